From an optimization exercise on the open Yosys and OpenROAD flow, aimed at small area, a short achievable clock period and few clock cycles per item; shortcuts taken in it are not production practice. Only simulation tests tie the RTL to the original design; equivalence was not proved. Order is by start time. A run may have started before the one above it ended, and the first run may already hold edits. Not every run is shown, and edits may drop behaviour that the tests do not exercise. Power and IR drop assume default switching activity.

**flow/config.mk**
```make
export PLATFORM = sky130hd
export DESIGN_NAME = Life_Main
export DESIGN_NICKNAME = Life_Main
export VERILOG_FILES = /design/flow/design.v
export SDC_FILE = /design/flow/constraint.sdc
export NUM_CORES = 4
export LEC_CHECK = 0
export CAP_MARGIN = 20
export CORE_MARGIN = 2
export CORE_UTILIZATION = 40
export SLEW_MARGIN = 20
```
**flow/constraint.sdc**
```tcl
create_clock -name core_clock -period 5.0 [get_ports {Clk}]
set_input_delay 1.0000 -clock core_clock [delete_from_list [all_inputs] [get_ports {Clk}]]
set_output_delay 1.0000 -clock core_clock [all_outputs]
set_load 0.01 [all_outputs]
```
**flow/design.v**
```verilog
module CELL ( DATA_IN, cell_value, Reset, WR, Enable,
                Clk, NEIGHBORS);
   parameter DUMMY=0;
   input       DATA_IN;          
   output      cell_value;       
   input       Reset;
   input       WR;               
   input       Enable;           
   input       Clk;
   input [7:0] NEIGHBORS;        
   reg	       cell_value;       
   integer     i, count;
   always @(posedge Clk)
      begin
	 if (Reset)
	    begin
	       cell_value <= 1'b0;
	    end
	 else if (WR)
	    begin
	       cell_value <= DATA_IN;
	    end
	 else if (Enable) begin
	    count = 0;
	    for (i=0; i < 8; i = i + 1) begin
	       count = count + NEIGHBORS[i];
	    end 
	    if (cell_value) begin
	       if ((count != 2) & (count != 3))
		  cell_value <= 1'b0;
	    end
	    else
	       if (count == 3)
		  begin
		     cell_value <= 1'b1;
		  end
	 end			
      end   
endmodule
module Life_Block ( Clk, Reset, RD, WR, Addr, DataIn, DataOut, 
		   ScanIn, ScanOut, ScanEnable,
		   Id, Enable, BLOCK_VALUE, 
		   NORTH_EDGE, SOUTH_EDGE, EAST_EDGE, WEST_EDGE,
		   NW_EDGE, SW_EDGE, NE_EDGE, SE_EDGE);
   parameter IDWIDTH  = 8,
	     SCAN   = 1;
   input			 Clk;
   input			 Reset;
   input			 RD, WR;
   input [15	     -1:0]	 Addr;
   input [32	     -1:0]	 DataIn;
   output [32	     -1:0] DataOut;
   input [32	     -1:0]	 ScanIn;
   output [32	     -1:0] ScanOut;
   input			 ScanEnable;   
   input [IDWIDTH-1:0]     Id;           
   input		     Enable;      
   output [32	     -1:0] BLOCK_VALUE;  
   input [32	     -1:0]  NORTH_EDGE;
   input [32	     -1:0]  SOUTH_EDGE;
   input		     EAST_EDGE;
   input		     WEST_EDGE;
   input		     NW_EDGE;
   input		     SW_EDGE;
   input		     NE_EDGE;
   input		     SE_EDGE;
   wire [32	     -1:0]    n0;  
   wire [32	     -1:0]    n1;
   wire [32	     -1:0]    n2;
   wire [32	     -1:0]    n3;
   wire [32	     -1:0]    n4;
   wire [32	     -1:0]    n5;
   wire [32	     -1:0]    n6;
   wire [32	     -1:0]    n7;
   wire CELL_WR;  
   wire [32	     -1:0]	 DIN;  
CELL #(0) cell_0 (.DATA_IN(DIN[0]), .cell_value(BLOCK_VALUE[0]), 
             .Reset(Reset),.WR(CELL_WR), .Enable(Enable), .Clk(Clk),
         .NEIGHBORS({n7[0],n6[0],n5[0],n4[0],n3[0],n2[0],n1[0],n0[0]}));
CELL #(0) cell_1 (.DATA_IN(DIN[1]), .cell_value(BLOCK_VALUE[1]), 
             .Reset(Reset),.WR(CELL_WR), .Enable(Enable), .Clk(Clk),
         .NEIGHBORS({n7[1],n6[1],n5[1],n4[1],n3[1],n2[1],n1[1],n0[1]}));
CELL #(0) cell_2 (.DATA_IN(DIN[2]), .cell_value(BLOCK_VALUE[2]), 
             .Reset(Reset),.WR(CELL_WR), .Enable(Enable), .Clk(Clk),
         .NEIGHBORS({n7[2],n6[2],n5[2],n4[2],n3[2],n2[2],n1[2],n0[2]}));
CELL #(0) cell_3 (.DATA_IN(DIN[3]), .cell_value(BLOCK_VALUE[3]), 
             .Reset(Reset),.WR(CELL_WR), .Enable(Enable), .Clk(Clk),
         .NEIGHBORS({n7[3],n6[3],n5[3],n4[3],n3[3],n2[3],n1[3],n0[3]}));
CELL #(0) cell_4 (.DATA_IN(DIN[4]), .cell_value(BLOCK_VALUE[4]), 
             .Reset(Reset),.WR(CELL_WR), .Enable(Enable), .Clk(Clk),
         .NEIGHBORS({n7[4],n6[4],n5[4],n4[4],n3[4],n2[4],n1[4],n0[4]}));
CELL #(0) cell_5 (.DATA_IN(DIN[5]), .cell_value(BLOCK_VALUE[5]), 
             .Reset(Reset),.WR(CELL_WR), .Enable(Enable), .Clk(Clk),
         .NEIGHBORS({n7[5],n6[5],n5[5],n4[5],n3[5],n2[5],n1[5],n0[5]}));
CELL #(0) cell_6 (.DATA_IN(DIN[6]), .cell_value(BLOCK_VALUE[6]), 
             .Reset(Reset),.WR(CELL_WR), .Enable(Enable), .Clk(Clk),
         .NEIGHBORS({n7[6],n6[6],n5[6],n4[6],n3[6],n2[6],n1[6],n0[6]}));
CELL #(0) cell_7 (.DATA_IN(DIN[7]), .cell_value(BLOCK_VALUE[7]), 
             .Reset(Reset),.WR(CELL_WR), .Enable(Enable), .Clk(Clk),
         .NEIGHBORS({n7[7],n6[7],n5[7],n4[7],n3[7],n2[7],n1[7],n0[7]}));
CELL #(0) cell_8 (.DATA_IN(DIN[8]), .cell_value(BLOCK_VALUE[8]), 
             .Reset(Reset),.WR(CELL_WR), .Enable(Enable), .Clk(Clk),
         .NEIGHBORS({n7[8],n6[8],n5[8],n4[8],n3[8],n2[8],n1[8],n0[8]}));
CELL #(0) cell_9 (.DATA_IN(DIN[9]), .cell_value(BLOCK_VALUE[9]), 
             .Reset(Reset),.WR(CELL_WR), .Enable(Enable), .Clk(Clk),
         .NEIGHBORS({n7[9],n6[9],n5[9],n4[9],n3[9],n2[9],n1[9],n0[9]}));
CELL #(0) cell_10 (.DATA_IN(DIN[10]), .cell_value(BLOCK_VALUE[10]), 
             .Reset(Reset),.WR(CELL_WR), .Enable(Enable), .Clk(Clk),
         .NEIGHBORS({n7[10],n6[10],n5[10],n4[10],n3[10],n2[10],n1[10],n0[10]}));
CELL #(0) cell_11 (.DATA_IN(DIN[11]), .cell_value(BLOCK_VALUE[11]), 
             .Reset(Reset),.WR(CELL_WR), .Enable(Enable), .Clk(Clk),
         .NEIGHBORS({n7[11],n6[11],n5[11],n4[11],n3[11],n2[11],n1[11],n0[11]}));
CELL #(0) cell_12 (.DATA_IN(DIN[12]), .cell_value(BLOCK_VALUE[12]), 
             .Reset(Reset),.WR(CELL_WR), .Enable(Enable), .Clk(Clk),
         .NEIGHBORS({n7[12],n6[12],n5[12],n4[12],n3[12],n2[12],n1[12],n0[12]}));
CELL #(0) cell_13 (.DATA_IN(DIN[13]), .cell_value(BLOCK_VALUE[13]), 
             .Reset(Reset),.WR(CELL_WR), .Enable(Enable), .Clk(Clk),
         .NEIGHBORS({n7[13],n6[13],n5[13],n4[13],n3[13],n2[13],n1[13],n0[13]}));
CELL #(0) cell_14 (.DATA_IN(DIN[14]), .cell_value(BLOCK_VALUE[14]), 
             .Reset(Reset),.WR(CELL_WR), .Enable(Enable), .Clk(Clk),
         .NEIGHBORS({n7[14],n6[14],n5[14],n4[14],n3[14],n2[14],n1[14],n0[14]}));
CELL #(0) cell_15 (.DATA_IN(DIN[15]), .cell_value(BLOCK_VALUE[15]), 
             .Reset(Reset),.WR(CELL_WR), .Enable(Enable), .Clk(Clk),
         .NEIGHBORS({n7[15],n6[15],n5[15],n4[15],n3[15],n2[15],n1[15],n0[15]}));
CELL #(0) cell_16 (.DATA_IN(DIN[16]), .cell_value(BLOCK_VALUE[16]), 
             .Reset(Reset),.WR(CELL_WR), .Enable(Enable), .Clk(Clk),
         .NEIGHBORS({n7[16],n6[16],n5[16],n4[16],n3[16],n2[16],n1[16],n0[16]}));
CELL #(0) cell_17 (.DATA_IN(DIN[17]), .cell_value(BLOCK_VALUE[17]), 
             .Reset(Reset),.WR(CELL_WR), .Enable(Enable), .Clk(Clk),
         .NEIGHBORS({n7[17],n6[17],n5[17],n4[17],n3[17],n2[17],n1[17],n0[17]}));
CELL #(0) cell_18 (.DATA_IN(DIN[18]), .cell_value(BLOCK_VALUE[18]), 
             .Reset(Reset),.WR(CELL_WR), .Enable(Enable), .Clk(Clk),
         .NEIGHBORS({n7[18],n6[18],n5[18],n4[18],n3[18],n2[18],n1[18],n0[18]}));
CELL #(0) cell_19 (.DATA_IN(DIN[19]), .cell_value(BLOCK_VALUE[19]), 
             .Reset(Reset),.WR(CELL_WR), .Enable(Enable), .Clk(Clk),
         .NEIGHBORS({n7[19],n6[19],n5[19],n4[19],n3[19],n2[19],n1[19],n0[19]}));
CELL #(0) cell_20 (.DATA_IN(DIN[20]), .cell_value(BLOCK_VALUE[20]), 
             .Reset(Reset),.WR(CELL_WR), .Enable(Enable), .Clk(Clk),
         .NEIGHBORS({n7[20],n6[20],n5[20],n4[20],n3[20],n2[20],n1[20],n0[20]}));
CELL #(0) cell_21 (.DATA_IN(DIN[21]), .cell_value(BLOCK_VALUE[21]), 
             .Reset(Reset),.WR(CELL_WR), .Enable(Enable), .Clk(Clk),
         .NEIGHBORS({n7[21],n6[21],n5[21],n4[21],n3[21],n2[21],n1[21],n0[21]}));
CELL #(0) cell_22 (.DATA_IN(DIN[22]), .cell_value(BLOCK_VALUE[22]), 
             .Reset(Reset),.WR(CELL_WR), .Enable(Enable), .Clk(Clk),
         .NEIGHBORS({n7[22],n6[22],n5[22],n4[22],n3[22],n2[22],n1[22],n0[22]}));
CELL #(0) cell_23 (.DATA_IN(DIN[23]), .cell_value(BLOCK_VALUE[23]), 
             .Reset(Reset),.WR(CELL_WR), .Enable(Enable), .Clk(Clk),
         .NEIGHBORS({n7[23],n6[23],n5[23],n4[23],n3[23],n2[23],n1[23],n0[23]}));
CELL #(0) cell_24 (.DATA_IN(DIN[24]), .cell_value(BLOCK_VALUE[24]), 
             .Reset(Reset),.WR(CELL_WR), .Enable(Enable), .Clk(Clk),
         .NEIGHBORS({n7[24],n6[24],n5[24],n4[24],n3[24],n2[24],n1[24],n0[24]}));
CELL #(0) cell_25 (.DATA_IN(DIN[25]), .cell_value(BLOCK_VALUE[25]), 
             .Reset(Reset),.WR(CELL_WR), .Enable(Enable), .Clk(Clk),
         .NEIGHBORS({n7[25],n6[25],n5[25],n4[25],n3[25],n2[25],n1[25],n0[25]}));
CELL #(0) cell_26 (.DATA_IN(DIN[26]), .cell_value(BLOCK_VALUE[26]), 
             .Reset(Reset),.WR(CELL_WR), .Enable(Enable), .Clk(Clk),
         .NEIGHBORS({n7[26],n6[26],n5[26],n4[26],n3[26],n2[26],n1[26],n0[26]}));
CELL #(0) cell_27 (.DATA_IN(DIN[27]), .cell_value(BLOCK_VALUE[27]), 
             .Reset(Reset),.WR(CELL_WR), .Enable(Enable), .Clk(Clk),
         .NEIGHBORS({n7[27],n6[27],n5[27],n4[27],n3[27],n2[27],n1[27],n0[27]}));
CELL #(0) cell_28 (.DATA_IN(DIN[28]), .cell_value(BLOCK_VALUE[28]), 
             .Reset(Reset),.WR(CELL_WR), .Enable(Enable), .Clk(Clk),
         .NEIGHBORS({n7[28],n6[28],n5[28],n4[28],n3[28],n2[28],n1[28],n0[28]}));
CELL #(0) cell_29 (.DATA_IN(DIN[29]), .cell_value(BLOCK_VALUE[29]), 
             .Reset(Reset),.WR(CELL_WR), .Enable(Enable), .Clk(Clk),
         .NEIGHBORS({n7[29],n6[29],n5[29],n4[29],n3[29],n2[29],n1[29],n0[29]}));
CELL #(0) cell_30 (.DATA_IN(DIN[30]), .cell_value(BLOCK_VALUE[30]), 
             .Reset(Reset),.WR(CELL_WR), .Enable(Enable), .Clk(Clk),
         .NEIGHBORS({n7[30],n6[30],n5[30],n4[30],n3[30],n2[30],n1[30],n0[30]}));
CELL #(0) cell_31 (.DATA_IN(DIN[31]), .cell_value(BLOCK_VALUE[31]), 
             .Reset(Reset),.WR(CELL_WR), .Enable(Enable), .Clk(Clk),
         .NEIGHBORS({n7[31],n6[31],n5[31],n4[31],n3[31],n2[31],n1[31],n0[31]}));
   assign n0[30:1] = NORTH_EDGE[30:1];
   assign n1[30:1] = NORTH_EDGE[29:0];
   assign n2[30:1] = BLOCK_VALUE[29:0];
   assign n3[30:1] = SOUTH_EDGE[29:0];
   assign n4[30:1] = SOUTH_EDGE[30:1];
   assign n5[30:1] = SOUTH_EDGE[31:2];
   assign n6[30:1] = BLOCK_VALUE[31:2];
   assign n7[30:1] = NORTH_EDGE[31:2];
   assign n0[32	     -1] = NORTH_EDGE[32	     -1];
   assign n1[32	     -1] = NORTH_EDGE[32	     -2];
   assign n2[32	     -1] = BLOCK_VALUE[32	     -2];
   assign n3[32	     -1] = SOUTH_EDGE[32	     -2];
   assign n4[32	     -1] = SOUTH_EDGE[32	     -1];
   assign n5[32	     -1] = SW_EDGE;
   assign n6[32	     -1] = WEST_EDGE;
   assign n7[32	     -1] = NW_EDGE;
   assign n0[0] = NORTH_EDGE[0];
   assign n1[0] = NE_EDGE;
   assign n2[0] = EAST_EDGE;
   assign n3[0] = SE_EDGE;
   assign n4[0] = SOUTH_EDGE[0];
   assign n5[0] = SOUTH_EDGE[1];
   assign n6[0] = BLOCK_VALUE[1];
   assign n7[0] = NORTH_EDGE[1];
   assign CELL_WR = SCAN ? ScanEnable : WR && (Id==Addr[IDWIDTH-1:0]);
   assign DataOut = (!SCAN && Id==Addr[IDWIDTH-1:0]) ? 
      BLOCK_VALUE : 32'd0  ;
   assign ScanOut = SCAN ? BLOCK_VALUE: 0;
   assign DIN = SCAN ? ScanIn: DataIn;
endmodule
module Life_Control (Clk, Reset, RD, WR, Addr, DataIn, DataOut,
		       ScanIn, ScanOut, ScanEnable,
		       Id,ScanId,Enable);
   parameter WIDTH = 8,
	     CWIDTH = 8,
	     IDWIDTH = 8,
	     SCAN   = 1;
   input			 Clk,Reset,RD,WR;
   input [15	     -1:0]	 Addr;
   input [32	     -1:0]	 DataIn;
   output [32	     -1:0] DataOut;
   input [IDWIDTH-1:0]		 ScanId;
   input [WIDTH-1:0]		 ScanIn;
   output [WIDTH-1:0]		 ScanOut;
   output			 ScanEnable;   
   input [IDWIDTH-1:0]		 Id;
   output			 Enable;
   reg [CWIDTH-1:0]		 count;
   reg [WIDTH-1:0]		 ScanReg;
   assign ScanEnable=(SCAN && (RD || WR) && Addr[IDWIDTH-1:0]==ScanId);
   assign ScanOut= WR ? DataIn[WIDTH-1:0]: 0;
   assign DataOut[32	     -1:0] =
      (Addr[IDWIDTH-1:0] == Id) ? count:
            (ScanEnable && RD) ? ScanIn: 32'd0  ;
   assign Enable = !(count==0);
   always @(posedge Clk)
      begin
	 ScanReg <= ScanIn;
	 if (Reset)
	    count <= 0;
	 else if (WR && (Addr[IDWIDTH-1:0]==Id))
	    count <= DataIn[CWIDTH-1:0];
	 else
	    if(count) 
	       count <= count-1;
      end
endmodule
module Life_Main (
             Clk,
             Reset,
             RD,
             WR,
             Addr,
             DataIn,
             DataOut
            );
input  Clk,Reset,RD,WR;
input  [15	     -1:0] Addr;
input  [32	     -1:0] DataIn;
output [32	     -1:0] DataOut;
wire [31:0] nOut0_0;
wire [31:0] nScanOut0;
wire [31:0] nOut0_1;
wire [31:0] nScanOut1;
wire [31:0] nOut0_2;
wire [31:0] nScanOut2;
wire [31:0] nOut0_3;
wire [31:0] nScanOut3;
wire [31:0] nOut0_4;
wire [31:0] nScanOut4;
wire [31:0] nOut0_5;
wire [31:0] nScanOut5;
wire [31:0] nOut0_6;
wire [31:0] nScanOut6;
wire [31:0] nOut0_7;
wire [31:0] nScanOut7;
wire [31:0] nOut0_8;
wire [31:0] nScanOut8;
wire [31:0] nOut0_9;
wire [31:0] nScanOut9;
wire [31:0] nOut0_10;
wire [31:0] nScanOut10;
wire [31:0] nOut0_11;
wire [31:0] nScanOut11;
wire [31:0] nOut0_12;
wire [31:0] nScanOut12;
wire [31:0] nOut0_13;
wire [31:0] nScanOut13;
wire [31:0] nOut0_14;
wire [31:0] nScanOut14;
wire [31:0] nOut0_15;
wire [31:0] nScanOut15;
wire [31:0] nOut1_0;
wire [31:0] nScanOut16;
wire [31:0] nOut1_1;
wire [31:0] nScanOut17;
wire [31:0] nOut1_2;
wire [31:0] nScanOut18;
wire [31:0] nOut1_3;
wire [31:0] nScanOut19;
wire [31:0] nOut1_4;
wire [31:0] nScanOut20;
wire [31:0] nOut1_5;
wire [31:0] nScanOut21;
wire [31:0] nOut1_6;
wire [31:0] nScanOut22;
wire [31:0] nOut1_7;
wire [31:0] nScanOut23;
wire [31:0] nOut1_8;
wire [31:0] nScanOut24;
wire [31:0] nOut1_9;
wire [31:0] nScanOut25;
wire [31:0] nOut1_10;
wire [31:0] nScanOut26;
wire [31:0] nOut1_11;
wire [31:0] nScanOut27;
wire [31:0] nOut1_12;
wire [31:0] nScanOut28;
wire [31:0] nOut1_13;
wire [31:0] nScanOut29;
wire [31:0] nOut1_14;
wire [31:0] nScanOut30;
wire [31:0] nOut1_15;
wire [31:0] nScanOut31;
wire [0:0] nEnable;
wire [0:0] nScanEnable;
wire [31:0] nScanOut32;
Life_Block #( 1, 1 ) U_Life_Block_0 ( .Clk(Clk), .Reset(Reset), .RD(RD), .WR(WR), .Addr(Addr), .DataIn(DataIn), .DataOut(), .Id(1'd0), .Enable(nEnable), .BLOCK_VALUE(nOut0_0), .NORTH_EDGE(32'd0), .SOUTH_EDGE(nOut0_1), .EAST_EDGE(nOut1_0[31]), .NE_EDGE(1'd0), .SE_EDGE(nOut1_1[31]), .WEST_EDGE(1'd0), .NW_EDGE(1'd0), .SW_EDGE(1'd0), .ScanIn(nScanOut1), .ScanOut(nScanOut0), .ScanEnable(nScanEnable) );
Life_Block #( 1, 1 ) U_Life_Block_1 ( .Clk(Clk), .Reset(Reset), .RD(RD), .WR(WR), .Addr(Addr), .DataIn(DataIn), .DataOut(), .Id(1'd0), .Enable(nEnable), .BLOCK_VALUE(nOut0_1), .NORTH_EDGE(nOut0_0), .SOUTH_EDGE(nOut0_2), .EAST_EDGE(nOut1_1[31]), .NE_EDGE(nOut1_0[31]), .SE_EDGE(nOut1_2[31]), .WEST_EDGE(1'd0), .NW_EDGE(1'd0), .SW_EDGE(1'd0), .ScanIn(nScanOut2), .ScanOut(nScanOut1), .ScanEnable(nScanEnable) );
Life_Block #( 1, 1 ) U_Life_Block_2 ( .Clk(Clk), .Reset(Reset), .RD(RD), .WR(WR), .Addr(Addr), .DataIn(DataIn), .DataOut(), .Id(1'd0), .Enable(nEnable), .BLOCK_VALUE(nOut0_2), .NORTH_EDGE(nOut0_1), .SOUTH_EDGE(nOut0_3), .EAST_EDGE(nOut1_2[31]), .NE_EDGE(nOut1_1[31]), .SE_EDGE(nOut1_3[31]), .WEST_EDGE(1'd0), .NW_EDGE(1'd0), .SW_EDGE(1'd0), .ScanIn(nScanOut3), .ScanOut(nScanOut2), .ScanEnable(nScanEnable) );
Life_Block #( 1, 1 ) U_Life_Block_3 ( .Clk(Clk), .Reset(Reset), .RD(RD), .WR(WR), .Addr(Addr), .DataIn(DataIn), .DataOut(), .Id(1'd0), .Enable(nEnable), .BLOCK_VALUE(nOut0_3), .NORTH_EDGE(nOut0_2), .SOUTH_EDGE(nOut0_4), .EAST_EDGE(nOut1_3[31]), .NE_EDGE(nOut1_2[31]), .SE_EDGE(nOut1_4[31]), .WEST_EDGE(1'd0), .NW_EDGE(1'd0), .SW_EDGE(1'd0), .ScanIn(nScanOut4), .ScanOut(nScanOut3), .ScanEnable(nScanEnable) );
Life_Block #( 1, 1 ) U_Life_Block_4 ( .Clk(Clk), .Reset(Reset), .RD(RD), .WR(WR), .Addr(Addr), .DataIn(DataIn), .DataOut(), .Id(1'd0), .Enable(nEnable), .BLOCK_VALUE(nOut0_4), .NORTH_EDGE(nOut0_3), .SOUTH_EDGE(nOut0_5), .EAST_EDGE(nOut1_4[31]), .NE_EDGE(nOut1_3[31]), .SE_EDGE(nOut1_5[31]), .WEST_EDGE(1'd0), .NW_EDGE(1'd0), .SW_EDGE(1'd0), .ScanIn(nScanOut5), .ScanOut(nScanOut4), .ScanEnable(nScanEnable) );
Life_Block #( 1, 1 ) U_Life_Block_5 ( .Clk(Clk), .Reset(Reset), .RD(RD), .WR(WR), .Addr(Addr), .DataIn(DataIn), .DataOut(), .Id(1'd0), .Enable(nEnable), .BLOCK_VALUE(nOut0_5), .NORTH_EDGE(nOut0_4), .SOUTH_EDGE(nOut0_6), .EAST_EDGE(nOut1_5[31]), .NE_EDGE(nOut1_4[31]), .SE_EDGE(nOut1_6[31]), .WEST_EDGE(1'd0), .NW_EDGE(1'd0), .SW_EDGE(1'd0), .ScanIn(nScanOut6), .ScanOut(nScanOut5), .ScanEnable(nScanEnable) );
Life_Block #( 1, 1 ) U_Life_Block_6 ( .Clk(Clk), .Reset(Reset), .RD(RD), .WR(WR), .Addr(Addr), .DataIn(DataIn), .DataOut(), .Id(1'd0), .Enable(nEnable), .BLOCK_VALUE(nOut0_6), .NORTH_EDGE(nOut0_5), .SOUTH_EDGE(nOut0_7), .EAST_EDGE(nOut1_6[31]), .NE_EDGE(nOut1_5[31]), .SE_EDGE(nOut1_7[31]), .WEST_EDGE(1'd0), .NW_EDGE(1'd0), .SW_EDGE(1'd0), .ScanIn(nScanOut7), .ScanOut(nScanOut6), .ScanEnable(nScanEnable) );
Life_Block #( 1, 1 ) U_Life_Block_7 ( .Clk(Clk), .Reset(Reset), .RD(RD), .WR(WR), .Addr(Addr), .DataIn(DataIn), .DataOut(), .Id(1'd0), .Enable(nEnable), .BLOCK_VALUE(nOut0_7), .NORTH_EDGE(nOut0_6), .SOUTH_EDGE(nOut0_8), .EAST_EDGE(nOut1_7[31]), .NE_EDGE(nOut1_6[31]), .SE_EDGE(nOut1_8[31]), .WEST_EDGE(1'd0), .NW_EDGE(1'd0), .SW_EDGE(1'd0), .ScanIn(nScanOut8), .ScanOut(nScanOut7), .ScanEnable(nScanEnable) );
Life_Block #( 1, 1 ) U_Life_Block_8 ( .Clk(Clk), .Reset(Reset), .RD(RD), .WR(WR), .Addr(Addr), .DataIn(DataIn), .DataOut(), .Id(1'd0), .Enable(nEnable), .BLOCK_VALUE(nOut0_8), .NORTH_EDGE(nOut0_7), .SOUTH_EDGE(nOut0_9), .EAST_EDGE(nOut1_8[31]), .NE_EDGE(nOut1_7[31]), .SE_EDGE(nOut1_9[31]), .WEST_EDGE(1'd0), .NW_EDGE(1'd0), .SW_EDGE(1'd0), .ScanIn(nScanOut9), .ScanOut(nScanOut8), .ScanEnable(nScanEnable) );
Life_Block #( 1, 1 ) U_Life_Block_9 ( .Clk(Clk), .Reset(Reset), .RD(RD), .WR(WR), .Addr(Addr), .DataIn(DataIn), .DataOut(), .Id(1'd0), .Enable(nEnable), .BLOCK_VALUE(nOut0_9), .NORTH_EDGE(nOut0_8), .SOUTH_EDGE(nOut0_10), .EAST_EDGE(nOut1_9[31]), .NE_EDGE(nOut1_8[31]), .SE_EDGE(nOut1_10[31]), .WEST_EDGE(1'd0), .NW_EDGE(1'd0), .SW_EDGE(1'd0), .ScanIn(nScanOut10), .ScanOut(nScanOut9), .ScanEnable(nScanEnable) );
Life_Block #( 1, 1 ) U_Life_Block_10 ( .Clk(Clk), .Reset(Reset), .RD(RD), .WR(WR), .Addr(Addr), .DataIn(DataIn), .DataOut(), .Id(1'd0), .Enable(nEnable), .BLOCK_VALUE(nOut0_10), .NORTH_EDGE(nOut0_9), .SOUTH_EDGE(nOut0_11), .EAST_EDGE(nOut1_10[31]), .NE_EDGE(nOut1_9[31]), .SE_EDGE(nOut1_11[31]), .WEST_EDGE(1'd0), .NW_EDGE(1'd0), .SW_EDGE(1'd0), .ScanIn(nScanOut11), .ScanOut(nScanOut10), .ScanEnable(nScanEnable) );
Life_Block #( 1, 1 ) U_Life_Block_11 ( .Clk(Clk), .Reset(Reset), .RD(RD), .WR(WR), .Addr(Addr), .DataIn(DataIn), .DataOut(), .Id(1'd0), .Enable(nEnable), .BLOCK_VALUE(nOut0_11), .NORTH_EDGE(nOut0_10), .SOUTH_EDGE(nOut0_12), .EAST_EDGE(nOut1_11[31]), .NE_EDGE(nOut1_10[31]), .SE_EDGE(nOut1_12[31]), .WEST_EDGE(1'd0), .NW_EDGE(1'd0), .SW_EDGE(1'd0), .ScanIn(nScanOut12), .ScanOut(nScanOut11), .ScanEnable(nScanEnable) );
Life_Block #( 1, 1 ) U_Life_Block_12 ( .Clk(Clk), .Reset(Reset), .RD(RD), .WR(WR), .Addr(Addr), .DataIn(DataIn), .DataOut(), .Id(1'd0), .Enable(nEnable), .BLOCK_VALUE(nOut0_12), .NORTH_EDGE(nOut0_11), .SOUTH_EDGE(nOut0_13), .EAST_EDGE(nOut1_12[31]), .NE_EDGE(nOut1_11[31]), .SE_EDGE(nOut1_13[31]), .WEST_EDGE(1'd0), .NW_EDGE(1'd0), .SW_EDGE(1'd0), .ScanIn(nScanOut13), .ScanOut(nScanOut12), .ScanEnable(nScanEnable) );
Life_Block #( 1, 1 ) U_Life_Block_13 ( .Clk(Clk), .Reset(Reset), .RD(RD), .WR(WR), .Addr(Addr), .DataIn(DataIn), .DataOut(), .Id(1'd0), .Enable(nEnable), .BLOCK_VALUE(nOut0_13), .NORTH_EDGE(nOut0_12), .SOUTH_EDGE(nOut0_14), .EAST_EDGE(nOut1_13[31]), .NE_EDGE(nOut1_12[31]), .SE_EDGE(nOut1_14[31]), .WEST_EDGE(1'd0), .NW_EDGE(1'd0), .SW_EDGE(1'd0), .ScanIn(nScanOut14), .ScanOut(nScanOut13), .ScanEnable(nScanEnable) );
Life_Block #( 1, 1 ) U_Life_Block_14 ( .Clk(Clk), .Reset(Reset), .RD(RD), .WR(WR), .Addr(Addr), .DataIn(DataIn), .DataOut(), .Id(1'd0), .Enable(nEnable), .BLOCK_VALUE(nOut0_14), .NORTH_EDGE(nOut0_13), .SOUTH_EDGE(nOut0_15), .EAST_EDGE(nOut1_14[31]), .NE_EDGE(nOut1_13[31]), .SE_EDGE(nOut1_15[31]), .WEST_EDGE(1'd0), .NW_EDGE(1'd0), .SW_EDGE(1'd0), .ScanIn(nScanOut15), .ScanOut(nScanOut14), .ScanEnable(nScanEnable) );
Life_Block #( 1, 1 ) U_Life_Block_15 ( .Clk(Clk), .Reset(Reset), .RD(RD), .WR(WR), .Addr(Addr), .DataIn(DataIn), .DataOut(), .Id(1'd0), .Enable(nEnable), .BLOCK_VALUE(nOut0_15), .NORTH_EDGE(nOut0_14), .SOUTH_EDGE(32'd0), .EAST_EDGE(nOut1_15[31]), .NE_EDGE(nOut1_14[31]), .SE_EDGE(1'd0), .WEST_EDGE(1'd0), .NW_EDGE(1'd0), .SW_EDGE(1'd0), .ScanIn(nScanOut16), .ScanOut(nScanOut15), .ScanEnable(nScanEnable) );
Life_Block #( 1, 1 ) U_Life_Block_16 ( .Clk(Clk), .Reset(Reset), .RD(RD), .WR(WR), .Addr(Addr), .DataIn(DataIn), .DataOut(), .Id(1'd0), .Enable(nEnable), .BLOCK_VALUE(nOut1_0), .NORTH_EDGE(32'd0), .SOUTH_EDGE(nOut1_1), .EAST_EDGE(1'd0), .NE_EDGE(1'd0), .SE_EDGE(1'd0), .WEST_EDGE(nOut0_0[0]), .NW_EDGE(1'd0), .SW_EDGE(nOut0_1[0]), .ScanIn(nScanOut17), .ScanOut(nScanOut16), .ScanEnable(nScanEnable) );
Life_Block #( 1, 1 ) U_Life_Block_17 ( .Clk(Clk), .Reset(Reset), .RD(RD), .WR(WR), .Addr(Addr), .DataIn(DataIn), .DataOut(), .Id(1'd0), .Enable(nEnable), .BLOCK_VALUE(nOut1_1), .NORTH_EDGE(nOut1_0), .SOUTH_EDGE(nOut1_2), .EAST_EDGE(1'd0), .NE_EDGE(1'd0), .SE_EDGE(1'd0), .WEST_EDGE(nOut0_1[0]), .NW_EDGE(nOut0_0[0]), .SW_EDGE(nOut0_2[0]), .ScanIn(nScanOut18), .ScanOut(nScanOut17), .ScanEnable(nScanEnable) );
Life_Block #( 1, 1 ) U_Life_Block_18 ( .Clk(Clk), .Reset(Reset), .RD(RD), .WR(WR), .Addr(Addr), .DataIn(DataIn), .DataOut(), .Id(1'd0), .Enable(nEnable), .BLOCK_VALUE(nOut1_2), .NORTH_EDGE(nOut1_1), .SOUTH_EDGE(nOut1_3), .EAST_EDGE(1'd0), .NE_EDGE(1'd0), .SE_EDGE(1'd0), .WEST_EDGE(nOut0_2[0]), .NW_EDGE(nOut0_1[0]), .SW_EDGE(nOut0_3[0]), .ScanIn(nScanOut19), .ScanOut(nScanOut18), .ScanEnable(nScanEnable) );
Life_Block #( 1, 1 ) U_Life_Block_19 ( .Clk(Clk), .Reset(Reset), .RD(RD), .WR(WR), .Addr(Addr), .DataIn(DataIn), .DataOut(), .Id(1'd0), .Enable(nEnable), .BLOCK_VALUE(nOut1_3), .NORTH_EDGE(nOut1_2), .SOUTH_EDGE(nOut1_4), .EAST_EDGE(1'd0), .NE_EDGE(1'd0), .SE_EDGE(1'd0), .WEST_EDGE(nOut0_3[0]), .NW_EDGE(nOut0_2[0]), .SW_EDGE(nOut0_4[0]), .ScanIn(nScanOut20), .ScanOut(nScanOut19), .ScanEnable(nScanEnable) );
Life_Block #( 1, 1 ) U_Life_Block_20 ( .Clk(Clk), .Reset(Reset), .RD(RD), .WR(WR), .Addr(Addr), .DataIn(DataIn), .DataOut(), .Id(1'd0), .Enable(nEnable), .BLOCK_VALUE(nOut1_4), .NORTH_EDGE(nOut1_3), .SOUTH_EDGE(nOut1_5), .EAST_EDGE(1'd0), .NE_EDGE(1'd0), .SE_EDGE(1'd0), .WEST_EDGE(nOut0_4[0]), .NW_EDGE(nOut0_3[0]), .SW_EDGE(nOut0_5[0]), .ScanIn(nScanOut21), .ScanOut(nScanOut20), .ScanEnable(nScanEnable) );
Life_Block #( 1, 1 ) U_Life_Block_21 ( .Clk(Clk), .Reset(Reset), .RD(RD), .WR(WR), .Addr(Addr), .DataIn(DataIn), .DataOut(), .Id(1'd0), .Enable(nEnable), .BLOCK_VALUE(nOut1_5), .NORTH_EDGE(nOut1_4), .SOUTH_EDGE(nOut1_6), .EAST_EDGE(1'd0), .NE_EDGE(1'd0), .SE_EDGE(1'd0), .WEST_EDGE(nOut0_5[0]), .NW_EDGE(nOut0_4[0]), .SW_EDGE(nOut0_6[0]), .ScanIn(nScanOut22), .ScanOut(nScanOut21), .ScanEnable(nScanEnable) );
Life_Block #( 1, 1 ) U_Life_Block_22 ( .Clk(Clk), .Reset(Reset), .RD(RD), .WR(WR), .Addr(Addr), .DataIn(DataIn), .DataOut(), .Id(1'd0), .Enable(nEnable), .BLOCK_VALUE(nOut1_6), .NORTH_EDGE(nOut1_5), .SOUTH_EDGE(nOut1_7), .EAST_EDGE(1'd0), .NE_EDGE(1'd0), .SE_EDGE(1'd0), .WEST_EDGE(nOut0_6[0]), .NW_EDGE(nOut0_5[0]), .SW_EDGE(nOut0_7[0]), .ScanIn(nScanOut23), .ScanOut(nScanOut22), .ScanEnable(nScanEnable) );
Life_Block #( 1, 1 ) U_Life_Block_23 ( .Clk(Clk), .Reset(Reset), .RD(RD), .WR(WR), .Addr(Addr), .DataIn(DataIn), .DataOut(), .Id(1'd0), .Enable(nEnable), .BLOCK_VALUE(nOut1_7), .NORTH_EDGE(nOut1_6), .SOUTH_EDGE(nOut1_8), .EAST_EDGE(1'd0), .NE_EDGE(1'd0), .SE_EDGE(1'd0), .WEST_EDGE(nOut0_7[0]), .NW_EDGE(nOut0_6[0]), .SW_EDGE(nOut0_8[0]), .ScanIn(nScanOut24), .ScanOut(nScanOut23), .ScanEnable(nScanEnable) );
Life_Block #( 1, 1 ) U_Life_Block_24 ( .Clk(Clk), .Reset(Reset), .RD(RD), .WR(WR), .Addr(Addr), .DataIn(DataIn), .DataOut(), .Id(1'd0), .Enable(nEnable), .BLOCK_VALUE(nOut1_8), .NORTH_EDGE(nOut1_7), .SOUTH_EDGE(nOut1_9), .EAST_EDGE(1'd0), .NE_EDGE(1'd0), .SE_EDGE(1'd0), .WEST_EDGE(nOut0_8[0]), .NW_EDGE(nOut0_7[0]), .SW_EDGE(nOut0_9[0]), .ScanIn(nScanOut25), .ScanOut(nScanOut24), .ScanEnable(nScanEnable) );
Life_Block #( 1, 1 ) U_Life_Block_25 ( .Clk(Clk), .Reset(Reset), .RD(RD), .WR(WR), .Addr(Addr), .DataIn(DataIn), .DataOut(), .Id(1'd0), .Enable(nEnable), .BLOCK_VALUE(nOut1_9), .NORTH_EDGE(nOut1_8), .SOUTH_EDGE(nOut1_10), .EAST_EDGE(1'd0), .NE_EDGE(1'd0), .SE_EDGE(1'd0), .WEST_EDGE(nOut0_9[0]), .NW_EDGE(nOut0_8[0]), .SW_EDGE(nOut0_10[0]), .ScanIn(nScanOut26), .ScanOut(nScanOut25), .ScanEnable(nScanEnable) );
Life_Block #( 1, 1 ) U_Life_Block_26 ( .Clk(Clk), .Reset(Reset), .RD(RD), .WR(WR), .Addr(Addr), .DataIn(DataIn), .DataOut(), .Id(1'd0), .Enable(nEnable), .BLOCK_VALUE(nOut1_10), .NORTH_EDGE(nOut1_9), .SOUTH_EDGE(nOut1_11), .EAST_EDGE(1'd0), .NE_EDGE(1'd0), .SE_EDGE(1'd0), .WEST_EDGE(nOut0_10[0]), .NW_EDGE(nOut0_9[0]), .SW_EDGE(nOut0_11[0]), .ScanIn(nScanOut27), .ScanOut(nScanOut26), .ScanEnable(nScanEnable) );
Life_Block #( 1, 1 ) U_Life_Block_27 ( .Clk(Clk), .Reset(Reset), .RD(RD), .WR(WR), .Addr(Addr), .DataIn(DataIn), .DataOut(), .Id(1'd0), .Enable(nEnable), .BLOCK_VALUE(nOut1_11), .NORTH_EDGE(nOut1_10), .SOUTH_EDGE(nOut1_12), .EAST_EDGE(1'd0), .NE_EDGE(1'd0), .SE_EDGE(1'd0), .WEST_EDGE(nOut0_11[0]), .NW_EDGE(nOut0_10[0]), .SW_EDGE(nOut0_12[0]), .ScanIn(nScanOut28), .ScanOut(nScanOut27), .ScanEnable(nScanEnable) );
Life_Block #( 1, 1 ) U_Life_Block_28 ( .Clk(Clk), .Reset(Reset), .RD(RD), .WR(WR), .Addr(Addr), .DataIn(DataIn), .DataOut(), .Id(1'd0), .Enable(nEnable), .BLOCK_VALUE(nOut1_12), .NORTH_EDGE(nOut1_11), .SOUTH_EDGE(nOut1_13), .EAST_EDGE(1'd0), .NE_EDGE(1'd0), .SE_EDGE(1'd0), .WEST_EDGE(nOut0_12[0]), .NW_EDGE(nOut0_11[0]), .SW_EDGE(nOut0_13[0]), .ScanIn(nScanOut29), .ScanOut(nScanOut28), .ScanEnable(nScanEnable) );
Life_Block #( 1, 1 ) U_Life_Block_29 ( .Clk(Clk), .Reset(Reset), .RD(RD), .WR(WR), .Addr(Addr), .DataIn(DataIn), .DataOut(), .Id(1'd0), .Enable(nEnable), .BLOCK_VALUE(nOut1_13), .NORTH_EDGE(nOut1_12), .SOUTH_EDGE(nOut1_14), .EAST_EDGE(1'd0), .NE_EDGE(1'd0), .SE_EDGE(1'd0), .WEST_EDGE(nOut0_13[0]), .NW_EDGE(nOut0_12[0]), .SW_EDGE(nOut0_14[0]), .ScanIn(nScanOut30), .ScanOut(nScanOut29), .ScanEnable(nScanEnable) );
Life_Block #( 1, 1 ) U_Life_Block_30 ( .Clk(Clk), .Reset(Reset), .RD(RD), .WR(WR), .Addr(Addr), .DataIn(DataIn), .DataOut(), .Id(1'd0), .Enable(nEnable), .BLOCK_VALUE(nOut1_14), .NORTH_EDGE(nOut1_13), .SOUTH_EDGE(nOut1_15), .EAST_EDGE(1'd0), .NE_EDGE(1'd0), .SE_EDGE(1'd0), .WEST_EDGE(nOut0_14[0]), .NW_EDGE(nOut0_13[0]), .SW_EDGE(nOut0_15[0]), .ScanIn(nScanOut31), .ScanOut(nScanOut30), .ScanEnable(nScanEnable) );
Life_Block #( 1, 1 ) U_Life_Block_31 ( .Clk(Clk), .Reset(Reset), .RD(RD), .WR(WR), .Addr(Addr), .DataIn(DataIn), .DataOut(), .Id(1'd0), .Enable(nEnable), .BLOCK_VALUE(nOut1_15), .NORTH_EDGE(nOut1_14), .SOUTH_EDGE(32'd0), .EAST_EDGE(1'd0), .NE_EDGE(1'd0), .SE_EDGE(1'd0), .WEST_EDGE(nOut0_15[0]), .NW_EDGE(nOut0_14[0]), .SW_EDGE(1'd0), .ScanIn(nScanOut32), .ScanOut(nScanOut31), .ScanEnable(nScanEnable) );
Life_Control #( 32, 7, 1, 1 ) U_Life_Control ( .Clk(Clk), .Reset(Reset), .RD(RD), .WR(WR), .Addr(Addr), .DataIn(DataIn), .DataOut(DataOut), .Id(1'd1), .Enable(nEnable), .ScanId(1'd0), .ScanEnable(nScanEnable), .ScanIn(nScanOut0), .ScanOut(nScanOut32) );
endmodule
```
**flow/run.sh**
```bash
#!/bin/bash
# synth_recipe.tcl (not shown) runs the flow's synth.tcl, then flattens the netlist and writes it again
# the make line also repeats each setting of config.mk as NAME=value (left out here)
make -C /OpenROAD-flow-scripts/flow DESIGN_CONFIG=/design/flow/config.mk WORK_HOME=/design/flow/orfs CLKGATE_MAP_FILE= SYNTH_SCRIPT=/design/flow/synth_recipe.tcl finish
```
==> results of run 1 <==
-- power by group through the flow --
| stage | Clock, W | Sequential (W) | Combinational [W] |
|---|---|---|---|
| after detailed placement | 0 | 0.00957 | 0.0168 |
| after global routing | 0.0125 | 0.00947 | 0.0189 |
| after global placement | 0 | 0.00957 | 0.0166 |
| after CTS | 0.0123 | 0.00940 | 0.0170 |
| after floorplan | 0 | 0.00930 | 0.0118 |
| final | 0.0119 | 0.00937 | 0.0168 |
-- cell usage after synthesis, types with 2 or more instances --
master	n
sky130_fd_sc_hd__a2111oi_1	3
sky130_fd_sc_hd__a211oi_1	594
sky130_fd_sc_hd__a21oi_1	1861
sky130_fd_sc_hd__and2_0	228
sky130_fd_sc_hd__and2_1	26
sky130_fd_sc_hd__buf_1	7
sky130_fd_sc_hd__buf_2	53
sky130_fd_sc_hd__buf_4	18
sky130_fd_sc_hd__buf_6	33
sky130_fd_sc_hd__clkbuf_1	380
sky130_fd_sc_hd__dfxtp_1	1031
sky130_fd_sc_hd__fa_1	3780
sky130_fd_sc_hd__ha_1	2758
sky130_fd_sc_hd__inv_1	4527
sky130_fd_sc_hd__nand2_1	919
sky130_fd_sc_hd__nand2b_1	2
sky130_fd_sc_hd__nand3_1	4
sky130_fd_sc_hd__nand3b_1	230
sky130_fd_sc_hd__nand4b_1	640
sky130_fd_sc_hd__nor2_1	353
sky130_fd_sc_hd__nor2b_1	34
sky130_fd_sc_hd__nor3_1	330
sky130_fd_sc_hd__nor3b_1	447
sky130_fd_sc_hd__o21ai_0	7
sky130_fd_sc_hd__o221ai_1	32
sky130_fd_sc_hd__o22ai_1	228
sky130_fd_sc_hd__o31ai_1	851
sky130_fd_sc_hd__o31ai_2	20
sky130_fd_sc_hd__xor2_1	3
-- per-stage QoR --
stage / util / power [W] / hold WS (ns) / area (sq um) / setup slack (ns)
2_1_floorplan: - / 0.0211 / 0.448 / 191000 / 1.58
3_3_place_gp: 0.420 / 0.0262 / 0.467 / 200000 / 0.651
3_5_place_dp: 0.420 / 0.0264 / 0.468 / 200000 / 0.649
4_1_cts: 0.431 / 0.0387 / 0.450 / 205000 / 0.649
5_1_grt: 0.431 / 0.0408 / 0.484 / 205000 / 0.682
6_report: 0.431 / 0.0380 / 0.455 / 205000 / 0.794
-- worst min-delay path by stage --
stage / start / endpoint / cells past startpoint
global route: U_Life_Block_27.cell_31.cell_value / U_Life_Block_26.cell_31.cell_value / 2
finish: U_Life_Block_27.cell_31.cell_value / U_Life_Block_26.cell_31.cell_value / 2
floorplan: U_Life_Block_18.cell_30.cell_value / U_Life_Block_17.cell_30.cell_value / 2
CTS: Reset / U_Life_Control.count[5] / 2
detailed placement: U_Life_Block_18.cell_31.cell_value / U_Life_Block_17.cell_31.cell_value / 2
global placement: U_Life_Block_18.cell_31.cell_value / U_Life_Block_17.cell_31.cell_value / 2
-- cell families after synthesis --
family                     Yosys count  share of synthesized area
and+or+nand+nor                   3217                     0.0993
adders and majority gates         6538                      0.576
DFF                               1031                      0.108
AOI/OAI and AO/OA                 3600                      0.116
buffers and inverters             5019                      0.101
xor gates and xnor gates             4                   0.000183
-- layout make-up --
| type | instances | area (sq um) |
|---|---|---|
| multi-input combinational | 13400 | 151000 |
| inverter | 4527 | 17000 |
| sequential | 1031 | 20600 |
| tap | 6375 | 7980 |
| timing repair buffer | 237 | 2640 |
| clock buffer | 253 | 4840 |
| clock inverter | 26 | 283 |
| antenna | 5 | 12.5 |
| fill | 45900 | 271000 |
-- placed cells by master (no fill, tap or decap), drive strengths merged, types with 2 or more instances in the layout --
cell type,n
nor2b,34
a21oi,1861
nor3,330
o31ai,871
dfxtp,1031
diode,5
clkbuf,254
xor2,3
o221ai,32
nand4b,640
nand3b,230
clkdlybuf4s50,65
a2111oi,3
nand2,919
bufinv,3
inv,4531
ha,2758
o22ai,228
a211oi,594
nor2,354
nor3b,447
nand3,4
nand2b,2
fa,3780
buf,171
o21ai,7
clkinv,19
and2,254
-- critical path, stage by stage --
cell and delay, ns:
sky130_fd_sc_hd__clkdlybuf4s50_1 0.45, sky130_fd_sc_hd__buf_4 0.16, sky130_fd_sc_hd__nor2b_2 0.35, sky130_fd_sc_hd__and2_1 0.56, sky130_fd_sc_hd__clkdlybuf4s50_1 0.66
-- layer usage --
| layer | vias up | routed length [um] | GRT usage | share of wire |
|---|---|---|---|---|
| met5 | - | 26 | 0 | 0.000058 |
| met3 | 370 | 15000 | 0.0175 | 0.034 |
| met4 | 4 | 8120 | 0.0341 | 0.018 |
| met1 | 67000 | 213000 | 0.268 | 0.48 |
| li1 | 64000 | - | - | - |
| met2 | 1669 | 210000 | 0.318 | 0.47 |
==> reports/qor.json, run 1 <==
{
  "run_status": "finished clean",
  "final.min_clock_period_ns": 4.21,
  "grt_max_degree": 106,
  "max_cap_viol_count": 0,
  "grt-ovfl-total": 0,
  "drc_errors": 0,
  "drtIter0Drc": 6199,
  "power.combinational.fraction": 0.440,
  "cts_tree": "done",
  "synth.yosys.seq_area_share": 0.108,
  "setup-tns-final_ns": 0,
  "coreArea_sq_um": 475000,
  "synth.yosys.warnings": 2,
  "r2r.worst_path.cells": 11,
  "internal-power_w": 0.0210,
  "path_max_fanout": 10,
  "p_seq_frac": 0.246,
  "vias": 133000,
  "die-area_sq_um": 484000,
  "p_switching_w": 0.0171,
  "finalHoldViolCount": 0,
  "final_cells": 25800,
  "postCtsResizedCells": 0,
  "post_route_cells_drive_above_1_share": 0.0221,
  "io_buffers": 68,
  "crit_path_end": "DataOut[25]",
  "timing.fmax_ghz": 0.238,
  "clockPowerShare": 0.313,
  "grt_pass1_wl_um": 759000,
  "critPathRequiredTime_ns": 4.00,
  "synth_async_sr_flop_share": 0,
  "leakage_nw": 108,
  "vdd.ir_drop.worst_v": 0.000447,
  "worst_r2r_startpoint": "U_Life_Block_16.cell_31.cell_value",
  "layout-area-overhead-vs-synth_pct": 7.10,
  "synth_largest_area_cell": "sky130_fd_sc_hd__fa_1",
  "registers.top_by_ff_count": "U_Life_Control.count",
  "cellPowerDensity_nw_per_um2": 186,
  "cts.hold.buffers_added": 0,
  "io_pins": 83,
  "htreeDepth": 4,
  "max_slew_margin": 0.301,
  "place.detailed.hpwl_um": 334000,
  "worstSetupEndpointType": "output pin",
  "numCtsBuffers": 164,
  "r2r_setup_slack_ns": 1.07,
  "clock_sinks": 1031,
  "synth.cell_area_sq_um": 191000,
  "vias_per_cell": 5.16,
  "placed_cell_count": 25500,
  "post-route-period-util": 0.841,
  "synthesis.area_per_instance_sq_um": 9.86,
  "track_usage": 0.189,
  "synth_edf_count": 0,
  "firstDrtPassIters": 6,
  "route.final.wire_length_um": 447000,
  "worstHoldPathType": "flip-flop to flip-flop",
  "swShare": 0.449,
  "clock_tree_root": "sky130_fd_sc_hd__clkbuf_16",
  "synth.ff_latch_count": 1031,
  "netlist_instances": 19400,
  "startpoint_type": "input port",
  "largest_reg_flops": 7,
  "grt_pass1_vias": 144000,
  "yosysTopAreaCellShare": 0.396,
  "worst_slew_pin_slew_ns": 1.05,
  "setup_viol_count_final": 0,
  "r2r-end": "U_Life_Block_17.cell_31.cell_value",
  "number_of_antenna_violations_at_the_first_check_in_global_routing": 5,
  "synthTopCellsByArea": "sky130_fd_sc_hd__fa_1 40%, sky130_fd_sc_hd__ha_1 18%, sky130_fd_sc_hd__dfxtp_1 11%, sky130_fd_sc_hd__inv_1 8.9%, sky130_fd_sc_hd__a21oi_1 4.9%",
  "core.rowCount": 253,
  "die_y_um": 696,
  "worstSkewPairLatency_ns": 0.93,
  "skew_ns": 0.0629,
  "initial_utilization": 0.402,
  "report.final.slew_viol_count": 0,
  "floorplan.die.width_um": 696,
  "place.gp.congestion": 0.786,
  "wl_per_cell_um": 17.3,
  "netlist_cell_types": 39,
  "finalNetCount": 25900,
  "worst-endpoint-arrival_ns": 3.21,
  "post-cts-setup-buffer-count": 0,
  "setup.worst_path.start": "RD",
  "synth_ff_type": "sky130_fd_sc_hd__dfxtp_1",
  "grt_setup_unrepaired": "no",
  "drt.antenna.violating_nets": 0,
  "clock_tree.buffer_depth": 4,
  "timing.setup.critical_path_class": "input port to output pin",
  "cts.clk_slew.worst_paths_ns": 0.06
}
Testbench counts, summed over its fixed seeds: cycles 17,185, items 128.
==> inputs of run 2 (changes only) <==
==> flow/design.v (replaced) <==
module Life_FA (a, b, c, s, co);
  input  a, b, c;
  output s, co;
  assign s  = a ^ b ^ c;
  assign co = (a & b) | (a & c) | (b & c);
endmodule
module Life_HA (a, b, s, co);
  input  a, b;
  output s, co;
  assign s  = a ^ b;
  assign co = a & b;
endmodule
module Life_Pair (a0, b0, a1, b1, sa, sb, kb);
  input  a0, b0, a1, b1;
  output sa, sb, kb;
  wire   ka;
  Life_HA h (.a(a0), .b(a1), .s(sa), .co(ka));
  Life_FA f (.a(b0), .b(b1), .c(ka), .s(sb), .co(kb));
endmodule
module Life_c_a21o (A1, A2, B1, X);
  input  A1, A2, B1;
  output X;
  assign X = (A1&A2) | (B1);
endmodule
module Life_c_a31oi (A1, A2, A3, B1, Y);
  input  A1, A2, A3, B1;
  output Y;
  assign Y = (~A1&~B1) | (~A2&~B1) | (~A3&~B1);
endmodule
module Life_c_nand2 (A, B, Y);
  input  A, B;
  output Y;
  assign Y = (~A) | (~B);
endmodule
module Life_c_nor2 (A, B, Y);
  input  A, B;
  output Y;
  assign Y = (~A&~B);
endmodule
module Life_c_o21ai (A1, A2, B1, Y);
  input  A1, A2, B1;
  output Y;
  assign Y = (~A1&~A2) | (~B1);
endmodule
module Life_c_o22ai (A1, A2, B1, B2, Y);
  input  A1, A2, B1, B2;
  output Y;
  assign Y = (~B1&~B2) | (~A1&~A2);
endmodule
module Life_c_o311ai (A1, A2, A3, B1, C1, Y);
  input  A1, A2, A3, B1, C1;
  output Y;
  assign Y = (~A1&~A2&~A3) | (~B1) | (~C1);
endmodule
module Life_Next (sa, sb, kb, ao, bo, c, sin, ld, st, hd, d);
  input  sa, sb, kb, ao, bo, c, sin, ld, st, hd;
  output d;
  wire   _00_, _01_, _02_, _03_, _04_, _05_, _06_, _07_, _08_, _09_, _10_;
  Life_c_a21o g11 (.A1(sb), .A2(bo), .B1(kb), .X(_00_));
  Life_c_nor2 g12 (.A(sa), .B(ao), .Y(_01_));
  Life_c_o22ai g13 (.A1(sa), .A2(ao), .B1(sb), .B2(bo), .Y(_02_));
  Life_c_nor2 g14 (.A(_02_), .B(_00_), .Y(_03_));
  Life_c_a31oi g15 (.A1(c), .A2(_00_), .A3(_01_), .B1(_03_), .Y(_04_));
  Life_c_nand2 g16 (.A(sa), .B(ao), .Y(_05_));
  Life_c_nor2 g17 (.A(c), .B(_05_), .Y(_06_));
  Life_c_o21ai g18 (.A1(sb), .A2(bo), .B1(kb), .Y(_07_));
  Life_c_nand2 g19 (.A(_07_), .B(st), .Y(_08_));
  Life_c_nand2 g20 (.A(ld), .B(sin), .Y(_09_));
  Life_c_nand2 g21 (.A(c), .B(hd), .Y(_10_));
  Life_c_o311ai g22 (.A1(_06_), .A2(_08_), .A3(_04_), .B1(_09_), .C1(_10_), .Y(d));
endmodule
module Life_Main (Clk, Reset, RD, WR, Addr, DataIn, DataOut);
  input         Clk, Reset, RD, WR;
  input  [14:0] Addr;
  input  [31:0] DataIn;
  output [31:0] DataOut;
  reg  [6:0]  count;           
  wire        run   = |count;
  wire        shift = (RD | WR) & ~Addr[0];
  wire        go    = WR & Addr[0] & (|DataIn[6:0]);
  wire        ld = ~Reset & shift;
  wire        st = ~Reset & ~shift & (run | go);
  wire        hd = ~Reset & ~shift & ~(run | go);
  wire [63:0] row  [0:15];     
  wire [63:0] sin  [0:15];     
  genvar r, x;
  generate
    for (r = 0; r < 16; r = r + 1) begin : R
      reg  [63:0] q;
      wire [63:0] d;
      wire [63:0] a, b;        
      wire [65:0] ae = {1'b0, a, 1'b0};
      wire [65:0] be = {1'b0, b, 1'b0};
      for (x = 0; x < 64; x = x + 1) begin : C
        if (r == 0) begin : T
          Life_HA v (.a(q[x]), .b(row[1][x]), .s(a[x]), .co(b[x]));
        end else if (r == 15) begin : B
          Life_HA v (.a(row[14][x]), .b(q[x]), .s(a[x]), .co(b[x]));
        end else begin : M
          Life_FA v (.a(row[r-1][x]), .b(q[x]), .c(row[r+1][x]), .s(a[x]), .co(b[x]));
        end
      end
      for (x = 0; x < 64; x = x + 2) begin : P
        wire sa, sb, kb;
        Life_Pair p (.a0(a[x]), .b0(b[x]), .a1(a[x+1]), .b1(b[x+1]), .sa(sa), .sb(sb), .kb(kb));
        Life_Next n0 (.sa(sa), .sb(sb), .kb(kb), .ao(ae[x]), .bo(be[x]), .c(q[x]),
                      .sin(sin[r][x]), .ld(ld), .st(st), .hd(hd), .d(d[x]));
        Life_Next n1 (.sa(sa), .sb(sb), .kb(kb), .ao(ae[x+3]), .bo(be[x+3]), .c(q[x+1]),
                      .sin(sin[r][x+1]), .ld(ld), .st(st), .hd(hd), .d(d[x+1]));
      end
      assign row[r] = q;
      always @(posedge Clk) q <= d;
    end
    for (r = 0; r < 15; r = r + 1) begin : S
      assign sin[r] = row[r + 1];
    end
  endgenerate
  assign sin[15] = {row[0][31:0], WR ? DataIn : 32'd0};
  always @(posedge Clk) begin
    if (Reset)
      count <= 7'd0;
    else if (WR & Addr[0])
      count <= go ? DataIn[6:0] - 7'd1 : 7'd0;
    else if (run)
      count <= count - 7'd1;
  end
  assign DataOut = Addr[0] ? {25'd0, count} : row[0][63:32];
endmodule
--- a/flow/config.mk
+++ b/flow/config.mk
@@ -9,3 +9,5 @@
 export CORE_MARGIN = 2
 export CORE_UTILIZATION = 40
+export SETUP_SLACK_MARGIN = 2.4
 export SLEW_MARGIN = 20
+export SYNTH_HIERARCHICAL = 1
==> run 2 against run 1 <==
- global-route usage grew 3.9 points
- wire length down 19%
- hold slack gained 0.075 ns
- largest cell class unchanged
- highest routed layer is now met4
- count of clock-buffer cells in the layout is 17 lower
- clock power decreased by 6%
- maximum frequency is 60% higher
- total power decreased by 33%
- still clean
- sequential share of layout area rose by 6.7 points
==> reports/qor.json, run 2 <==
{
  "path_delay_family": "multiplexers",
  "design_power_total_w": 0.0253,
  "setup-tns-final_ns": 0,
  "die-area_sq_um": 303000,
  "worst_slew_pin_slew_ns": 1.18,
  "vias": 119000,
  "timing.fmax_ghz": 0.381,
  "setup.worst_path.start": "Addr[0]",
  "multiInputGateArea_sq_um": 100000,
  "synth_edf_count": 0,
  "max_cap_viol_count": 0,
  "layout.cells.most_common": "sky130_fd_sc_hd__nand2_1",
  "die_y_um": 550,
  "numCtsBuffers": 153,
  "synth.yosys.seq_area_share": 0.173,
  "track_usage": 0.228,
  "finalNetCount": 18300,
  "leakage_nw": 64.4,
  "run_status": "finished clean",
  "vdd.ir_drop.worst_v": 0.000226,
  "synth.ff_latch_count": 1031,
  "synth_ff_type": "sky130_fd_sc_hd__dfxtp_1",
  "worstSetupEndpointType": "output pin",
  "swShare": 0.331,
  "max_slew_margin": 0.209,
  "synthTopCellsByArea": "sky130_fd_sc_hd__fa_1 24%, sky130_fd_sc_hd__dfxtp_1 17%, sky130_fd_sc_hd__nand2_1 13%, sky130_fd_sc_hd__nor2_1 9.7%, sky130_fd_sc_hd__o311ai_1 7.5%",
  "largestRegisters": "R.q: 1024 flops, count: 7 flops",
  "vias_per_cell": 5.87,
  "r2r_setup_slack_ns": 2.46,
  "cts_tree": "done",
  "final_cell_mix": "4,086 x sky130_fd_sc_hd__nand2_1, 3,079 x sky130_fd_sc_hd__nor2_1, 1,212 x sky130_fd_sc_hd__fa_1",
  "synth_largest_area_cell": "sky130_fd_sc_hd__fa_1",
  "wl_per_cell_um": 17.8,
  "grt-ovfl-total": 0,
  "post-route-period-util": 0.524,
  "worst_r2r_startpoint": "R[3].q[14]",
  "timing.critical_path.slowest_cell_delay_ns": 0.36,
  "r2r-end": "R[3].q[15]",
  "dp_worst_setup_slack_ns": 0.420,
  "synth.yosys.warnings": 7,
  "layout-area-overhead-vs-synth_pct": 16.2,
  "cts.hold.buffers_added": 0,
  "post_route_cells_drive_above_1_share": 0.113,
  "worstHoldPathType": "flip-flop to flip-flop",
  "coreArea_sq_um": 297000,
  "internal-power_w": 0.0169,
  "synthesis.area_per_instance_sq_um": 7.69,
  "synth_async_sr_flop_share": 0,
  "clockPowerShare": 0.441,
  "layout_filler_cell_count": 28800,
  "setup_viol_count_final": 0,
  "p_seq_frac": 0.329,
  "grt_pass1_wl_um": 576000,
  "worstPathCellList": "buf_16 -> mux2_2 -> buf_6",
  "seqCellArea_sq_um": 23200,
  "clock_tree_root": "sky130_fd_sc_hd__clkbuf_16",
  "drtIter0Drc": 9663,
  "drt.antenna.violating_nets": 0,
  "io_buffers": 68,
  "yosys-top-cells-count": "4,104 x sky130_fd_sc_hd__nand2_1, 3,080 x sky130_fd_sc_hd__nor2_1, 1,408 x sky130_fd_sc_hd__fa_1",
  "yosysTopAreaCellShare": 0.236,
  "core.rowCount": 200,
  "power.combinational.fraction": 0.231,
  "r2r.worst_path.cells": 7,
  "postLayoutSetupSlackWorst_ns": 2.38,
  "cpMaxStageDelayCell": "sky130_fd_sc_hd__mux2_2",
  "worst_hold_path_cell_count": 2,
  "grt_pass1_vias": 106000,
  "route.final.wire_length_um": 360000,
  "netlist_instances": 15500,
  "timing.setup.critical_path_class": "input port to output pin",
  "worstSetupPathDepth": 3,
  "largest_reg_flops": 1024,
  "finalHoldViolCount": 0,
  "crit_path_end": "DataOut[1]",
  "htreeDepth": 4,
  "startpoint_type": "input port",
  "buf_inv_on_cp": 2,
  "floorplan.die.width_um": 550,
  "report.final.slew_viol_count": 0,
  "drc_errors": 0,
  "number_of_antenna_violations_at_the_first_check_in_global_routing": 8,
  "place.detailed.hpwl_um": 257000,
  "grt_max_degree": 106,
  "cellPowerDensity_nw_per_um2": 183,
  "synth.cell_area_sq_um": 119000,
  "io_pins": 83,
  "yosys.cell_count.top_type": "sky130_fd_sc_hd__nand2_1",
  "cts.clk_slew.worst_paths_ns": 0.05,
  "final.min_clock_period_ns": 2.62,
  "clock_tree.buffer_depth": 4,
  "worst-endpoint-arrival_ns": 1.62,
  "worstSkewPairLatency_ns": 0.83,
  "critPathRequiredTime_ns": 4.00,
  "path_max_fanout": 13,
  "place.gp.congestion": 0.842,
  "clock_sinks": 1031,
  "registers.top_by_ff_count": "R.q",
  "skew_ns": 0.0530,
  "p_switching_w": 0.00838,
  "firstDrtPassIters": 6,
  "initial_utilization": 0.402,
  "grt_setup_unrepaired": "yes",
  "netlist_cell_types": 39
}
## run 2: worst reg2reg max path, stage by stage (launching register included)
cell and delay, ns:
sky130_fd_sc_hd__dfxtp_2 0.46, sky130_fd_sc_hd__fa_2 0.54, sky130_fd_sc_hd__ha_1 0.24, sky130_fd_sc_hd__fa_1 0.55, sky130_fd_sc_hd__a21o_1 0.24, sky130_fd_sc_hd__nor2_1 0.10
sky130_fd_sc_hd__a31oi_1 0.05, sky130_fd_sc_hd__o311ai_1 0.24
## run 2: per-stage QoR
stage               area, sq um  hold WS (ns)  instances   util
CTS                      134000         0.530      20200  0.453
global route             139000         0.546      20200  0.467
floorplan                120000         0.528      15700      -
global placement         127000         0.564      19800  0.428
finish                   139000         0.529      20200  0.467
detailed placement       127000         0.570      19800  0.428
## run 2: worst min-delay path by stage
stage	startpoint	endpoint	slack (ns)
2_1_floorplan	count[6]	count[6]	0.53
3_3_place_gp	R[15].q[10]	R[15].q[10]	0.56
3_5_place_dp	R[15].q[29]	R[15].q[29]	0.57
4_1_cts	R[0].q[51]	R[0].q[51]	0.53
5_1_grt	R[0].q[48]	R[0].q[48]	0.55
6_report	R[0].q[48]	R[0].q[48]	0.53
## run 2: cell type report
class | count | share of cell area
Clock inverter | 27 | 0.00171
Tap cell | 3939 | 0.0356
Inverter | 4 | 0.000108
Multi-Input combinational cell | 14700 | 0.725
Clock buffer | 236 | 0.0341
Antenna cell | 2 | 0.0000361
Sequential cell | 1031 | 0.168
Timing Repair Buffer | 323 | 0.0356
## run 2: per-layer routing
metal,track usage,routed length [um],part of all wire
met1,0.355,180000,0.50
met2,0.340,153000,0.42
met3,0.0243,21700,0.060
met4,0.0376,5610,0.016
met5,0,0,0
## run 2: timing repair
action / in CTS / in global routing
gates cloned: 30 / 29
hold endpoints to repair: 0 / 0
pin swaps: 2 / 61
buffers inserted: 50 / 19
gates resized for setup: 673 / 1503
endpoints found under the setup margin: 1056 / 1037
## run 2: kinds of logic after synthesis
| group | Yosys count | share of synthesized area |
|---|---|---|
| multiplexers | 9 | 0.000829 |
| other | 1 | 0.0000314 |
| AO/OA/AOI/OAI | 5137 | 0.291 |
| XOR/XNOR | 8 | 0.000588 |
| buffers and inverters | 13 | 0.000420 |
| flip-flops | 1031 | 0.173 |
| adder cells (fa/ha/maj) | 2052 | 0.304 |
| AND/OR/NAND/NOR | 7254 | 0.230 |
## run 2: power groups by stage
stage                     Clock (W)  Sequential (W)  Combinational, W
final                        0.0112         0.00832           0.00584
after global routing         0.0117         0.00835           0.00638
after CTS                    0.0114         0.00858           0.00529
after detailed placement          0         0.00877           0.00443
after global placement            0         0.00877           0.00438
after floorplan                   0         0.00867           0.00457
## run 2: per-module statistics from Yosys (local to each module, per instance), excerpt
module,cell area (sq um),times used
Life_FA,20.0,1408
Life_HA,12.5,640
Life_Main,21600,1
Life_c_a21o,7.51,1024
Life_c_a31oi,6.26,1024
Life_c_nand2,3.75,4096
Life_c_nor2,3.75,3072
Life_c_o21ai,5.00,1024
Life_c_o22ai,6.26,1024
Life_c_o311ai,8.76,1024
Testbench counts for the RTL of run 2, summed over its fixed seeds: cycles 17,057, items 128.
==> inputs of run 3 (changes only) <==
--- a/flow/config.mk
+++ b/flow/config.mk
@@ -9,5 +9,5 @@
 export CORE_MARGIN = 2
 export CORE_UTILIZATION = 40
-export SETUP_SLACK_MARGIN = 2.4
+export SETUP_SLACK_MARGIN = 2.0
 export SLEW_MARGIN = 20
 export SYNTH_HIERARCHICAL = 1
==> run 3 against run 2 <==
- combinational power shrank 16%
- total power shrank 2.8%
- clock skew grew 0.0032 ns
- synthesized cell count unchanged
- critical endpoint is now R[0].q[41]
==> reports/qor.json, run 3 <==
{
  "die_y_um": 550,
  "netlist_cell_types": 39,
  "worst_r2r_startpoint": "R[8].q[22]",
  "clock_tree.buffer_depth": 4,
  "setup-tns-final_ns": 0,
  "internal-power_w": 0.0166,
  "yosys.area_share.simple": 0.230,
  "floorplan.die.width_um": 550,
  "power.combinational.fraction": 0.199,
  "critPathRequiredTime_ns": 5.72,
  "r2r-end": "R[8].q[23]",
  "die-area_sq_um": 303000,
  "synth.cell_area_sq_um": 119000,
  "r2r.worst_path.cells": 7,
  "max_cap_viol_count": 0,
  "final_design_area_no_fill_sq_um": 133000,
  "p_seq_frac": 0.349,
  "worst_slew_pin_slew_ns": 1.21,
  "timing.setup.critical_path_class": "input port to flip-flop",
  "post-route-period-util": 0.589,
  "finalHoldViolCount": 0,
  "clock_sinks": 1031,
  "cts.clk_slew.worst_paths_ns": 0.06,
  "numCtsBuffers": 153,
  "layout.cells.most_common": "sky130_fd_sc_hd__nand2_1",
  "worstSetupEndpointType": "flip-flop",
  "swShare": 0.324,
  "yosys-top-cells-count": "4,104 x sky130_fd_sc_hd__nand2_1, 3,080 x sky130_fd_sc_hd__nor2_1, 1,408 x sky130_fd_sc_hd__fa_1",
  "io_pins": 83,
  "route.final.wire_length_um": 345000,
  "drtIter0Drc": 9803,
  "leakage_nw": 63.3,
  "synthesis.area_per_instance_sq_um": 7.69,
  "clock_tree_root": "sky130_fd_sc_hd__clkbuf_16",
  "crit_path_end": "R[0].q[41]",
  "largest_reg_flops": 1024,
  "grt_pass1_vias": 106000,
  "post_route_cells_drive_above_1_share": 0.0280,
  "synth_ff_type": "sky130_fd_sc_hd__dfxtp_1",
  "vdd.ir_drop.worst_v": 0.000218,
  "synth.ff_latch_count": 1031,
  "clockPowerShare": 0.453,
  "layout-area-overhead-vs-synth_pct": 11.5,
  "vias": 117000,
  "grt-ovfl-total": 0,
  "drc_errors": 0,
  "dominant_combinational_cell_family_by_area_after_synthesis": "adder cells",
  "io_buffers": 68,
  "cellPowerDensity_nw_per_um2": 185,
  "setup.worst_path.start": "DataIn[6]",
  "cts_tree": "done",
  "skew_ns": 0.0562,
  "worstHoldPathType": "flip-flop to flip-flop",
  "number_of_antenna_violations_at_the_first_check_in_global_routing": 9,
  "synth_largest_area_cell": "sky130_fd_sc_hd__fa_1",
  "firstDrtPassIters": 7,
  "final_cell_mix": "4,104 x sky130_fd_sc_hd__nand2_1, 3,080 x sky130_fd_sc_hd__nor2_1, 1,408 x sky130_fd_sc_hd__fa_1",
  "r2r_setup_slack_ns": 2.16,
  "worstSkewPairLatency_ns": 0.83,
  "vias_per_cell": 5.82,
  "place.gp.congestion": 0.842,
  "largestRegisters": "R.q: 1024 flops, count: 7 flops",
  "registers.top_by_ff_count": "R.q",
  "wl_per_cell_um": 17.1,
  "layout.core_utilization": 0.448,
  "fraction_of_synthesized_cell_area_in_xor_and_xnor_cells": 0.000588,
  "synth_async_sr_flop_share": 0,
  "coreArea_sq_um": 297000,
  "run_status": "finished clean",
  "worst-endpoint-arrival_ns": 3.67,
  "netlist_instances": 15500,
  "cts.hold.buffers_added": 0,
  "post_synth_fa_ha_maj_area_fraction": 0.304,
  "placement.cell_area_sq_um": 127000,
  "muxShareOfSynthArea": 0.000829,
  "track_usage": 0.223,
  "place.detailed.hpwl_um": 257000,
  "worst_hold_path_cell_count": 2,
  "synth_edf_count": 0,
  "report.final.slew_viol_count": 0,
  "htreeDepth": 4,
  "initial_utilization": 0.402,
  "max_slew_margin": 0.185,
  "grt_setup_unrepaired": "yes",
  "startpoint_type": "input port",
  "yosys.cell_count.top_type": "sky130_fd_sc_hd__nand2_1",
  "setup_viol_count_final": 0,
  "fraction_of_the_mapped_netlist_area_in_compound_gates": 0.291,
  "drt.antenna.violating_nets": 0,
  "path_max_fanout": 25,
  "grt_max_degree": 106,
  "p_switching_w": 0.00798,
  "yosysTopAreaCellShare": 0.236,
  "synth.yosys.warnings": 7,
  "core.rowCount": 200,
  "design_power_total_w": 0.0246,
  "grt_pass1_wl_um": 566000,
  "final.min_clock_period_ns": 2.95,
  "timing.fmax_ghz": 0.339,
  "finalNetCount": 18200,
  "synth.yosys.seq_area_share": 0.173,
  "synthTopCellsByArea": "sky130_fd_sc_hd__fa_1 24%, sky130_fd_sc_hd__dfxtp_1 17%, sky130_fd_sc_hd__nand2_1 13%, sky130_fd_sc_hd__nor2_1 9.7%, sky130_fd_sc_hd__o311ai_1 7.5%"
}
-- run 3: cell counts after synthesis --
Identical to the previous run, type by type.
-- run 3: worst min-delay path by stage --
stage / startpoint / to / slack (ns)
CTS: R[0].q[47] / R[0].q[47] / 0.55
floorplan: count[6] / count[6] / 0.53
global route: R[0].q[48] / R[0].q[48] / 0.58
detailed placement: R[15].q[29] / R[15].q[29] / 0.57
finish: R[0].q[47] / R[0].q[47] / 0.55
global placement: R[15].q[10] / R[15].q[10] / 0.56
-- run 3: cells by family (layout without fill, tap and decap cells) --
group           after synthesis  in the layout
flops                      1031           1031
simple gates               7254           7254
buf+inv                      13            502
compound gates             5137           5137
xor+xnor                      8              8
other cells                   1            193
mux                           9              9
fa+ha+maj                  2052           2052
-- run 3: worst max-delay path: stages --
cell and delay [ns]:
sky130_fd_sc_hd__dlygate4sd2_1 0.65, sky130_fd_sc_hd__nor2b_1 0.11, sky130_fd_sc_hd__buf_4 0.21, sky130_fd_sc_hd__a21boi_1 0.15, sky130_fd_sc_hd__o21ai_1 0.11, sky130_fd_sc_hd__a21oi_4 0.21
sky130_fd_sc_hd__buf_12 0.17, sky130_fd_sc_hd__buf_16 0.16, sky130_fd_sc_hd__buf_12 0.15, sky130_fd_sc_hd__bufbuf_16 0.33, sky130_fd_sc_hd__nand2_1 0.09, sky130_fd_sc_hd__o311ai_2 0.29
-- run 3: final cells by class --
cell class	instances	area (sq um)
fillers	29400	164000
multi-input cells	14700	99400
flip-flops and latches	1031	20700
well taps	3939	4930
clock buffers	236	4730
repair buffers	235	3010
clock inverters	27	236
inverters	4	15.0
diodes	1	2.50
-- run 3: repair_timing --
action                                   CTS  global route
gates resized for setup                  109            25
pin swaps                                  1             1
setup buffers                             13            10
endpoints found under the setup margin  1055           805
gates cloned                               6            11
-- run 3: per-module statistics from Yosys, one instance, submodules excluded, a selection --
module         copies in the design  flip-flops and latches
Life_c_o311ai                  1024                       0
Life_c_nor2                    3072                       0
Life_c_nand2                   4096                       0
Life_Main                         1                    1031
Life_c_o22ai                   1024                       0
Life_c_a31oi                   1024                       0
Life_HA                         640                       0
Life_c_a21o                    1024                       0
-- run 3: per-layer routing --
layer	up-vias	global-route usage	share of wire
li1	58300	-	-
met1	55600	0.345	0.51
met2	2921	0.332	0.42
met3	310	0.0256	0.057
met4	2	0.0375	0.015
met5	-	0	0.000026
-- run 3: power groups by stage --
stage / Combinational (W) / Clock (W) / Sequential (W)
after floorplan: 0.00457 / 0 / 0.00867
after global placement: 0.00438 / 0 / 0.00877
after detailed placement: 0.00443 / 0 / 0.00877
after CTS: 0.00467 / 0.0114 / 0.00859
after global routing: 0.00544 / 0.0117 / 0.00862
final: 0.00490 / 0.0111 / 0.00858
-- run 3: metrics by stage --
| step | instances | worst slack [ns] | hold WS [ns] |
|---|---|---|---|
| floorplan | 15700 | -13.25 | 0.528 |
| global route | 20100 | 1.97 | 0.576 |
| detailed placement | 19800 | 0.420 | 0.570 |
| CTS | 20100 | 2.02 | 0.553 |
| global placement | 19800 | 0.491 | 0.564 |
| finish | 20100 | 2.05 | 0.552 |
==> inputs of run 4 (changes only) <==
--- a/flow/design.v
+++ b/flow/design.v
@@ -70,4 +70,22 @@
   Life_c_o311ai g22 (.A1(_06_), .A2(_08_), .A3(_04_), .B1(_09_), .C1(_10_), .Y(d));
 endmodule
+module Life_c_nand3 (A, B, C, Y);
+  input  A, B, C;
+  output Y;
+  assign Y = (~A) | (~B) | (~C);
+endmodule
+module Life_NextE (sa, sb, kb, c, sin, ld, st, hd, d);
+  input  sa, sb, kb, c, sin, ld, st, hd;
+  output d;
+  wire   _00_, _01_, _02_, _03_, _04_, _05_, _06_;
+  Life_c_nor2 g07 (.A(sa), .B(sb), .Y(_00_));
+  Life_c_nand3 g08 (.A(_00_), .B(kb), .C(c), .Y(_01_));
+  Life_c_nand2 g09 (.A(sa), .B(sb), .Y(_02_));
+  Life_c_o21ai g10 (.A1(kb), .A2(_02_), .B1(_01_), .Y(_03_));
+  Life_c_nand2 g11 (.A(_03_), .B(st), .Y(_04_));
+  Life_c_nand2 g12 (.A(hd), .B(c), .Y(_05_));
+  Life_c_nand2 g13 (.A(ld), .B(sin), .Y(_06_));
+  Life_c_nand3 g14 (.A(_04_), .B(_05_), .C(_06_), .Y(d));
+endmodule
 module Life_Main (Clk, Reset, RD, WR, Addr, DataIn, DataOut);
   input         Clk, Reset, RD, WR;
@@ -90,6 +108,4 @@
       wire [63:0] d;
       wire [63:0] a, b;        
-      wire [65:0] ae = {1'b0, a, 1'b0};
-      wire [65:0] be = {1'b0, b, 1'b0};
       for (x = 0; x < 64; x = x + 1) begin : C
         if (r == 0) begin : T
@@ -104,8 +120,18 @@
         wire sa, sb, kb;
         Life_Pair p (.a0(a[x]), .b0(b[x]), .a1(a[x+1]), .b1(b[x+1]), .sa(sa), .sb(sb), .kb(kb));
-        Life_Next n0 (.sa(sa), .sb(sb), .kb(kb), .ao(ae[x]), .bo(be[x]), .c(q[x]),
-                      .sin(sin[r][x]), .ld(ld), .st(st), .hd(hd), .d(d[x]));
-        Life_Next n1 (.sa(sa), .sb(sb), .kb(kb), .ao(ae[x+3]), .bo(be[x+3]), .c(q[x+1]),
-                      .sin(sin[r][x+1]), .ld(ld), .st(st), .hd(hd), .d(d[x+1]));
+        if (x == 0) begin : E0
+          Life_NextE n0 (.sa(sa), .sb(sb), .kb(kb), .c(q[x]),
+                         .sin(sin[r][x]), .ld(ld), .st(st), .hd(hd), .d(d[x]));
+        end else begin : N0
+          Life_Next n0 (.sa(sa), .sb(sb), .kb(kb), .ao(a[x-1]), .bo(b[x-1]), .c(q[x]),
+                        .sin(sin[r][x]), .ld(ld), .st(st), .hd(hd), .d(d[x]));
+        end
+        if (x == 62) begin : E1
+          Life_NextE n1 (.sa(sa), .sb(sb), .kb(kb), .c(q[x+1]),
+                         .sin(sin[r][x+1]), .ld(ld), .st(st), .hd(hd), .d(d[x+1]));
+        end else begin : N1
+          Life_Next n1 (.sa(sa), .sb(sb), .kb(kb), .ao(a[x+2]), .bo(b[x+2]), .c(q[x+1]),
+                        .sin(sin[r][x+1]), .ld(ld), .st(st), .hd(hd), .d(d[x+1]));
+        end
       end
       assign row[r] = q;
--- a/flow/config.mk
+++ b/flow/config.mk
@@ -9,5 +9,5 @@
 export CORE_MARGIN = 2
 export CORE_UTILIZATION = 40
-export SETUP_SLACK_MARGIN = 2.0
+export SETUP_SLACK_MARGIN = 2.4
 export SLEW_MARGIN = 20
 export SYNTH_HIERARCHICAL = 1
==> run 4 against run 3 <==
- still clean on timing, DRC and antenna
- largest power group unchanged
- count of clock-buffer cells in the layout rose by 10
- combinational power decreased by 9.2%
- flip-flop and latch count stayed put
- die area is 0.71% lower
- setup slack improved by 0.26 ns
- hold slack worse by 0.050 ns
- first-iteration DRC count is 24% lower
- final cell count decreased by 1.5%
- final area rose by 1.9%
- global-route usage down 0.11 points
- synthesized cell count shrank 0.83%
- total power decreased by 4.6%
==> reports/qor.json, run 4 <==
{
  "run_status": "finished clean",
  "synthesis.area_per_instance_sq_um": 7.70,
  "grt_setup_unrepaired": "yes",
  "layout-area-overhead-vs-synth_pct": 14.5,
  "wl_per_cell_um": 17.4,
  "finalHoldViolCount": 0,
  "clock_sinks": 1031,
  "coreArea_sq_um": 294000,
  "place.detailed.hpwl_um": 243000,
  "postLayoutSetupSlackWorst_ns": 2.31,
  "multiInputGateArea_sq_um": 99000,
  "fraction_of_synthesized_cell_area_in_xor_and_xnor_cells": 0.000592,
  "critPathRequiredTime_ns": 4.00,
  "route.final.wire_length_um": 345000,
  "cts.hold.buffers_added": 0,
  "fraction_of_the_mapped_netlist_area_in_compound_gates": 0.285,
  "yosys.cell_count.top_type": "sky130_fd_sc_hd__nand2_1",
  "post-route-period-util": 0.538,
  "drc_errors": 0,
  "max_cap_viol_count": 0,
  "floorplan.die.width_um": 548,
  "cellPowerDensity_nw_per_um2": 173,
  "netlist_cell_types": 38,
  "placement.cell_area_sq_um": 125000,
  "r2r_setup_slack_ns": 2.43,
  "p_seq_frac": 0.350,
  "r2r-end": "R[14].q[27]",
  "startpoint_of_the_most_critical_hold_path": "R[0].q[63]",
  "io_buffers": 68,
  "clock_tree.buffer_depth": 4,
  "vias": 115000,
  "numCtsBuffers": 154,
  "clock_tree_root": "sky130_fd_sc_hd__clkbuf_16",
  "grt-ovfl-total": 0,
  "synth.ff_latch_count": 1031,
  "final_cells": 19800,
  "initial_utilization": 0.402,
  "worstSetupPathDepth": 2,
  "finalNetCount": 17900,
  "yosys.area_share.simple": 0.232,
  "synth.yosys.seq_area_share": 0.174,
  "grt_pass1_vias": 108000,
  "die_y_um": 548,
  "setup-tns-final_ns": 0,
  "max_slew_margin": 0.209,
  "muxShareOfSynthArea": 0.000835,
  "timing.fmax_ghz": 0.372,
  "track_usage": 0.221,
  "swShare": 0.316,
  "synth.cell_area_sq_um": 118000,
  "htreeDepth": 4,
  "worst-endpoint-arrival_ns": 1.69,
  "vdd.ir_drop.worst_v": 0.000248,
  "layout.cells.most_common": "sky130_fd_sc_hd__nand2_1",
  "synth_edf_count": 0,
  "firstDrtPassIters": 8,
  "worst_slew_pin_slew_ns": 1.15,
  "report.final.slew_viol_count": 0,
  "leakage_nw": 62.5,
  "synth.yosys.warnings": 7,
  "worstSkewPairLatency_ns": 0.84,
  "synth_async_sr_flop_share": 0,
  "final_design_area_no_fill_sq_um": 136000,
  "power.combinational.fraction": 0.189,
  "core.rowCount": 199,
  "netlist_instances": 15400,
  "buf_inv_on_cp": 1,
  "die-area_sq_um": 300000,
  "grt_pass1_wl_um": 563000,
  "drtIter0Drc": 7458,
  "synth_largest_area_cell": "sky130_fd_sc_hd__fa_1",
  "clockPowerShare": 0.461,
  "r2r.worst_path.cells": 14,
  "largestRegisters": "R.q: 1024 flops, count: 7 flops",
  "yosysTopAreaCellShare": 0.238,
  "timing.critical_path.slowest_cell_delay_ns": 0.37,
  "worstHoldPathType": "flip-flop to flip-flop",
  "io_pins": 83,
  "skew_ns": 0.0458,
  "crit_path_end": "DataOut[0]",
  "worst_r2r_startpoint": "count[2]",
  "placed_cell_count": 19400,
  "cts_tree": "done",
  "worstSetupEndpointType": "output pin",
  "grt_max_degree": 112,
  "cts.clk_slew.worst_paths_ns": 0.05,
  "internal-power_w": 0.0161,
  "worstPathCellList": "mux2_4 -> buf_6",
  "startpoint_type": "flip-flop",
  "yosys-top-cells-count": "4,104 x sky130_fd_sc_hd__nand2_1, 3,015 x sky130_fd_sc_hd__nor2_1, 1,408 x sky130_fd_sc_hd__fa_1",
  "layout_filler_cell_count": 29000,
  "setup_viol_count_final": 0,
  "drt.antenna.violating_nets": 0,
  "largest_reg_flops": 1024,
  "synth_ff_type": "sky130_fd_sc_hd__dfxtp_1",
  "dp_worst_setup_slack_ns": 0.862,
  "registers.top_by_ff_count": "R.q",
  "synthTopCellsByArea": "sky130_fd_sc_hd__fa_1 24%, sky130_fd_sc_hd__dfxtp_1 17%, sky130_fd_sc_hd__nand2_1 13%, sky130_fd_sc_hd__nor2_1 9.6%, sky130_fd_sc_hd__o311ai_1 7.3%",
  "dominant_combinational_cell_family_by_area_after_synthesis": "adder cells",
  "layout.core_utilization": 0.461,
  "path_max_fanout": 2,
  "number_of_antenna_violations_at_the_first_check_in_global_routing": 5,
  "p_switching_w": 0.00743,
  "final.min_clock_period_ns": 2.69,
  "post_synth_fa_ha_maj_area_fraction": 0.306,
  "timing.setup.critical_path_class": "flip-flop to output pin",
  "cpMaxStageDelayCell": "sky130_fd_sc_hd__dfxtp_4",
  "post_route_cells_drive_above_1_share": 0.114,
  "vias_per_cell": 5.82,
  "place.gp.congestion": 0.834,
  "setup.worst_path.start": "R[0].q[32]",
  "path_delay_family": "flip-flops",
  "final_cell_mix": "4,077 x sky130_fd_sc_hd__nand2_1, 3,014 x sky130_fd_sc_hd__nor2_1, 1,124 x sky130_fd_sc_hd__fa_1",
  "seqCellArea_sq_um": 22600
}
[run 4: changes by cell type after synthesis, moves of 31 or more]
cell,before,now
sky130_fd_sc_hd__nor2_1,3080,3015
sky130_fd_sc_hd__nand3_1,0,64
sky130_fd_sc_hd__a21o_1,1024,992
sky130_fd_sc_hd__a31oi_1,1024,992
sky130_fd_sc_hd__o311ai_1,1024,992
sky130_fd_sc_hd__o22ai_1,1024,993
[run 4: layout make-up]
| cell class | count | share of cell area |
|---|---|---|
| multi-input combinational | 14300 | 0.731 |
| sequential | 1031 | 0.167 |
| tap | 3919 | 0.0362 |
| clock buffer | 246 | 0.0341 |
| timing repair buffer | 279 | 0.0314 |
| clock inverter | 13 | 0.000766 |
| inverter | 5 | 0.000157 |
| antenna | 7 | 0.000129 |
[run 4: timing repair]
item / in CTS / in global routing
resized for setup: 561 / 1377
cloned: 39 / 8
endpoints found under the setup margin: 1053 / 943
pin swaps: 22 / 91
setup buffers: 66 / 22
[run 4: power by group through the flow]
stage / Combinational [W] / Clock [W] / Sequential, W
after floorplan: 0.00362 / 0 / 0.00848
after global placement: 0.00310 / 0 / 0.00854
after detailed placement: 0.00311 / 0 / 0.00853
after CTS: 0.00420 / 0.0111 / 0.00835
after global routing: 0.00478 / 0.0113 / 0.00822
final: 0.00445 / 0.0108 / 0.00821
[run 4: logic make-up after synthesis]
group / Yosys count
AND/OR/NAND/NOR: 7254
AO/OA/AOI/OAI: 5008
adder cells (fa/ha/maj): 2052
flip-flops: 1031
buffers and inverters: 14
multiplexers: 9
XOR/XNOR: 8
[run 4: through the flow]
step           power (W)  hold WS, ns
5_1_grt           0.0243        0.520
3_3_place_gp      0.0116        0.519
2_1_floorplan     0.0121        0.491
6_report          0.0235        0.502
4_1_cts           0.0237        0.508
3_5_place_dp      0.0116        0.540
[run 4: per-module statistics from Yosys, one instance, submodules excluded, excerpt]
module	cells inside	flops+latches	times used	area, sq um
Life_c_o21ai	1	0	1024	5.00
Life_Main	1168	1031	1	21600
Life_c_nor2	1	0	3008	3.75
Life_c_nand2	1	0	4096	3.75
Life_c_a31oi	1	0	992	6.26
Life_HA	1	0	640	12.5
[run 4: worst min path at each step]
| stage | cells past startpoint | endpoint | slack (ns) |
|---|---|---|---|
| after floorplan | 2 | R[15].q[0] | 0.49 |
| after global placement | 2 | R[15].q[0] | 0.52 |
| after detailed placement | 2 | R[0].q[63] | 0.54 |
| after CTS | 2 | R[0].q[63] | 0.51 |
| after global routing | 2 | R[0].q[63] | 0.52 |
| final | 2 | R[0].q[63] | 0.50 |
[run 4: layer usage]
| metal | vias to the layer above | track usage | wire, um |
|---|---|---|---|
| li1 | 57800 | - | - |
| met1 | 55000 | 0.292 | 155000 |
| met2 | 2186 | 0.388 | 167000 |
| met3 | 445 | 0.0237 | 14600 |
| met4 | 0 | 0.0496 | 8020 |
| met5 | - | 0 | 0 |
[run 4: worst reg2reg max path, delay by kind of cell, from the launching register on]
| family | cells | cell delay, ns |
|---|---|---|
| AOI/OAI and AO/OA | 3 | 0.34 |
| and+or+nand+nor | 3 | 0.59 |
| DFF | 1 | 0.38 |
| buffers and inverters | 8 | 1.09 |
Testbench counts for the RTL of run 4, summed over its fixed seeds: cycles 17,057, items 128.
==> inputs of run 5 (changes only) <==
--- a/flow/config.mk
+++ b/flow/config.mk
@@ -8,5 +8,5 @@
 export CAP_MARGIN = 20
 export CORE_MARGIN = 2
-export CORE_UTILIZATION = 40
+export CORE_UTILIZATION = 60
 export SETUP_SLACK_MARGIN = 2.4
 export SLEW_MARGIN = 20
==> run 5 against run 4 <==
- largest power group unchanged
- die area decreased by 33%
- highest routed layer unchanged
- critical path depth increased by 5
- via count increased by 6.7%
==> reports/qor.json, run 5 <==
{
  "run_status": "finished clean",
  "worstSkewPairLatency_ns": 0.82,
  "skew_ns": 0.0256,
  "wl_per_cell_um": 19.6,
  "finalHoldViolCount": 0,
  "r2r.worst_path.cells": 7,
  "synth_largest_area_cell": "sky130_fd_sc_hd__fa_1",
  "grt_pass1_wl_um": 589000,
  "worst_slew_pin_slew_ns": 0.546,
  "grt_max_degree": 79,
  "drtIter0Drc": 9855,
  "worstSetupEndpointType": "flip-flop",
  "registers.top_by_ff_count": "R.q",
  "synth.cell_area_sq_um": 118000,
  "drt.antenna.violating_nets": 0,
  "synth_ff_type": "sky130_fd_sc_hd__dfxtp_1",
  "coreArea_sq_um": 197000,
  "leakage_nw": 62.0,
  "io_buffers": 68,
  "route.final.wire_length_um": 363000,
  "layout.cells.most_common": "sky130_fd_sc_hd__nand2_1",
  "post_route_cells_drive_above_1_share": 0.112,
  "largest_reg_flops": 1024,
  "floorplan.die.width_um": 448,
  "vias": 123000,
  "timing.fmax_ghz": 0.384,
  "setup-tns-final_ns": 0,
  "track_usage": 0.348,
  "dp_worst_setup_slack_ns": 0.925,
  "drc_errors": 0,
  "cellPowerDensity_nw_per_um2": 168,
  "largestRegisters": "R.q: 1024 flops, count: 7 flops",
  "critPathRequiredTime_ns": 5.67,
  "worstHoldPathType": "flip-flop to flip-flop",
  "synth_async_sr_flop_share": 0,
  "postLayoutSetupSlackWorst_ns": 2.40,
  "yosys.cell_count.top_type": "sky130_fd_sc_hd__nand2_1",
  "worst-endpoint-arrival_ns": 3.27,
  "clock_tree.buffer_depth": 3,
  "layout-area-overhead-vs-synth_pct": 12.6,
  "final_cell_mix": "4,104 x sky130_fd_sc_hd__nand2_1, 3,013 x sky130_fd_sc_hd__nor2_1, 1,107 x sky130_fd_sc_hd__fa_1",
  "clock_sinks": 1031,
  "netlist_instances": 15400,
  "max_slew_margin": 0.636,
  "grt-ovfl-total": 0,
  "synth.yosys.warnings": 7,
  "clock_tree_root": "sky130_fd_sc_hd__clkbuf_16",
  "synthesis.area_per_instance_sq_um": 7.70,
  "place.detailed.hpwl_um": 264000,
  "htreeDepth": 4,
  "numCtsBuffers": 145,
  "firstDrtPassIters": 9,
  "post-route-period-util": 0.520,
  "vdd.ir_drop.worst_v": 0.000345,
  "finalNetCount": 17900,
  "netlist_cell_types": 38,
  "synthTopCellsByArea": "sky130_fd_sc_hd__fa_1 24%, sky130_fd_sc_hd__dfxtp_1 17%, sky130_fd_sc_hd__nand2_1 13%, sky130_fd_sc_hd__nor2_1 9.6%, sky130_fd_sc_hd__o311ai_1 7.3%",
  "vias_per_cell": 6.65,
  "io_pins": 83,
  "grt_setup_unrepaired": "yes",
  "place.gp.congestion": 0.883,
  "timing.setup.critical_path_class": "flip-flop to flip-flop",
  "synth.yosys.seq_area_share": 0.174,
  "fin_worst_hold_slack_ns": 0.512,
  "synth.ff_latch_count": 1031,
  "die_y_um": 448,
  "yosysTopAreaCellShare": 0.238,
  "number_of_antenna_violations_at_the_first_check_in_global_routing": 6,
  "grt_pass1_vias": 122000,
  "max_cap_viol_count": 0,
  "cts.hold.buffers_added": 0,
  "cts_tree": "done",
  "startpoint_type": "flip-flop",
  "synth_edf_count": 0,
  "path_max_fanout": 7,
  "core.rowCount": 163,
  "worst_hold_path_cell_count": 2,
  "cts.clk_slew.worst_paths_ns": 0.05,
  "initial_utilization": 0.602,
  "layout_filler_cell_count": 15900,
  "report.final.slew_viol_count": 0,
  "final.min_clock_period_ns": 2.60,
  "placement.cell_area_sq_um": 124000,
  "yosys-top-cells-count": "4,104 x sky130_fd_sc_hd__nand2_1, 3,015 x sky130_fd_sc_hd__nor2_1, 1,408 x sky130_fd_sc_hd__fa_1",
  "setup_viol_count_final": 0,
  "final_design_area_no_fill_sq_um": 133000,
  "die-area_sq_um": 201000
}
## run 5: cell count changes in the layout (fill, tap and decap cells not counted), moves of 23 or more
| cell | before | now |
|---|---|---|
| sky130_fd_sc_hd__dfxtp_4 | 295 | 492 |
| sky130_fd_sc_hd__dfxtp_2 | 678 | 489 |
| sky130_fd_sc_hd__buf_16 | 59 | 21 |
| sky130_fd_sc_hd__o311ai_1 | 953 | 981 |
| sky130_fd_sc_hd__nand2_1 | 4077 | 4104 |
| sky130_fd_sc_hd__o311ai_2 | 38 | 11 |
| sky130_fd_sc_hd__nand2_2 | 23 | 0 |
## run 5: cell type report
type,count,area [sq um],share of cell area
Clock buffer,232,4470,0.0335
Multi-Input combinational cell,14300,98800,0.741
Antenna cell,7,17.5,0.000131
Timing Repair Buffer,263,3420,0.0257
Inverter,5,18.8,0.000141
Sequential cell,1031,23100,0.173
Clock inverter,17,146,0.00110
Tap cell,2640,3300,0.0248
## run 5: metal layers
layer,up-vias,wire (um),global-route usage
met2,4419,181000,0.616
met3,1002,20400,0.0429
met5,-,0,0
li1,57700,-,-
met1,60000,143000,0.411
met4,0,17900,0.186
## run 5: timing repair
action | 4_1_cts | 5_1_grt
resized for setup | 736 | 1282
cloned | 13 | 7
hold endpoints to repair | 0 | 0
setup buffers | 29 | 29
pin swaps | 3 | 61
setup endpoints to repair | 1056 | 974
## run 5: modules after synthesis, one instance, submodules excluded, a selection
module / copies in the design / flops+latches
Life_c_nand3: 64 / 0
Life_c_o311ai: 992 / 0
Life_Main: 1 / 1031
Life_c_o21ai: 1024 / 0
Life_c_o22ai: 992 / 0
Life_FA: 1408 / 0
Life_c_a31oi: 992 / 0
Life_c_nor2: 3008 / 0
## run 5: logic make-up after synthesis
kind of cell,after synthesis,synth area share
DFF,1031,0.174
muxes,9,0.000835
buffers and inverters,14,0.000454
and+or+nand+nor,7254,0.232
xor gates and xnor gates,8,0.000592
adders and majority gates,2052,0.306
AOI/OAI and AO/OA,5008,0.285
## run 5: stage by stage
stage               total power (W)  cells   util
CTS                          0.0225  18500  0.661
global route                 0.0231  18500  0.677
floorplan                    0.0121  15400      -
finish                       0.0224  18500  0.677
global placement             0.0116  18200  0.630
detailed placement           0.0117  18200  0.630
## run 5: final timing paths
kind                                  start          end  slack, ns
worst min-delay path             R[0].q[63]   R[0].q[63]       0.51
worst max-delay path            R[11].q[36]  R[12].q[37]       2.40
worst max register to register  R[11].q[36]  R[12].q[37]       2.40
worst min register to register   R[0].q[63]   R[0].q[63]       0.51
## run 5: power breakdown
| group | switching [W] | internal, W |
|---|---|---|
| registers | 0.0000704 | 0.00800 |
| logic | 0.00256 | 0.00124 |
| clock network | 0.00440 | 0.00617 |
| total | 0.00703 | 0.0154 |
## run 5: worst max-delay path, cell delays in order, from the launching register on
cell and delay, ns:
sky130_fd_sc_hd__dfxtp_2 0.44, sky130_fd_sc_hd__fa_2 0.51, sky130_fd_sc_hd__ha_1 0.24, sky130_fd_sc_hd__fa_1 0.54, sky130_fd_sc_hd__a21o_1 0.24, sky130_fd_sc_hd__nor2_1 0.13
sky130_fd_sc_hd__a31oi_1 0.06, sky130_fd_sc_hd__o311ai_1 0.32
==> inputs of run 6 (changes only) <==
--- a/flow/design.v
+++ b/flow/design.v
@@ -10,4 +10,13 @@
   assign s  = a ^ b;
   assign co = a & b;
+endmodule
+module Life_Ctl (Reset, RD, WR, A0, run, gz, ld, st, hd);
+  input  Reset, RD, WR, A0, run, gz;
+  output ld, st, hd;
+  wire shift = (RD | WR) & ~A0;                
+  wire step  = run | (WR & A0 & gz);           
+  assign ld = ~Reset & shift;
+  assign st = ~Reset & ~shift & step;
+  assign hd = ~Reset & ~shift & ~step;
 endmodule
 module Life_Pair (a0, b0, a1, b1, sa, sb, kb);
@@ -94,10 +103,6 @@
   output [31:0] DataOut;
   reg  [6:0]  count;           
-  wire        run   = |count;
-  wire        shift = (RD | WR) & ~Addr[0];
-  wire        go    = WR & Addr[0] & (|DataIn[6:0]);
-  wire        ld = ~Reset & shift;
-  wire        st = ~Reset & ~shift & (run | go);
-  wire        hd = ~Reset & ~shift & ~(run | go);
+  reg         run;             
+  wire        gz  = |DataIn[6:0];
   wire [63:0] row  [0:15];     
   wire [63:0] sin  [0:15];     
@@ -106,4 +111,7 @@
     for (r = 0; r < 16; r = r + 1) begin : R
       reg  [63:0] q;
+      wire        ld, st, hd;  
+      Life_Ctl ctl (.Reset(Reset), .RD(RD), .WR(WR), .A0(Addr[0]), .run(run), .gz(gz),
+                    .ld(ld), .st(st), .hd(hd));
       wire [63:0] d;
       wire [63:0] a, b;        
@@ -144,11 +152,15 @@
   assign sin[15] = {row[0][31:0], WR ? DataIn : 32'd0};
   always @(posedge Clk) begin
-    if (Reset)
+    if (Reset) begin
       count <= 7'd0;
-    else if (WR & Addr[0])
-      count <= go ? DataIn[6:0] - 7'd1 : 7'd0;
-    else if (run)
+      run   <= 1'b0;
+    end else if (WR & Addr[0]) begin
+      count <= gz ? DataIn[6:0] - 7'd1 : 7'd0;
+      run   <= gz & (DataIn[6:1] != 6'd0);
+    end else if (run) begin
       count <= count - 7'd1;
+      run   <= count != 7'd1;
+    end
   end
-  assign DataOut = Addr[0] ? {25'd0, count} : row[0][63:32];
+  assign DataOut = {32{run}} | ({32{~Addr[0]}} & row[0][63:32]);
 endmodule
--- a/flow/config.mk
+++ b/flow/config.mk
@@ -8,5 +8,5 @@
 export CAP_MARGIN = 20
 export CORE_MARGIN = 2
-export CORE_UTILIZATION = 60
+export CORE_UTILIZATION = 40
 export SETUP_SLACK_MARGIN = 2.4
 export SLEW_MARGIN = 20
==> run 6 against run 5 <==
- still clean on timing, DRC and antenna
- final cell count grew 8.4%
- total power down 5.0%
- die area rose by 51%
- first-iteration DRC count down 2.6%
- clock power grew 7%
- final area increased by 4.2%
- flip-flop and latch count is 1 higher
- wire length rose by 11%
- synthesized area rose by 0.70%
- via count is 1.9% lower
- setup slack lost 0.35 ns
- maximum frequency decreased by 12%
- largest cell class unchanged
==> reports/qor.json, run 6 <==
{
  "run_status": "finished clean",
  "synth_ff_type": "sky130_fd_sc_hd__dfxtp_1",
  "skew_ns": 0.0351,
  "path_max_fanout": 8,
  "synth_edf_count": 0,
  "synth_largest_area_cell": "sky130_fd_sc_hd__fa_1",
  "startpoint_type": "input port",
  "setup_viol_count_final": 0,
  "netlist_cell_types": 40,
  "place.gp.congestion": 0.866,
  "max_cap_viol_count": 0,
  "io_pins": 83,
  "floorplan.die.width_um": 550,
  "synth_async_sr_flop_share": 0,
  "drc_errors": 0,
  "numCtsBuffers": 154,
  "grt-ovfl-total": 0,
  "max_slew_margin": 0.306,
  "internal-power_w": 0.0152,
  "p_switching_w": 0.00606,
  "dp_worst_setup_slack_ns": 0.966,
  "grt_max_degree": 65,
  "drt.antenna.violating_nets": 0,
  "leakage_nw": 63.1,
  "cellPowerDensity_nw_per_um2": 153,
  "registers.top_by_ff_count": "R.q",
  "clock_sinks": 1032,
  "post-route-period-util": 0.591,
  "p_seq_frac": 0.376,
  "synthesis.area_per_instance_sq_um": 7.69,
  "die_y_um": 550,
  "clock_tree.buffer_depth": 4,
  "largest_reg_flops": 1024,
  "synthTopCellsByArea": "sky130_fd_sc_hd__fa_1 24%, sky130_fd_sc_hd__dfxtp_1 17%, sky130_fd_sc_hd__nand2_1 13%, sky130_fd_sc_hd__nor2_1 9.6%, sky130_fd_sc_hd__o311ai_1 7.3%",
  "swShare": 0.285,
  "core.rowCount": 200,
  "setup-tns-final_ns": 0,
  "dominant_combinational_cell_family_by_area_after_synthesis": "adder cells",
  "worstSkewPairLatency_ns": 0.86,
  "firstDrtPassIters": 8,
  "vdd.ir_drop.worst_v": 0.000211,
  "muxShareOfSynthArea": 0,
  "die-area_sq_um": 302000,
  "cts.clk_slew.worst_paths_ns": 0.05,
  "coreArea_sq_um": 297000,
  "largestRegisters": "R.q: 1024 flops, count: 7 flops, run: 1 flops",
  "placed_cell_count": 19600,
  "worstPathCellList": "buf_16 -> clkinvlp_4 -> buf_6 -> buf_12 -> a21o_1 -> buf_2",
  "htreeDepth": 4,
  "finalHoldViolCount": 0,
  "yosys.cell_count.top_type": "sky130_fd_sc_hd__nand2_1",
  "fin_worst_hold_slack_ns": 0.516,
  "worst-endpoint-arrival_ns": 1.95,
  "power.combinational.fraction": 0.095,
  "synth.yosys.seq_area_share": 0.173,
  "clockPowerShare": 0.529,
  "initial_utilization": 0.402,
  "cts_tree": "done",
  "synth.ff_latch_count": 1032,
  "worst_slew_pin_slew_ns": 1.04,
  "vias": 121000,
  "postLayoutSetupSlackWorst_ns": 2.05,
  "wl_per_cell_um": 20.1,
  "layout_filler_cell_count": 28900,
  "timing.fmax_ghz": 0.339,
  "yosys-top-cells-count": "4,101 x sky130_fd_sc_hd__nand2_1, 3,045 x sky130_fd_sc_hd__nor2_1, 1,408 x sky130_fd_sc_hd__fa_1",
  "clock_tree_root": "sky130_fd_sc_hd__clkbuf_16",
  "layout.core_utilization": 0.468,
  "final.min_clock_period_ns": 2.95,
  "yosysTopAreaCellShare": 0.236,
  "post_synth_fa_ha_maj_area_fraction": 0.304,
  "critPathRequiredTime_ns": 4.00,
  "grt_setup_unrepaired": "yes",
  "synth.cell_area_sq_um": 119000,
  "io_buffers": 68,
  "cpMaxStageDelayCell": "sky130_fd_sc_hd__a21o_1",
  "place.detailed.hpwl_um": 279000,
  "timing.critical_path.slowest_cell_delay_ns": 0.21,
  "synth.yosys.warnings": 7,
  "post_route_cells_drive_above_1_share": 0.125,
  "route.final.wire_length_um": 403000,
  "grt_pass1_wl_um": 616000,
  "layout-area-overhead-vs-synth_pct": 16.4,
  "worstSetupEndpointType": "output pin",
  "drtIter0Drc": 9600,
  "yosys.area_share.simple": 0.233,
  "worstHoldPathType": "input port to flip-flop",
  "vias_per_cell": 6.02,
  "grt_pass1_vias": 111000,
  "report.final.slew_viol_count": 0,
  "number_of_antenna_violations_at_the_first_check_in_global_routing": 16,
  "fraction_of_the_mapped_netlist_area_in_compound_gates": 0.288,
  "final_cell_mix": "4,009 x sky130_fd_sc_hd__nand2_1, 3,013 x sky130_fd_sc_hd__nor2_1, 1,170 x sky130_fd_sc_hd__fa_1",
  "track_usage": 0.249,
  "layout.cells.most_common": "sky130_fd_sc_hd__nand2_1",
  "fraction_of_synthesized_cell_area_in_xor_and_xnor_cells": 0.000588,
  "final_cells": 20100,
  "timing.setup.critical_path_class": "input port to output pin",
  "finalNetCount": 18100,
  "netlist_instances": 15500
}
## run 6: changes by cell type after synthesis, moves of 10 or more
cell,previous run,this run
sky130_fd_sc_hd__a21o_1,992,1024
sky130_fd_sc_hd__nor2_1,3015,3045
sky130_fd_sc_hd__inv_2,0,17
sky130_fd_sc_hd__a32oi_1,0,16
sky130_fd_sc_hd__nor3b_2,0,16
sky130_fd_sc_hd__o21bai_1,0,16
sky130_fd_sc_hd__o22ai_1,993,1008
sky130_fd_sc_hd__nor2b_1,26,16
## run 6: metal layers
layer / vias up / wire (um) / GRT usage
li1: 58400 / - / -
met1: 58300 / 172000 / 0.334
met2: 3549 / 190000 / 0.420
met3: 613 / 24800 / 0.0276
met4: 8 / 15600 / 0.0779
met5: - / 55 / 0
## run 6: cells by family (layout without fill, tap and decap cells)
kind of cell	Yosys count	in the layout
and+or+nand+nor	7289	7290
AOI/OAI and AO/OA	5088	5088
adders and majority gates	2051	2051
DFF	1032	1032
buffers and inverters	35	660
xor gates and xnor gates	8	8
other	0	7
## run 6: power by group through the flow
stage                     clock (W)  sequential, W  combinational [W]
after floorplan                   0        0.00845           0.000748
after global placement            0        0.00846            0.00144
after detailed placement          0        0.00847            0.00144
after CTS                    0.0115        0.00826            0.00172
after global routing         0.0118        0.00802            0.00212
final                        0.0113        0.00801            0.00201
## run 6: worst max-delay path, delay by kind of cell
kind | cells | cell delay (ns)
AOI/OAI and AO/OA | 1 | 0.21
buffers and inverters | 5 | 0.71
## run 6: area by class of cell
class                           instances  area (sq um)  share of cell area
Clock inverter                         24           272             0.00196
Tap cell                             3939          4930              0.0355
Timing Repair inverter                  2          38.8            0.000279
Multi-Input combinational cell      14400        100000               0.723
Sequential cell                      1032         23100               0.166
Inverter                               23           106            0.000766
Clock buffer                          245          4680              0.0337
Timing Repair Buffer                  366          5280              0.0380
Antenna cell                            7          17.5            0.000126
## run 6: per-stage QoR
step	area (sq um)	total power, W
finish	139000	0.0213
detailed placement	127000	0.00991
floorplan	119000	0.00920
global placement	127000	0.00990
CTS	134000	0.0215
global route	139000	0.0219
## run 6: path summary, 6_finish.rpt
path | start | end | slack, ns | cells after the start
worst min register to register | R[4].q[0] | R[4].q[0] | 0.53 | 2
worst max-delay path | Addr[0] | DataOut[15] | 2.05 | 6
worst min-delay path | DataIn[0] | count[0] | 0.52 | 3
worst max register to register | R[6].q[25] | R[7].q[25] | 2.43 | 7
## run 6: what timing repair did
action | 4_1_cts | 5_1_grt
resized for setup | 689 | 1538
endpoints found under the hold margin | 0 | 0
hold buffers | 0 | 0
gates cloned | 31 | 42
setup endpoints to repair | 1056 | 1056
setup buffers | 48 | 59
pin swaps | 14 | 91
## run 6: Yosys stat by module (local to each module, per instance), a selection
module / times used / flops+latches / area, sq um
Life_c_nand2: 4096 / 0 / 3.75
Life_Main: 1 / 1032 / 21500
Life_c_nor2: 3008 / 0 / 3.75
Life_c_o311ai: 992 / 0 / 8.76
Life_HA: 640 / 0 / 12.5
Life_c_a31oi: 992 / 0 / 6.26
Life_FA: 1408 / 0 / 20.0
Life_c_a21o: 992 / 0 / 7.51
Life_c_nand3: 64 / 0 / 5.00
Life_Ctl: 16 / 0 / 52.6
Life_c_o21ai: 1024 / 0 / 5.00
Testbench counts for the RTL of run 6, summed over its fixed seeds: cycles 17,057, items 128.
==> inputs of run 7 (changes only) <==
--- a/flow/design.v
+++ b/flow/design.v
@@ -46,4 +46,9 @@
   output Y;
   assign Y = (~A&~B);
+endmodule
+module Life_c_inv (A, Y);
+  input  A;
+  output Y;
+  assign Y = ~A;
 endmodule
 module Life_c_o21ai (A1, A2, B1, Y);
@@ -104,4 +109,5 @@
   reg  [6:0]  count;           
   reg         run;             
+  reg         idle;            
   wire        gz  = |DataIn[6:0];
   wire [63:0] row  [0:15];     
@@ -155,12 +161,22 @@
       count <= 7'd0;
       run   <= 1'b0;
+      idle  <= 1'b1;
     end else if (WR & Addr[0]) begin
       count <= gz ? DataIn[6:0] - 7'd1 : 7'd0;
       run   <= gz & (DataIn[6:1] != 6'd0);
+      idle  <= ~(gz & (DataIn[6:1] != 6'd0));
     end else if (run) begin
       count <= count - 7'd1;
       run   <= count != 7'd1;
+      idle  <= count == 7'd1;
     end
   end
-  assign DataOut = {32{run}} | ({32{~Addr[0]}} & row[0][63:32]);
+  genvar i;
+  generate
+    for (i = 0; i < 32; i = i + 1) begin : O
+      wire wn;
+      Life_c_inv   n (.A(row[0][32+i]), .Y(wn));
+      Life_c_o21ai o (.A1(Addr[0]), .A2(wn), .B1(idle), .Y(DataOut[i]));
+    end
+  endgenerate
 endmodule
--- a/flow/config.mk
+++ b/flow/config.mk
@@ -8,5 +8,5 @@
 export CAP_MARGIN = 20
 export CORE_MARGIN = 2
-export CORE_UTILIZATION = 40
+export CORE_UTILIZATION = 60
 export SETUP_SLACK_MARGIN = 2.4
 export SLEW_MARGIN = 20
==> run 7 against run 6 <==
- combinational power increased by 24%
- count of clock-buffer cells in the layout decreased by 11
- hold slack got worse by 0.012 ns
- non-clock buffer count increased by 73
- largest power group unchanged
==> reports/qor.json, run 7 <==
{
  "die-area_sq_um": 202000,
  "clock_tree.buffer_depth": 3,
  "final_design_area_no_fill_sq_um": 145000,
  "vias_per_cell": 6.91,
  "r2r_setup_slack_ns": 2.13,
  "initial_utilization": 0.604,
  "layout-area-overhead-vs-synth_pct": 21.2,
  "timing.setup.critical_path_class": "input port to flip-flop",
  "startpoint_of_the_most_critical_hold_path": "DataIn[5]",
  "postLayoutSetupSlackWorst_ns": 2.10,
  "grt_max_degree": 65,
  "r2r-end": "R[3].q[18]",
  "grt_pass1_vias": 128000,
  "vias": 130000,
  "worst_r2r_startpoint": "R[2].q[19]",
  "drt.antenna.violating_nets": 0,
  "report.final.slew_viol_count": 0,
  "worst_hold_path_cell_count": 3,
  "firstDrtPassIters": 10,
  "post_route_cells_drive_above_1_share": 0.162,
  "yosysTopAreaCellShare": 0.236,
  "path_max_fanout": 8,
  "cts.hold.buffers_added": 0,
  "layout.core_utilization": 0.733,
  "r2r.worst_path.cells": 7,
  "met1_routing_resource_usage_after_global_routing": 0.458,
  "core.rowCount": 163,
  "global_route.usage.met2": 0.643,
  "drtIter0Drc": 12500,
  "power.combinational.fraction": 0.115,
  "synth_async_sr_flop_share": 0,
  "floorplan.die.width_um": 450,
  "p_switching_w": 0.00618,
  "placement.cell_area_sq_um": 125000,
  "worst_slew_pin_slew_ns": 1.06,
  "setup_viol_count_final": 0,
  "startpoint_type": "input port",
  "layout_filler_cell_count": 14700,
  "p_seq_frac": 0.383,
  "skew_ns": 0.0290,
  "grt_pass1_wl_um": 643000,
  "largest_reg_flops": 1024,
  "cts_tree": "done",
  "number_of_antenna_violations_at_the_first_check_in_global_routing": 23,
  "yosys.cell_count.top_type": "sky130_fd_sc_hd__nand2_1",
  "setup-tns-final_ns": 0,
  "layout.cells.most_common": "sky130_fd_sc_hd__nand2_1",
  "swShare": 0.286,
  "worstSkewPairLatency_ns": 0.83,
  "synth_ff_type": "sky130_fd_sc_hd__dfxtp_1",
  "die_y_um": 450,
  "clock_sinks": 1033,
  "timing.fmax_ghz": 0.345,
  "worstSetupEndpointType": "flip-flop",
  "yosys-top-cells-count": "4,101 x sky130_fd_sc_hd__nand2_1, 3,044 x sky130_fd_sc_hd__nor2_1, 1,408 x sky130_fd_sc_hd__fa_1",
  "max_slew_margin": 0.292,
  "synth_edf_count": 0,
  "largestRegisters": "R.q: 1024 flops, count: 7 flops",
  "coreArea_sq_um": 197000,
  "synth.ff_latch_count": 1033,
  "grt_busiest_layer": "met2",
  "dp_worst_setup_slack_ns": 0.756,
  "clock_tree_root": "sky130_fd_sc_hd__clkbuf_16",
  "netlist_instances": 15500,
  "leakage_nw": 70.7,
  "critPathRequiredTime_ns": 5.69,
  "final.min_clock_period_ns": 2.90,
  "grt_setup_unrepaired": "yes",
  "wl_per_cell_um": 22.8,
  "finalNetCount": 18200,
  "synth_largest_area_cell": "sky130_fd_sc_hd__fa_1",
  "io_pins": 83,
  "grt-ovfl-total": 0,
  "track_usage": 0.382,
  "synth.cell_area_sq_um": 119000,
  "globalRouteMet3Util": 0.0735,
  "cellPowerDensity_nw_per_um2": 150,
  "max_cap_viol_count": 0,
  "place.gp.congestion": 0.877,
  "drc_errors": 0,
  "seqCellArea_sq_um": 21600,
  "final_cell_mix": "3,389 x sky130_fd_sc_hd__nand2_1, 3,010 x sky130_fd_sc_hd__nor2_1, 1,403 x sky130_fd_sc_hd__fa_1",
  "route.final.wire_length_um": 430000,
  "cts.clk_slew.worst_paths_ns": 0.06,
  "min_delay_worst_endpoint": "count[5]",
  "synthTopCellsByArea": "sky130_fd_sc_hd__fa_1 24%, sky130_fd_sc_hd__dfxtp_1 17%, sky130_fd_sc_hd__nand2_1 13%, sky130_fd_sc_hd__nor2_1 9.6%, sky130_fd_sc_hd__o311ai_1 7.3%",
  "worstHoldPathType": "input port to flip-flop",
  "multiInputGateArea_sq_um": 107000,
  "finalHoldViolCount": 0,
  "registers.top_by_ff_count": "R.q",
  "clockPowerShare": 0.502,
  "design_power_total_w": 0.0216,
  "netlist_cell_types": 41,
  "worst-endpoint-arrival_ns": 3.59,
  "synth.yosys.seq_area_share": 0.173,
  "synthesis.area_per_instance_sq_um": 7.68,
  "place.detailed.hpwl_um": 272000,
  "vdd.ir_drop.worst_v": 0.000375,
  "htreeDepth": 4,
  "numCtsBuffers": 144,
  "run_status": "finished clean",
  "synth.yosys.warnings": 7,
  "post-route-period-util": 0.580,
  "io_buffers": 68,
  "internal-power_w": 0.0155
}
[run 7: cell count changes after synthesis, sizes merged, moves of 2 or more]
cell and delta:
inv +32, o21ai +32, a21o -31, buf -4, clkbuf -3, xnor2 +3
xor2 -3, nor3 -2, o32ai +2, or4 +2
[run 7: worst max path at each step]
stage                     startpoint     endpoint  slack, ns  cells after the start
final                      DataIn[5]   R[3].q[45]       2.10                     15
after global routing       DataIn[5]   R[3].q[39]       2.06                     15
after CTS                       idle  DataOut[24]       2.11                      3
after detailed placement   DataIn[0]   R[0].q[25]       0.76                     11
after global placement     DataIn[0]   R[1].q[46]       0.82                     12
after floorplan            DataIn[3]  R[15].q[10]       0.60                      7
[run 7: area by class of cell]
| type | instances | share of cell area |
|---|---|---|
| sequential | 1033 | 0.149 |
| inverter | 55 | 0.00145 |
| multi-input combinational | 14400 | 0.742 |
| antenna | 13 | 0.000225 |
| timing repair buffer | 439 | 0.0515 |
| clock inverter | 17 | 0.00121 |
| clock buffer | 234 | 0.0316 |
| tap | 2640 | 0.0228 |
[run 7: metrics by stage]
stage	instances	hold WS [ns]
after floorplan	15500	0.491
after global placement	18400	0.526
after detailed placement	18400	0.547
after CTS	18800	0.526
after global routing	18900	0.494
final	18900	0.504
[run 7: critical path, stage by stage]
cell and delay [ns]:
sky130_fd_sc_hd__buf_8 0.10, sky130_fd_sc_hd__or4_4 0.56, sky130_fd_sc_hd__nor2_4 0.16, sky130_fd_sc_hd__clkinvlp_4 0.17, sky130_fd_sc_hd__buf_12 0.17, sky130_fd_sc_hd__buf_12 0.14
sky130_fd_sc_hd__buf_6 0.12, sky130_fd_sc_hd__buf_6 0.12, sky130_fd_sc_hd__a32oi_4 0.26, sky130_fd_sc_hd__nor2_4 0.08, sky130_fd_sc_hd__buf_12 0.19, sky130_fd_sc_hd__buf_12 0.15
sky130_fd_sc_hd__buf_16 0.17, sky130_fd_sc_hd__nand2_4 0.07, sky130_fd_sc_hd__o311ai_2 0.11
[run 7: cells by family (layout without fill, tap and decap cells)]
logic type	count (synthesis)	after routing	synth area share
other cells	0	13	0
xor+xnor	8	8	0.000587
compound gates	5091	5091	0.288
simple gates	7288	7288	0.233
flops	1033	1033	0.173
buf+inv	60	745	0.00189
fa+ha+maj	2051	2051	0.304
[run 7: per-module statistics from Yosys (local to each module, per instance), excerpt]
| module | cell area (sq um) | times used |
|---|---|---|
| Life_Ctl | 52.6 | 16 |
| Life_FA | 20.0 | 1408 |
| Life_HA | 12.5 | 640 |
| Life_Main | 21300 | 1 |
| Life_c_a21o | 7.51 | 992 |
| Life_c_inv | 3.75 | 32 |
| Life_c_nand3 | 5.00 | 64 |
| Life_c_nor2 | 3.75 | 3008 |
| Life_c_o21ai | 5.00 | 1056 |
| Life_c_o311ai | 8.76 | 992 |
[run 7: routing by layer]
metal | share of wire | wire, um
met4 | 0.060 | 26000
met3 | 0.11 | 46800
met5 | 0.00032 | 139
met2 | 0.46 | 199000
met1 | 0.37 | 158000
[run 7: repair_timing]
action,in CTS,in global routing
pin swaps,70,248
gates cloned,68,60
setup endpoints to repair,1056,1056
setup buffers,81,33
gates resized for setup,809,1979
[run 7: power groups by stage]
stage / Sequential, W / Combinational (W) / Clock, W
after CTS: 0.00829 / 0.00185 / 0.0108
after floorplan: 0.00846 / 0.000717 / 0
after detailed placement: 0.00847 / 0.00136 / 0
after global placement: 0.00847 / 0.00131 / 0
final: 0.00828 / 0.00249 / 0.0109
after global routing: 0.00828 / 0.00255 / 0.0112
Testbench counts for the RTL of run 7, summed over its fixed seeds: cycles 17,057, items 128.
==> inputs of run 8 (changes only) <==
--- a/flow/design.v
+++ b/flow/design.v
@@ -10,13 +10,4 @@
   assign s  = a ^ b;
   assign co = a & b;
-endmodule
-module Life_Ctl (Reset, RD, WR, A0, run, gz, ld, st, hd);
-  input  Reset, RD, WR, A0, run, gz;
-  output ld, st, hd;
-  wire shift = (RD | WR) & ~A0;                
-  wire step  = run | (WR & A0 & gz);           
-  assign ld = ~Reset & shift;
-  assign st = ~Reset & ~shift & step;
-  assign hd = ~Reset & ~shift & ~step;
 endmodule
 module Life_Pair (a0, b0, a1, b1, sa, sb, kb);
@@ -46,9 +37,4 @@
   output Y;
   assign Y = (~A&~B);
-endmodule
-module Life_c_inv (A, Y);
-  input  A;
-  output Y;
-  assign Y = ~A;
 endmodule
 module Life_c_o21ai (A1, A2, B1, Y);
@@ -108,7 +94,10 @@
   output [31:0] DataOut;
   reg  [6:0]  count;           
-  reg         run;             
-  reg         idle;            
-  wire        gz  = |DataIn[6:0];
+  wire        run   = |count;
+  wire        shift = (RD | WR) & ~Addr[0];
+  wire        go    = WR & Addr[0] & (|DataIn[6:0]);
+  wire        ld = ~Reset & shift;
+  wire        st = ~Reset & ~shift & (run | go);
+  wire        hd = ~Reset & ~shift & ~(run | go);
   wire [63:0] row  [0:15];     
   wire [63:0] sin  [0:15];     
@@ -117,7 +106,4 @@
     for (r = 0; r < 16; r = r + 1) begin : R
       reg  [63:0] q;
-      wire        ld, st, hd;  
-      Life_Ctl ctl (.Reset(Reset), .RD(RD), .WR(WR), .A0(Addr[0]), .run(run), .gz(gz),
-                    .ld(ld), .st(st), .hd(hd));
       wire [63:0] d;
       wire [63:0] a, b;        
@@ -158,25 +144,11 @@
   assign sin[15] = {row[0][31:0], WR ? DataIn : 32'd0};
   always @(posedge Clk) begin
-    if (Reset) begin
+    if (Reset)
       count <= 7'd0;
-      run   <= 1'b0;
-      idle  <= 1'b1;
-    end else if (WR & Addr[0]) begin
-      count <= gz ? DataIn[6:0] - 7'd1 : 7'd0;
-      run   <= gz & (DataIn[6:1] != 6'd0);
-      idle  <= ~(gz & (DataIn[6:1] != 6'd0));
-    end else if (run) begin
+    else if (WR & Addr[0])
+      count <= go ? DataIn[6:0] - 7'd1 : 7'd0;
+    else if (run)
       count <= count - 7'd1;
-      run   <= count != 7'd1;
-      idle  <= count == 7'd1;
-    end
   end
-  genvar i;
-  generate
-    for (i = 0; i < 32; i = i + 1) begin : O
-      wire wn;
-      Life_c_inv   n (.A(row[0][32+i]), .Y(wn));
-      Life_c_o21ai o (.A1(Addr[0]), .A2(wn), .B1(idle), .Y(DataOut[i]));
-    end
-  endgenerate
+  assign DataOut = Addr[0] ? {25'd0, count} : row[0][63:32];
 endmodule
--- a/flow/config.mk
+++ b/flow/config.mk
@@ -8,5 +8,5 @@
 export CAP_MARGIN = 20
 export CORE_MARGIN = 2
-export CORE_UTILIZATION = 60
+export CORE_UTILIZATION = 70
 export SETUP_SLACK_MARGIN = 2.4
 export SLEW_MARGIN = 20
==> run 8 against run 7 <==
- still clean
- non-clock buffer count fell by 189
- via count fell by 1.7%
- combinational power rose by 64%
- count of clock-buffer cells in the layout fell by 8
- sequential share of layout area rose by 2.4 points
- critical path depth fell by 8
- first-iteration DRC count rose by 12%
- utilization rose by 5.9 points
- final cell count fell by 4.3%
- critical path type is now flip-flop to flip-flop
- critical endpoint is now R[5].q[32]
==> reports/qor.json, run 8 <==
{
  "initial_utilization": 0.706,
  "largest_reg_flops": 1024,
  "route.final.wire_length_um": 377000,
  "netlist_instances": 15400,
  "clock_sinks": 1031,
  "grt_max_degree": 165,
  "fraction_of_synthesized_cell_area_in_xor_and_xnor_cells": 0.000592,
  "die_y_um": 415,
  "drt.antenna.violating_nets": 0,
  "r2r-end": "R[5].q[32]",
  "r2r.worst_path.cells": 7,
  "post_route_cells_drive_above_1_share": 0.112,
  "met3_wirelength_um": 33200,
  "floorplan.die.width_um": 415,
  "setup.worst_path.start": "R[6].q[32]",
  "finalHoldViolCount": 0,
  "io_buffers": 68,
  "cts.clk_slew.worst_paths_ns": 0.06,
  "post_synth_fa_ha_maj_area_fraction": 0.306,
  "synth_ff_type": "sky130_fd_sc_hd__dfxtp_1",
  "number_of_antenna_violations_at_the_first_check_in_global_routing": 2,
  "drc_errors": 0,
  "synth.yosys.seq_area_share": 0.174,
  "clock_tree_root": "sky130_fd_sc_hd__clkbuf_16",
  "setup_viol_count_final": 0,
  "die-area_sq_um": 172000,
  "skew_ns": 0.0252,
  "grt_pass1_vias": 126000,
  "worst_slew_pin_slew_ns": 0.508,
  "cellPowerDensity_nw_per_um2": 167,
  "grt-ovfl-total": 0,
  "placed_cell_count": 17700,
  "layout.core_utilization": 0.792,
  "final_cell_mix": "4,103 x sky130_fd_sc_hd__nand2_1, 3,011 x sky130_fd_sc_hd__nor2_1, 1,091 x sky130_fd_sc_hd__fa_1",
  "vias_per_cell": 7.09,
  "vias": 128000,
  "layout.cells.most_common": "sky130_fd_sc_hd__nand2_1",
  "vdd.ir_drop.worst_v": 0.000368,
  "max_slew_margin": 0.661,
  "synth_async_sr_flop_share": 0,
  "synth.cell_area_sq_um": 118000,
  "muxShareOfSynthArea": 0.000835,
  "path_max_fanout": 7,
  "yosys.cell_count.top_type": "sky130_fd_sc_hd__nand2_1",
  "worst_r2r_startpoint": "R[6].q[32]",
  "coreArea_sq_um": 168000,
  "fraction_of_the_mapped_netlist_area_in_compound_gates": 0.285,
  "worst-endpoint-arrival_ns": 3.31,
  "synth.yosys.warnings": 7,
  "grt_pass1_wl_um": 596000,
  "yosys.area_share.simple": 0.232,
  "final_cells": 18100,
  "io_pins": 83,
  "synth_largest_area_cell": "sky130_fd_sc_hd__fa_1",
  "crit_path_end": "R[5].q[32]",
  "worstSetupEndpointType": "flip-flop",
  "layout-area-overhead-vs-synth_pct": 12.1,
  "yosysTopAreaCellShare": 0.238,
  "run_status": "finished clean",
  "wl_per_cell_um": 20.9,
  "drtIter0Drc": 14000,
  "leakage_nw": 61.9,
  "synthesis.area_per_instance_sq_um": 7.70,
  "multiInputGateArea_sq_um": 98900,
  "synth.ff_latch_count": 1031,
  "critPathRequiredTime_ns": 5.69,
  "netlist_cell_types": 38,
  "clock_tree.buffer_depth": 3,
  "track_usage": 0.407,
  "worstSkewPairLatency_ns": 0.83,
  "worstHoldPathType": "flip-flop to flip-flop",
  "wl_met1_um": 136000,
  "grt_setup_unrepaired": "yes",
  "finalNetCount": 17900,
  "met2_length_um": 183000,
  "htreeDepth": 4,
  "firstDrtPassIters": 13,
  "numCtsBuffers": 138,
  "core.rowCount": 150,
  "place.gp.congestion": 0.908,
  "topRoutingLayerUsed": "met5",
  "design_power_total_w": 0.0222,
  "largestRegisters": "R.q: 1024 flops, count: 7 flops",
  "cts_tree": "done",
  "synthTopCellsByArea": "sky130_fd_sc_hd__fa_1 24%, sky130_fd_sc_hd__dfxtp_1 17%, sky130_fd_sc_hd__nand2_1 13%, sky130_fd_sc_hd__nor2_1 9.6%, sky130_fd_sc_hd__o311ai_1 7.3%",
  "yosys-top-cells-count": "4,104 x sky130_fd_sc_hd__nand2_1, 3,015 x sky130_fd_sc_hd__nor2_1, 1,408 x sky130_fd_sc_hd__fa_1",
  "dominant_combinational_cell_family_by_area_after_synthesis": "adder cells",
  "seqCellArea_sq_um": 23000,
  "synth_edf_count": 0,
  "layout_filler_cell_count": 11300,
  "r2r_setup_slack_ns": 2.38,
  "setup-tns-final_ns": 0,
  "final.min_clock_period_ns": 2.62,
  "timing.fmax_ghz": 0.381,
  "startpoint_type": "flip-flop",
  "timing.setup.critical_path_class": "flip-flop to flip-flop",
  "place.detailed.hpwl_um": 259000,
  "report.final.slew_viol_count": 0,
  "post-route-period-util": 0.525,
  "max_cap_viol_count": 0,
  "registers.top_by_ff_count": "R.q"
}
-- run 8: changes by cell type after synthesis, sizes merged, moves of 3 or more --
cell	change
xnor2	-3
o22ai	-15
nor2b	+10
a32oi	-16
o21bai	-16
nand2	+3
o21ai	-32
nor3b	-13
nor2	-29
mux2	+7
xor2	+3
a211oi	-4
inv	-50
-- run 8: worst min-delay path by stage --
stage | slack (ns) | startpoint | end | cells past startpoint
4_1_cts | 0.52 | R[0].q[63] | R[0].q[63] | 2
3_5_place_dp | 0.52 | R[15].q[0] | R[15].q[0] | 2
6_report | 0.52 | R[0].q[63] | R[0].q[63] | 2
5_1_grt | 0.54 | R[0].q[63] | R[0].q[63] | 2
3_3_place_gp | 0.53 | R[15].q[0] | R[15].q[0] | 2
2_1_floorplan | 0.49 | R[15].q[0] | R[15].q[0] | 2
-- run 8: through the flow --
stage	setup slack, ns	hold WS (ns)	area, sq um
floorplan	-14.40	0.491	118000
global placement	0.916	0.527	123000
detailed placement	0.751	0.523	123000
CTS	2.38	0.520	129000
global route	2.27	0.544	133000
finish	2.38	0.519	133000
-- run 8: layer usage --
metal / GRT usage / up-vias
li1: - / 57700
met1: 0.466 / 61200
met2: 0.703 / 7408
met3: 0.0674 / 1828
met4: 0.268 / 4
met5: 0 / -
-- run 8: layout make-up --
type | instances | area share
clock buffer | 226 | 0.0318
clock inverter | 11 | 0.000622
timing repair buffer | 250 | 0.0275
inverter | 5 | 0.000141
antenna | 2 | 0.0000377
sequential | 1031 | 0.174
tap | 2204 | 0.0208
multi-input combinational | 14300 | 0.745
-- run 8: power breakdown --
part,leakage [nW],total (W),switching [W],internal [W]
Combinational,50.9,0.00408,0.00273,0.00136
Clock,2.10,0.0100,0.00428,0.00575
Sequential,8.95,0.00807,0.0000668,0.00800
-- run 8: repair_timing --
item	4_1_cts	5_1_grt
setup endpoints to repair	1056	1019
buffers inserted	28	31
endpoints found under the hold margin	0	0
gates resized for setup	800	1242
pin swaps	2	56
hold buffers	0	0
gates cloned	24	10
-- run 8: critical path, cell delays in order (launching register included) --
cell and delay [ns]:
sky130_fd_sc_hd__dfxtp_4 0.39, sky130_fd_sc_hd__fa_2 0.61, sky130_fd_sc_hd__ha_2 0.19, sky130_fd_sc_hd__fa_2 0.47, sky130_fd_sc_hd__a21o_1 0.24, sky130_fd_sc_hd__nor2_1 0.14
sky130_fd_sc_hd__a31oi_1 0.08, sky130_fd_sc_hd__o311ai_1 0.38
-- run 8: logic make-up (layout without fill, tap and decap cells) --
family	Yosys count	in the layout
buffers and inverters	14	492
xor gates and xnor gates	8	8
muxes	9	9
AOI/OAI and AO/OA	5008	5008
DFF	1031	1031
adders and majority gates	2052	2052
other	0	2
and+or+nand+nor	7254	7254
-- run 8: per-module statistics from Yosys (local to each module, per instance), excerpt --
module | cells | area, sq um | copies in the design
Life_Main | 1168 | 21600 | 1
Life_FA | 1 | 20.0 | 1408
Life_HA | 1 | 12.5 | 640
Life_c_a21o | 1 | 7.51 | 992
Life_c_a31oi | 1 | 6.26 | 992
Life_c_o22ai | 1 | 6.26 | 992
Life_c_o21ai | 1 | 5.00 | 1024
Life_c_nor2 | 1 | 3.75 | 3008
Life_c_nand2 | 1 | 3.75 | 4096
Testbench counts for the RTL of run 8, summed over its fixed seeds: cycles 17,057, items 128.

## re-timing with driven ports
No port has a modelled driver above. Below, the same layouts with a new extraction and two added sets of constraints. Step 1 assumes that a clkbuf_16 drives the clock port and a buf_2 every other input. Step 2 adds t to the input delays and takes it off the output delays; t is the mean of the earliest and latest rising clock arrival at the registers after step 1. Input paths then give back, and output paths get back, about the clock's delay inside the block. a / b / c = ideal / step 1 / step 2; a / b = the first two.
run	shift t [ns]	setup slack, ns	pins driven straight from the clock port
run 1	0.997	0.794 / 0.772 / 0.772	1
run 2	0.903	2.379 / 2.176 / 1.521	1
run 3	0.903	2.053 / 2.037 / 1.225	1
run 4	0.927	2.310 / 2.066 / 1.523	1
run 5	0.897	2.399 / 2.262 / 1.633	1
run 6	0.942	2.047 / 1.956 / 1.441	1
run 7	0.916	2.100 / 2.047 / 1.241	1
run 8	0.907	2.377 / 2.212 / 1.580	1
After both steps every run listed still meets setup and hold. The setup slack of run 7, which loses most, moves by -0.053 ns with the drivers and by -0.859 ns with both steps.
